Background: an optimization exercise with open tools, aiming at small area and a short achievable clock period. Do not read the settings as production practice. Function was checked by simulation only, so behaviour that the tests miss may differ from the original. The runs stand in the order in which they began. Some may have run side by side, so a run need not build on the results above it, and the first need not be the original design. Not every run is shown, and edits may drop behaviour that the tests do not exercise. Power figures rest on the tool's default switching activity, not on a simulated workload.

==> design/flow/design.v <==
module AND2X1 (
input i0,
input i1,
output reg out_and);
	always@(*)
		out_and = i0 & i1;
endmodule
module ADDER_4 (
input [7:0] DATA_ADDER,
output reg [7:0] out_adder);
always@(*)
	out_adder = DATA_ADDER + 8'h4;  
endmodule
module ADDER_8 (
input [7:0] DATA_ADDER0,
input [7:0] DATA_ADDER1,
output reg [7:0] out_adder);
always@(*)
	out_adder = DATA_ADDER0 + DATA_ADDER1;  
endmodule
module CONTROL_UNIT(
input [6:0] OP,  
input [2:0] Funct3,  
input [6:0] Funct7,  
output reg [2:0] ULAControl, output reg ULASrc, output reg RegWrite,
output reg MemWrite, ResultSrc, Branch, output reg [1:0] ImmSrc);
reg [16:0] register_concatenation;  
	always@(*)begin
		register_concatenation = {OP, Funct3, Funct7};  
		RegWrite = 0;
		ULASrc = 0;
		ULAControl = 3'b000;
		ImmSrc = 2'b00;
		MemWrite = 0;
		ResultSrc = 0;
		Branch = 0;
		casez(register_concatenation)
			17'b01100110000000000	:	begin  
								RegWrite = 1;
								ULASrc = 0;
								ULAControl = 3'b000;
								ImmSrc = 2'b00;
								MemWrite = 0;
								ResultSrc = 0;
								Branch = 0;
							end
			17'b01100110000100000	:	begin  
								RegWrite = 1;
								ULASrc = 0;
								ULAControl = 3'b001;
								ImmSrc = 2'b00;
								MemWrite = 0;
								ResultSrc = 0;
								Branch = 0;
							end
			17'b01100111110000000	:	begin  
								RegWrite = 1;
								ULASrc = 0;
								ULAControl = 3'b010;
								ImmSrc = 2'b00;
								MemWrite = 0;
								ResultSrc = 0;
								Branch = 0;
							end
			17'b01100111100000000	:	begin  
								RegWrite = 1;
								ULASrc = 0;
								ULAControl = 3'b011;
								ImmSrc = 2'b00;
								MemWrite = 0;
								ResultSrc = 0;
								Branch = 0;
							end
			17'b01100111000000000	:	begin  
								RegWrite = 1;
								ULASrc = 0;
								ULAControl = 3'b100;
								ImmSrc = 2'b00;
								MemWrite = 0;
								ResultSrc = 0;
								Branch = 0;
							end
			17'b01100110100000000	:	begin  
								RegWrite = 1;
								ULASrc = 0;
								ULAControl = 3'b101;
								ImmSrc = 2'b00;
								MemWrite = 0;
								ResultSrc = 0;
								Branch = 0;
							end
			17'b0010011000???????	:	begin  
								RegWrite = 1;
								ULASrc = 1;
								ULAControl = 3'b000;
								ImmSrc = 2'b00;
								MemWrite = 0;
								ResultSrc = 0;
								Branch = 0;
							end
			17'b0000011000???????	:	begin  
								RegWrite = 1;
								ULASrc = 1;
								ULAControl = 3'b000;
								ImmSrc = 2'b00;
								MemWrite = 0;
								ResultSrc = 1;
								Branch = 0;
							end
			17'b0100011000???????	:	begin  
								RegWrite = 0;
								ULASrc = 1;
								ULAControl = 3'b000;
								ImmSrc = 2'b01;
								MemWrite = 1;
								ResultSrc = 1'b0;
								Branch = 0;
							end
			17'b1100011000???????	:	begin  
								RegWrite = 0;
								ULASrc = 0;
								ULAControl = 3'b001;
								ImmSrc = 2'b10;
								MemWrite = 0;
								ResultSrc = 1'b0;
								Branch = 1;
							end
			default	: register_concatenation = 17'b00000000000000000; 
		endcase
		end
endmodule
module dma_controler(  
input clock_reg,  
input reset,  
input [7:0] dest_addr,  
input [7:0] data_input,  
output reg [7:0] data);  
always@(posedge clock_reg or negedge reset)begin
	if(!reset) begin
		data <= 0;  
	end
	else if(dest_addr != 8'hFF) begin  
		data <= data_input;  
	end
end
endmodule
module MUX_4X1 #(parameter BITS=12)(
input [BITS-1:0] i0,
input [BITS-1:0] i1,
input [BITS-1:0] i2,
input [1:0] sel,
output reg [7:0] out_mux);
	always@(*)
		casez(sel)
			2'b00	:	begin  
				out_mux = i0;
			end
			2'b01	:	begin  
				out_mux = i1;
			end
			2'b10	:	begin  
				out_mux = i2;
			end
			default : out_mux = 0; 
		endcase
endmodule
module MUX_2X1 #(parameter BITS=8)(
input [BITS-1:0] i0,
input [BITS-1:0] i1,
input sel,
output reg [7:0] out_mux);
	always@(*)
		if(sel == 0)
			out_mux= i0;
		else
			out_mux = i1;
endmodule
module PROGRAM_COUNTER_8(  
input clock_reg,  
input reset,  
input [7:0] PCin,  
output reg [7:0] PC);  
always@(posedge clock_reg or negedge reset)begin
	if(!reset) begin
		PC <= 0;  
	end
	else begin
		PC <= PCin;
	end
end
endmodule
module ULA (
input [7:0] SrcA,  
input [7:0] SrcB,  
input [2:0] ULAControl,  
  output reg [7:0] ULAResult, output reg Zero);
	always@(*)
		begin	
		case(ULAControl)
			3'b000	:	ULAResult = SrcA + SrcB;  
			3'b001	:	ULAResult = SrcA + ~SrcB + 1;  
			3'b010	:	ULAResult = SrcA & SrcB;  
			3'b011	:	ULAResult = SrcA | SrcB;  
				3'b100	:	ULAResult = SrcA ^ SrcB;  
			3'b101	:	begin  
								if(SrcA < SrcB)
									ULAResult = 1;
								else
									ULAResult = 0;
							end
			default	:	ULAResult = 0;
	endcase
    if(ULAResult == 0)
		Zero = 1;
	else
		Zero = 0;
	end
endmodule
module DATA_MEMORY(
input clk,  
input rst,  
input WE,  
input [7:0] WD, 
input [7:0] A, 
input start_DMA,  
input [7:0] WD_DMA, 
input [7:0] A_DMA, 
output [7:0] RD
 );
reg [7:0] register [255:0]; 
integer j; 
assign RD = register[A];  
always@(posedge clk or negedge rst)begin
	if(!rst) begin
		for(j = 0; j < 256; j = j + 1) begin
			register[j] <= 8'b00000000;  
		end
	end		
	else begin
	if(WE == 1)begin
		register[A] <= WD;  
		register[0] <= 0;  
	end
	if(start_DMA == 1)begin  
		register[A_DMA] <= WD_DMA;  
		register[0] <= 0;
	end
	end
end
endmodule
module Parallel_IN (
input [7:0] Address,  
input [7:0] MemData,  
input [7:0] DataIn,  
output reg [7:0] RegData);
always@(*)begin
	if(Address == 8'hFF)begin
		RegData = DataIn;
	end
	else begin
		RegData = MemData;
	end
	end
endmodule
module Parallel_OUT (
input EN, 
input [7:0] Address,  
input [7:0] RegData,  
input clk,
input rst,
output reg [7:0] DataOut);
reg [7:0] register;
always@(posedge clk or negedge rst)begin
	if(!rst) begin
		register <= 8'b00000000;  
		end		
	else if(EN == 1 & Address == 8'hFF)begin
		register <= RegData;  
	end
end
always@(*)
	DataOut = register;  
endmodule
module register_8BITS(
input clock_reg,  
input reset,  
input write_enable,  
input [2:0] write_address,  
input [7:0] write_data,  
input [2:0]register_address1,  
input [2:0]register_address2,
output [7:0] register_data1,register_data2,
output [7:0] x0,x1,x2,x3,x4,x5,x6,x7);
reg [7:0] register [7:0];
always@(posedge clock_reg or negedge reset)begin
	if(!reset) begin
		register[0] <= 0;
		register[1] <= 0;
		register[2] <= 0;
		register[3] <= 0;
		register[4] <= 0;
		register[5] <= 0;
		register[6] <= 0;
		register[7] <= 0;
	end		
	else if(write_enable == 1)begin
		register[write_address] <= write_data;
		register[0] <= 0;  
	end
end
assign x0 = register[0];
assign x1 = register[1];
assign x2 = register[2];
assign x3 = register[3];
assign x4 = register[4];
assign x5 = register[5];
assign x6 = register[6];
assign x7 = register[7];
assign register_data1 = register[register_address1];
assign register_data2 = register[register_address2];
endmodule
`default_nettype none
module lasd_riscv8 (
    input  wire        clk,
    input  wire        rst_n,       
    input  wire [31:0] instr,       
    input  wire [7:0]  sw_in,       
    input  wire [7:0]  dma_addr,    
    output wire [7:0]  pc,          
    output wire [7:0]  io_out,      
    output wire [55:0] xregs        
);
wire w_ULASrc;
wire [2:0] w_ULAControl;
wire [7:0] w_rd1SrcA;
wire [7:0] w_rd2;
wire [7:0] w_SrcB;
wire [7:0] w_ULAResult;
wire w_Zero;
wire [7:0] w_PC;
wire [7:0] w_PCp4;
wire w_RegWrite;
wire [31:0] w_Inst;
wire [1:0] w_ImmSrc;
wire w_MemWrite;
wire w_ResultSrc;
wire [7:0] w_Wd3;
wire [7:0] w_Imm;
wire [7:0] w_RData;
wire w_PCSrc;
wire w_Branch;
wire [7:0] w_ImmPC;
wire [7:0] w_PCn;
wire [7:0] w_DataOut;
wire [7:0] w_DataIn;
wire [7:0] w_RegData;
wire [7:0] w_A_DMA;
wire [7:0] w_WD_DMA;
wire [7:0] w_dest_addr;
wire [7:0] w_x0, w_x1, w_x2, w_x3, w_x4, w_x5, w_x6, w_x7;
assign w_Inst = instr;
assign w_DataIn = sw_in;
assign w_dest_addr = dma_addr;
assign pc = w_PC;
assign io_out = w_DataOut;
assign xregs = {w_x7, w_x6, w_x5, w_x4, w_x3, w_x2, w_x1};
register_8BITS myReg(
.clock_reg(clk),
.reset(rst_n),
.write_enable(w_RegWrite),
.write_address(w_Inst[9:7]),
.write_data(w_Wd3),
.register_address1(w_Inst[17:15]),
.register_address2(w_Inst[22:20]),
.register_data1(w_rd1SrcA),
.register_data2(w_rd2),
.x0(w_x0), .x1(w_x1), .x2(w_x2), .x3(w_x3),
.x4(w_x4), .x5(w_x5), .x6(w_x6), .x7(w_x7)
);
MUX_2X1 MuxULASrc(
.i0(w_rd2),
.i1(w_Imm),
.sel(w_ULASrc),
.out_mux(w_SrcB)
);
MUX_4X1 #(8) MuxImmSrc(
.i0(w_Inst[27:20]),
.i1({w_Inst[27:25], w_Inst[11:7]}),
.i2({w_Inst[27:25], w_Inst[11:8], 1'b0}),
.sel(w_ImmSrc),
.out_mux(w_Imm)
);
MUX_2X1 MuxResSrc(
.i0(w_ULAResult),
.i1(w_RegData),
.sel(w_ResultSrc),
.out_mux(w_Wd3)
);
MUX_2X1 MuxPCSrc(
.i0(w_PCp4),
.i1(w_ImmPC),
.sel(w_PCSrc),
.out_mux(w_PCn)
);
ULA myULA(
.SrcA(w_rd1SrcA),
.SrcB(w_SrcB),
.ULAControl(w_ULAControl),
.Zero(w_Zero),
.ULAResult(w_ULAResult)
);
CONTROL_UNIT my_unit_control(
.OP(w_Inst[6:0]),
.Funct3(w_Inst[14:12]),
.Funct7(w_Inst[31:25]),
.ULAControl(w_ULAControl),
.ULASrc(w_ULASrc),
.RegWrite(w_RegWrite),
.ImmSrc(w_ImmSrc),
.MemWrite(w_MemWrite),
.ResultSrc(w_ResultSrc),
.Branch(w_Branch)
);
ADDER_4 my_adder(
.DATA_ADDER(w_PC),
.out_adder(w_PCp4)
);
ADDER_8 myadder8(
.DATA_ADDER0(w_Imm),
.DATA_ADDER1(w_PC),
.out_adder(w_ImmPC)
);
PROGRAM_COUNTER_8 my_program_counter(
.clock_reg(clk),
.reset(rst_n),
.PCin(w_PCn),
.PC(w_PC)
);
DATA_MEMORY my_data_memory(
.clk(clk),
.rst(rst_n),
.WE(w_MemWrite),
.WD(w_rd2),
.A(w_ULAResult),
.start_DMA(1'b1),
.WD_DMA(w_WD_DMA),
.A_DMA(w_A_DMA),
.RD(w_RData)
);
AND2X1 myAND(
.i0(w_Branch),
.i1(w_Zero),
.out_and(w_PCSrc)
);
Parallel_OUT my_parall_out(
.EN(w_MemWrite),
.Address(w_ULAResult),
.RegData(w_rd2),
.clk(clk),
.rst(rst_n),
.DataOut(w_DataOut)
);
Parallel_IN my_parall_in(
.Address(w_ULAResult),
.MemData(w_RData),
.DataIn(w_DataIn),
.RegData(w_RegData)
);
dma_controler my_dma_controler(
.clock_reg(clk),
.reset(rst_n),
.dest_addr(w_A_DMA),
.data_input(w_DataIn),
.data(w_WD_DMA)
);
ADDER_4 dma_adder(
.DATA_ADDER(w_dest_addr),
.out_adder(w_A_DMA)
);
endmodule
`default_nettype wire
==> design/flow/run.sh <==
#!/bin/bash
# synth_recipe.tcl (not shown) runs the flow's synth.tcl, then flattens the netlist and writes it again
# the make line also repeats each setting of config.mk as NAME=value (left out here)
make -C /OpenROAD-flow-scripts/flow DESIGN_CONFIG=/design/flow/config.mk WORK_HOME=/design/flow/orfs CLKGATE_MAP_FILE= SYNTH_SCRIPT=/design/flow/synth_recipe.tcl finish
==> design/flow/config.mk <==
export PLATFORM = sky130hd
export DESIGN_NAME = lasd_riscv8
export DESIGN_NICKNAME = lasd_riscv8
export VERILOG_FILES = /design/flow/design.v
export SDC_FILE = /design/flow/constraint.sdc
export NUM_CORES = 4
export LEC_CHECK = 0
export CAP_MARGIN = 40
export CORE_MARGIN = 2
export CORE_UTILIZATION = 25
export PLACE_DENSITY = 0.36
export SLEW_MARGIN = 40
==> design/flow/constraint.sdc <==
create_clock -name core_clock -period 16.0 [get_ports {clk}]
set_input_delay 3.2000 -clock core_clock [delete_from_list [all_inputs] [get_ports {clk}]]
set_output_delay 3.2000 -clock core_clock [all_outputs]
set_load 0.01 [all_outputs]
==> results of run 1 <==
area by class of cell:
type / count / area share
Sequential cell: 2112 / 0.378
Timing Repair Buffer: 951 / 0.0653
Antenna cell: 224 / 0.00401
Clock inverter: 61 / 0.00509
Inverter: 39 / 0.00105
Clock buffer: 455 / 0.0609
Tap cell: 6149 / 0.0550
Multi-Input combinational cell: 11700 / 0.430
through the flow:
step	cell area (sq um)	setup slack, ns	hold WS [ns]	instances	util
CTS	139000	4.52	0.479	21400	0.301
global placement	127000	2.99	0.463	20800	0.276
detailed placement	129000	3.50	0.467	20900	0.281
global route	139000	4.45	0.503	21500	0.303
finish	140000	4.17	0.472	21700	0.304
floorplan	116000	6.62	0.508	15200	-
registers in the layout (all words and copies together) (netlist names):
register	cells
my_parall_out.register	8
my_dma_controler.data	8
myReg.register	56
my_program_counter.PC	8
my_data_memory.register	2032
cell families (layout without fill, tap and decap cells):
| logic type | Yosys count | after routing |
|---|---|---|
| and+or+nand+nor | 6091 | 6091 |
| muxes | 122 | 122 |
| DFF | 2112 | 2112 |
| xor gates and xnor gates | 21 | 21 |
| other | 0 | 224 |
| AOI/OAI and AO/OA | 5398 | 5398 |
| adders and majority gates | 36 | 36 |
| buffers and inverters | 1427 | 1506 |
synth_stat cells, types with 23 or more instances:
| master | instances |
|---|---|
| inv_1 | 39 |
| nor2b_1 | 23 |
| and3_1 | 67 |
| a2111oi_0 | 25 |
| a22oi_1 | 293 |
| a22o_1 | 114 |
| nor4_1 | 86 |
| or4_1 | 24 |
| o21ai_1 | 54 |
| nand2_1 | 2694 |
| nor3_1 | 114 |
| a32oi_1 | 149 |
| mux2_2 | 35 |
| o21ai_0 | 2144 |
| a31oi_1 | 53 |
| nand4_1 | 160 |
| ha_1 | 32 |
| and4_1 | 30 |
| a21oi_1 | 2183 |
| a211oi_1 | 25 |
| buf_1 | 336 |
| nor2_1 | 2477 |
| mux2i_1 | 78 |
| o22ai_1 | 57 |
| a32o_1 | 42 |
| a221oi_1 | 33 |
| nand3_1 | 345 |
| buf_2 | 130 |
| dfrtp_1 | 2112 |
| clkbuf_1 | 914 |
placed cells by master, fill, tap and decap left out, drive strengths merged, types with 33 or more instances in the layout:
master / n
nand2: 2695
nor2: 2477
o21ai: 2202
a21oi: 2185
dfrtp: 2112
buf: 831
clkbuf: 459
nand3: 348
a22oi: 293
diode: 224
nand4: 161
a32oi: 149
clkdlybuf4s50: 116
nor3: 115
a22o: 114
nor4: 97
mux2i: 78
and3: 67
o22ai: 57
a31oi: 53
inv: 51
a32o: 42
clkinv: 42
mux2: 36
a221oi: 33
worst reg2reg max path, stage by stage, from the launching register on:
cell,delay (ns)
dfrtp_1,0.46
mux4_2,0.53
o21ai_4,0.37
mux2_2,0.26
inv_1,0.06
ha_1,0.21
fa_1,0.47
o21bai_1,0.20
nand3b_1,0.18
a211o_1,0.33
nand4_1,0.20
and2_4,0.44
buf_4,0.56
nor4_4,0.13
buf_12,0.27
buf_4,0.46
a22oi_1,0.73
o22ai_1,0.43
a221oi_1,0.63
nand4_1,0.19
or4_1,0.84
nor4_4,0.37
buf_4,0.31
o21ai_1,0.15
per-layer routing:
| metal | GRT usage | up-vias | part of all wire |
|---|---|---|---|
| met5 | 0.000102 | - | 0.00037 |
| met4 | 0.431 | 48 | 0.10 |
| met3 | 0.212 | 3137 | 0.13 |
| met2 | 0.639 | 11900 | 0.39 |
| met1 | 0.582 | 68200 | 0.38 |
| li1 | - | 53000 | - |
worst paths after layout:
path                                                   end  slack, ns  cells after the start
max                                   myReg.register[1][0]       4.17                     27
max reg2reg                           myReg.register[6][3]       7.09                     23
min in group asynchronous  my_data_memory.register[103][2]       2.08                      1
min reg2reg                       my_program_counter.PC[7]       0.47                      1
min                               my_program_counter.PC[7]       0.47                      1
max in group asynchronous  my_data_memory.register[233][0]      11.21                      5
report_power, final:
part           internal [mW]  total [mW]  switching, mW
registers               5.79        6.54          0.745
logic                  0.427        1.86           1.44
clock network           3.74        6.77           3.03
total                   9.96        15.2           5.21
==> out/metrics.csv, run 1 <==
stage,metric,value,unit
synthesis,"EDFF count, synth",0,
cts,Post-CTS Hold Buffers,0,
run,Max-Cap Viols,0,
worst_setup_path,CP peak stage delay,0.83,ns
global_routing,total global routing overflow,0,
cts,CTS root buffer,clkbuf_16,
synthesis,asr flop ratio synth,1.00,
outcome,status,finished clean,
synthesis,"flops & latches, synth",2112,
routing,Post-Route WL,1170000,um
worst_setup_path,arrival time at the worst endpoint,12.74,ns
synthesis,ranking of synthesized cells by area,"dfrtp_1 (46%), a21oi_1 (9.4%), o21ai_0 (9.3%)",
worst_setup_path,worst path required time,16.90,ns
synthesis,"area leader, netlist",dfrtp_1,
die,FP Rows,249,
power,Leak,53.2,nW
cells_and_area,Reg area,0.0529,sq mm
place,# port buffers,119,
synthesis,adder-cell share of the synthesized area,0.00407,
die,Starting Density,0.251,
sta,unrepaired setup endpoints after global routing,false,
global_routing,initial antenna violation count,248,
sta,Final Hold Fails,0,
worst_setup_path,worst-path maximum fanout,22,
routing,DRT antenna net count,0,
synthesis,xor and xnor area share after synthesis,0.00159,
cts,CTS tree,built,
worst_setup_path,critical path class,in2reg,
routing,drt pass-1 iters,7,
cts,post-CTS sizing,0,
place,GP Congestion,1.12,
synthesis,largest family of logic cells by synthesized area,compound AO/OA/AOI/OAI gates,
cts,CTS Sinks,2112,
die,Die X-Extent,684,um
sta,actual slew at the worst max-slew pin,1.14,ns
synthesis,Synth Area per Inst,7.60,sq um
worst_setup_path,crit path capture type,register,
cts,CTS buffer count,291,
worst_hold_path,Hold Crit Start,my_program_counter.PC[7],
place,DP HPWL,856000,um
cells_and_area,layout cells sized above 1,0.122,
synthesis,multiplexer share of the synthesized area,0.0118,
synthesis,"Cell Area, Synth",0.116,sq mm
sta,Slew HR,0.234,
synthesis,Syn. warnings,15,
synthesis,Synth Area in Compound Gates,0.262,
die,Die Y,684,um
cts,Clock Tree Buf Depth,4,
die,DIE AREA,0.468,sq mm
synthesis,Mapped Cells,15200,
sta,final slew viol count,0,
worst_setup_path,CP Launch Point,instr[20],
synthesis,register area share after synthesis,0.457,
worst_setup_path,RR Startpoint,myReg.register[6][0],
cts,Skew-Pair Late Insertion Delay,1.10,ns
cts,# Post-CTS Setup Buffers,0,
worst_hold_path,type of the tightest min-delay check,reg2reg,
die,Top Ports,122,
synthesis,share of the synthesized area in the top cell type,0.457,
global_routing,largest net degree at the start of global routing,128,
synthesis,Post-Synth Simple-Gate Area,0.215,
power,power density over the cells,108,mW/mm^2
worst_setup_path,Worst path most repeated cell,buf_4,
cts,CTS clock-pin slew for the worst setup and hold paths,0.06,ns
routing,Residual DRC,0,
sta,fmax,84.5,MHz
sta,Tcrit/Tclk final,0.740,
routing,drt wl/cell,53.8,um
global_routing,Tot GR Track Use,0.482,
sta,final setup fails,0,
cells_and_area,area grow syn2layout,21.0,%
worst_setup_path,Startpoint Class,primary input,
sta,post-layout min period,11.83,ns
sta,total negative setup slack,0,ns
cells_and_area,footprint of the multi-input gates,0.0602,sq mm
routing,DR vias,136000,
routing,Iter 0 DRT Violations,24700,
sta,Worst Skew,0.0705,ns
synthesis,Synth Flop Type,dfrtp_1,
worst_setup_path,CP max stage cell,a311oi_1,
synthesis,synth unique cells,97,
routing,Vias/cell,6.30,
worst_setup_path,Crit path buffers/inverters,8,
worst_setup_path,Crit path max-delay family,buffers and inverters,
global_routing,first-pass GRT wire length,1440000,um
power,total power,15.2,mW
cells_and_area,Nets,15100,
cts,H-tree Lvls,5,
die,Core Region,0.460,sq mm
cells_and_area,fill cell count,49000,
global_routing,vias in the first global route,115000,
power,Max rail drop VDD,0.0852,mV
==> run 2, diff against run 1 <==
==> design/flow/design.v (replaced) <==
`default_nettype none
module lasd_riscv8 (
    input  wire        clk,
    input  wire        rst_n,       
    input  wire [31:0] instr,       
    input  wire [7:0]  sw_in,       
    input  wire [7:0]  dma_addr,    
    output wire [7:0]  pc,          
    output wire [7:0]  io_out,      
    output wire [55:0] xregs        
);
reg [7:0] pc_r;
reg [7:0] io_r;
reg [7:0] dmad;
reg [7:0] x1, x2, x3, x4, x5, x6, x7;
assign pc = pc_r;
assign io_out = io_r;
assign xregs = {x7, x6, x5, x4, x3, x2, x1};
wire [6:0] op = instr[6:0];
wire [2:0] f3 = instr[14:12];
wire [6:0] f7 = instr[31:25];
wire [2:0] rd = instr[9:7];
wire [2:0] ra = instr[17:15];
wire [2:0] rb = instr[22:20];
wire f3z = (f3 == 3'b000);
wire is_r   = (op == 7'b0110011);
wire is_add = is_r & f3z & (f7 == 7'b0000000);
wire is_sub = is_r & f3z & (f7 == 7'b0100000);
wire is_and = is_r & (f3 == 3'b111) & (f7 == 7'b0000000);
wire is_or  = is_r & (f3 == 3'b110) & (f7 == 7'b0000000);
wire is_xor = is_r & (f3 == 3'b100) & (f7 == 7'b0000000);
wire is_slt = is_r & (f3 == 3'b010) & (f7 == 7'b0000000);
wire is_addi = (op == 7'b0010011) & f3z;
wire is_lb   = (op == 7'b0000011) & f3z;
wire is_sb   = (op == 7'b0100011) & f3z;
wire is_beq  = (op == 7'b1100011) & f3z;
wire reg_we = is_add | is_sub | is_and | is_or | is_xor | is_slt | is_addi | is_lb;
wire [7:0] imm_i = instr[27:20];
wire [7:0] imm_s = {instr[27:25], instr[11:7]};
wire [7:0] imm_b = {instr[27:25], instr[11:8], 1'b0};
function [7:0] rsel;
    input [2:0] n;
    input [7:0] r1, r2, r3, r4, r5, r6, r7;
    case (n)
        3'd1: rsel = r1;
        3'd2: rsel = r2;
        3'd3: rsel = r3;
        3'd4: rsel = r4;
        3'd5: rsel = r5;
        3'd6: rsel = r6;
        3'd7: rsel = r7;
        default: rsel = 8'h00;
    endcase
endfunction
wire [7:0] rs1 = rsel(ra, x1, x2, x3, x4, x5, x6, x7);
wire [7:0] rs2 = rsel(rb, x1, x2, x3, x4, x5, x6, x7);
wire [7:0] alu_b = is_addi ? imm_i : rs2;
wire [7:0] sum   = rs1 + alu_b;
wire [7:0] diff  = rs1 - rs2;
wire       ltu   = (rs1 < rs2);
wire [7:0] alu =
      ({8{is_add | is_addi}} & sum)
    | ({8{is_sub}} & diff)
    | ({8{is_and}} & (rs1 & rs2))
    | ({8{is_or}}  & (rs1 | rs2))
    | ({8{is_xor}} & (rs1 ^ rs2))
    | {7'b0, is_slt & ltu};
wire [7:0] ma = rs1;
wire [7:0] mb = instr[5] ? imm_s : imm_i;
wire [7:0] mp = ma ^ mb;
wire [7:0] mg = ma & mb;
wire [7:0] mt = ma | mb;
wire [255:0] line;
genvar k;
generate
    for (k = 0; k < 256; k = k + 1) begin : dec
        wire [7:0] kk = k;
        wire [7:0] cin = {(kk[6:0] & mg[6:0]) | (~kk[6:0] & mt[6:0]), 1'b0};
        assign line[k] = ((mp ^ kk) == cin);
    end
endgenerate
wire [255:0] dsel;        
wire [7:0]   mem [0:255];
assign mem[0] = 8'h00;
assign mem[255] = sw_in;    
generate
    for (k = 1; k < 255; k = k + 1) begin : m
        reg [7:0] b;
        wire [7:0] ka = k - 4;
        wire dma_hit = (dma_addr == ka);
        wire st_hit = is_sb & line[k];
        always @(posedge clk or negedge rst_n) begin
            if (!rst_n)
                b <= 8'h00;
            else if (dma_hit)
                b <= dmad;
            else if (st_hit)
                b <= rs2;
        end
        assign mem[k] = b;
    end
endgenerate
reg [7:0] ld;
integer j;
always @(*) begin
    ld = 8'h00;
    for (j = 1; j < 256; j = j + 1)
        ld = ld | ({8{line[j]}} & mem[j]);
end
wire [7:0] wd = is_lb ? ld : alu;
wire beq_taken = is_beq & (rs1 == rs2);
wire [7:0] pc_next = beq_taken ? (pc_r + imm_b) : (pc_r + 8'd4);
wire io_we = is_sb & line[255];
wire dma_keep = (dma_addr == 8'hFB);
always @(posedge clk or negedge rst_n) begin
    if (!rst_n) begin
        pc_r <= 8'h00;
        io_r <= 8'h00;
        dmad <= 8'h00;
        x1 <= 8'h00; x2 <= 8'h00; x3 <= 8'h00; x4 <= 8'h00;
        x5 <= 8'h00; x6 <= 8'h00; x7 <= 8'h00;
    end else begin
        pc_r <= pc_next;
        if (io_we) io_r <= rs2;
        if (!dma_keep) dmad <= sw_in;
        if (reg_we) begin
            case (rd)
                3'd1: x1 <= wd;
                3'd2: x2 <= wd;
                3'd3: x3 <= wd;
                3'd4: x4 <= wd;
                3'd5: x5 <= wd;
                3'd6: x6 <= wd;
                3'd7: x7 <= wd;
                default: ;
            endcase
        end
    end
end
endmodule
`default_nettype wire
==> run 2 against run 1 <==
Against the previous run: first-iteration DRC count decreased by 12%; global-route usage decreased by 6.9 points; via count decreased by 4.3%.
==> out/metrics.csv, run 2 <==
stage,metric,value,unit,change
die,Starting Density,0.251,,about the same
sta,actual slew at the worst max-slew pin,1.10,ns,-0.0441 ns
global_routing,vias in the first global route,114000,,-0.73%
cts,H-tree Lvls,5,,unchanged
die,DIE AREA,0.472,sq mm,+0.83%
worst_setup_path,crit path capture type,register,,
outcome,status,finished clean,,
cells_and_area,max reg flops,2032,,unchanged
worst_setup_path,worst-path maximum fanout,25,,+14%
cts,CTS Sinks,2111,,-0.047%
cells_and_area,layout cells sized above 1,0.119,,-0.00230
sta,post-layout min period,11.39,ns,-0.442 ns
die,Die Y,687,um,+0.41%
synthesis,synth unique cells,92,,-5.2%
worst_setup_path,critical path class,in2reg,,
routing,Top Layer Used,met5,,
place,GP Congestion,1.10,,-1.4%
routing,DR vias,130000,,-4.3%
cells_and_area,post-route cell area,0.140,sq mm,-0.22%
power,clock power share,0.450,,+0.004
synthesis,asr flop ratio synth,1.00,,unchanged
global_routing,Tot GR Track Use,0.413,,-0.0689
routing,met2 WL,389000,um,-14%
synthesis,Synth Flop Type,dfrtp_1,,
routing,Residual DRC,0,,unchanged
global_routing,largest net degree at the start of global routing,138,,+7.8%
die,Die X-Extent,687,um,+0.41%
synthesis,"area leader, netlist",dfrtp_1,,
routing,Iter 0 DRT Violations,21800,,-12%
worst_setup_path,Startpoint Class,primary input,,
routing,met1 WL,401000,um,-9.5%
cells_and_area,"commonest non-fill, non-tap cells in the layout","nand2_1 (2588), nor2_1 (2216), o21ai_0 (2157)",,
power,Leak,50.5,nW,-5.1%
routing,Vias/cell,6.05,,-3.9%
global_routing,initial antenna violation count,188,,-24%
sta,total negative setup slack,0,ns,unchanged
sta,fmax,87.8,MHz,+3.9%
routing,drt wl/cell,46.6,um,-13%
die,Core Region,0.464,sq mm,+0.81%
synthesis,register area share after synthesis,0.453,,-0.00401
routing,DRT antenna net count,0,,unchanged
power,Switching Fraction,0.334,,-0.00903
sta,unrepaired setup endpoints after global routing,false,,
cts,CTS tree,built,,
global_routing,first-pass GRT wire length,1280000,um,-11%
cts,post-CTS sizing,0,,unchanged
power,Gate power share,0.134,,+0.011
cells_and_area,Nets,15100,,-0.066%
cts,Skew-Pair Late Insertion Delay,1.03,ns,-0.07 ns
cells_and_area,fill cell count,49200,,+0.38%
routing,routed wl met3,125000,um,-15%
cts,CTS root buffer,clkbuf_16,,
synthesis,"EDFF count, synth",0,,unchanged
cells_and_area,area grow syn2layout,19.7,%,
cts,Post-CTS Hold Buffers,0,,unchanged
routing,Post-Route WL,1010000,um,-14%
power,total power,15.0,mW,-0.84%
routing,drt pass-1 iters,6,,-1
global_routing,total global routing overflow,0,,unchanged
cells_and_area,"most common cell after layout, fill and taps aside",nand2_1,,
cells_and_area,Largest Register,m.b,,
sta,Tcrit/Tclk final,0.712,,-0.0276
synthesis,"Cell Area, Synth",0.117,sq mm,+0.84%
power,internal power,10.0,mW,+0.52%
synthesis,commonest cells in the netlist,"nand2_1 (2622), nor2_1 (2472), o21ai_0 (2178)",,
worst_hold_path,type of the tightest min-delay check,reg2reg,,
run,Max-Cap Viols,0,,unchanged
sta,final setup fails,0,,unchanged
synthesis,share of the synthesized area in the top cell type,0.453,,-0.00401
sta,Final Hold Fails,0,,unchanged
cts,# Post-CTS Setup Buffers,0,,unchanged
cts,CTS buffer count,295,,+1.4%
place,# port buffers,118,,-0.84%
cts,Clock Tree Buf Depth,4,,unchanged
synthesis,Syn. warnings,1,,-14
die,Top Ports,122,,unchanged
power,power share of the sequential group,0.415,,-0.016
sta,Worst Skew,0.0598,ns,-0.0108 ns
die,FP Rows,250,,+0.40%
cts,CTS clock-pin slew for the worst setup and hold paths,0.05,ns,about the same
synthesis,Mapped Cells,15200,,+0.13%
power,power density over the cells,108,mW/mm^2,-0.62%
worst_setup_path,worst path required time,16.83,ns,-0.07 ns
sta,final slew viol count,0,,unchanged
place,DP HPWL,721000,um,-16%
power,Psw,5.03,mW,-3.4%
sta,Slew HR,0.265,,+0.0306
synthesis,"flops & latches, synth",2111,,-0.047%
synthesis,"count leader, synth",nand2_1,,
worst_setup_path,arrival time at the worst endpoint,12.23,ns,-0.51 ns
place,Placed Instance Area,0.129,sq mm,-0.16%
synthesis,ranking of synthesized cells by area,"dfrtp_1 (45%), o21ai_0 (9.4%), a21oi_1 (9.1%)",,
power,Max rail drop VDD,0.0684,mV,-20%
synthesis,Synth Area per Inst,7.66,sq um,+0.70%
==> run 2: metrics by stage <==
step / util / hold slack, ns / worst slack [ns] / std cells
floorplan: - / 0.508 / 8.09 / 15200
global placement: 0.274 / 0.461 / 3.88 / 20800
detailed placement: 0.278 / 0.469 / 4.09 / 20900
CTS: 0.298 / 0.482 / 5.12 / 21400
global route: 0.300 / 0.493 / 4.97 / 21500
finish: 0.301 / 0.474 / 4.61 / 21600
==> run 2: routing by layer <==
| metal | global-route usage | vias to the layer above |
|---|---|---|
| met5 | 0.00582 | - |
| met4 | 0.299 | 62 |
| met3 | 0.170 | 2430 |
| met2 | 0.553 | 9589 |
| met1 | 0.527 | 65100 |
| li1 | - | 53300 |
==> run 2: worst max-delay path, cell delays in order <==
cell and delay, ns:
clkdlybuf4s50_1 0.86, mux4_2 0.58, mux2i_1 0.59, inv_1 0.42
ha_4 0.74, buf_4 0.58, xnor2_2 0.18, buf_4 0.39
nor4_2 0.10, buf_4 0.28, buf_4 0.33, a22oi_1 0.37
nor4_4 0.16, a2111oi_1 0.82, o2111ai_1 0.72, a2111oi_0 0.57
nand4_1 0.34, nor4_4 0.35, buf_4 0.36, o31ai_1 0.12
==> run 2: power groups by stage <==
| stage | Combinational (mW) | Clock [mW] | Sequential, mW |
|---|---|---|---|
| floorplan | 0.753 | 0 | 6.02 |
| global placement | 1.86 | 0 | 6.30 |
| detailed placement | 1.90 | 0 | 6.30 |
| CTS | 1.90 | 6.81 | 6.20 |
| global route | 2.02 | 7.01 | 6.25 |
| finish | 2.02 | 6.77 | 6.24 |
==> run 2: cells by family (layout without fill, tap and decap cells) <==
group / after synthesis / count (layout) / share of synthesized area
mux: 85 / 85 / 0.00864
xor+xnor: 44 / 44 / 0.00350
buf+inv: 1436 / 1454 / 0.0474
flops: 2111 / 2111 / 0.453
simple gates: 5841 / 5841 / 0.202
fa+ha+maj: 55 / 55 / 0.00610
compound gates: 5654 / 5654 / 0.279
other cells: 1 / 141 / 0.0000322
==> run 2: path summary, 6_finish.rpt <==
path / start / end / slack [ns] / depth (start not counted)
hold reg to reg: io_r[4] / io_r[4] / 0.47 / 2
setup reg to reg: x6[1] / x1[0] / 7.35 / 19
hold / removal: io_r[4] / io_r[4] / 0.47 / 2
max in group asynchronous: rst_n / m[170].b[7] / 10.87 / 6
setup / recovery: instr[15] / x1[0] / 4.61 / 20
min in group asynchronous: rst_n / m[252].b[5] / 2.08 / 1
==> run 2: cell type report <==
class                           count  area (sq um)  area share
Timing Repair Buffer              899          8080      0.0579
Sequential cell                  2111         52900       0.379
Inverter                           46           173     0.00124
Clock inverter                     74           865     0.00620
Multi-Input combinational cell  11700         61100       0.438
Tap cell                         6174          7720      0.0554
Clock buffer                      435          8430      0.0604
Antenna cell                      140           350     0.00251
==> run 3, diff against run 2 <==
--- a/design/flow/design.v
+++ b/design/flow/design.v
@@ -39,20 +39,18 @@
 wire [7:0] imm_s = {instr[27:25], instr[11:7]};
 wire [7:0] imm_b = {instr[27:25], instr[11:8], 1'b0};
-function [7:0] rsel;
-    input [2:0] n;
-    input [7:0] r1, r2, r3, r4, r5, r6, r7;
-    case (n)
-        3'd1: rsel = r1;
-        3'd2: rsel = r2;
-        3'd3: rsel = r3;
-        3'd4: rsel = r4;
-        3'd5: rsel = r5;
-        3'd6: rsel = r6;
-        3'd7: rsel = r7;
-        default: rsel = 8'h00;
-    endcase
-endfunction
-wire [7:0] rs1 = rsel(ra, x1, x2, x3, x4, x5, x6, x7);
-wire [7:0] rs2 = rsel(rb, x1, x2, x3, x4, x5, x6, x7);
+genvar k;
+wire [7:1] ra_oh, rb_oh;
+generate
+    for (k = 1; k < 8; k = k + 1) begin : rdec
+        assign ra_oh[k] = (ra == k);
+        assign rb_oh[k] = (rb == k);
+    end
+endgenerate
+wire [7:0] rs1 = ({8{ra_oh[1]}} & x1) | ({8{ra_oh[2]}} & x2) | ({8{ra_oh[3]}} & x3)
+               | ({8{ra_oh[4]}} & x4) | ({8{ra_oh[5]}} & x5) | ({8{ra_oh[6]}} & x6)
+               | ({8{ra_oh[7]}} & x7);
+wire [7:0] rs2 = ({8{rb_oh[1]}} & x1) | ({8{rb_oh[2]}} & x2) | ({8{rb_oh[3]}} & x3)
+               | ({8{rb_oh[4]}} & x4) | ({8{rb_oh[5]}} & x5) | ({8{rb_oh[6]}} & x6)
+               | ({8{rb_oh[7]}} & x7);
 wire [7:0] alu_b = is_addi ? imm_i : rs2;
 wire [7:0] sum   = rs1 + alu_b;
@@ -72,5 +70,4 @@
 wire [7:0] mt = ma | mb;
 wire [255:0] line;
-genvar k;
 generate
     for (k = 0; k < 256; k = k + 1) begin : dec
@@ -101,11 +98,24 @@
     end
 endgenerate
-reg [7:0] ld;
-integer j;
-always @(*) begin
-    ld = 8'h00;
-    for (j = 1; j < 256; j = j + 1)
-        ld = ld | ({8{line[j]}} & mem[j]);
-end
+wire [7:0] row [0:15];
+generate
+    for (k = 0; k < 16; k = k + 1) begin : rd_row
+        wire [7:0] t [0:15];
+        genvar c;
+        for (c = 0; c < 16; c = c + 1) begin : col
+            assign t[c] = {8{line[16*k+c]}} & mem[16*k+c];
+        end
+        wire [7:0] q0 = t[0] | t[1] | t[2] | t[3];
+        wire [7:0] q1 = t[4] | t[5] | t[6] | t[7];
+        wire [7:0] q2 = t[8] | t[9] | t[10] | t[11];
+        wire [7:0] q3 = t[12] | t[13] | t[14] | t[15];
+        assign row[k] = (q0 | q1) | (q2 | q3);
+    end
+endgenerate
+wire [7:0] r0 = row[0] | row[1] | row[2] | row[3];
+wire [7:0] r1 = row[4] | row[5] | row[6] | row[7];
+wire [7:0] r2 = row[8] | row[9] | row[10] | row[11];
+wire [7:0] r3 = row[12] | row[13] | row[14] | row[15];
+wire [7:0] ld = (r0 | r1) | (r2 | r3);
 wire [7:0] wd = is_lb ? ld : alu;
 wire beq_taken = is_beq & (rs1 == rs2);
==> design/flow/flow/run.sh (new file) <==
#!/bin/bash
# Own layout flow: the standard ORFS flow (standard.sh, with the standard
# synthesis unchanged), with these changes to how the layout is optimised:
#  - timing repair (CTS and global-route stages) aims for 10 ns of setup slack
#    instead of 0, so it keeps shortening the critical paths although the
#    16 ns clock is met; only the worst 5% of endpoints are repaired;
#  - the floorplan-stage repair is replaced by plain removal of synthesis
#    buffers (REMOVE_ABC_BUFFERS);
set -euo pipefail
export REMOVE_ABC_BUFFERS=1
export SETUP_SLACK_MARGIN=10
export TNS_END_PERCENT=5
export BUFFER_PORTS_ARGS="-buffer_cell sky130_fd_sc_hd__buf_4"
bash standard.sh synth > make_synth.log 2>&1
bash standard.sh > make_finish.log 2>&1
==> design/flow/standard.sh (new file) <==
#!/bin/bash
# synth_recipe.tcl (not shown) runs the flow's synth.tcl, then flattens the netlist and writes it again
# the make line also repeats each setting of config.mk as NAME=value (left out here)
make -C /OpenROAD-flow-scripts/flow DESIGN_CONFIG=/design/flow/config.mk WORK_HOME=/design/flow/orfs CLKGATE_MAP_FILE= SYNTH_SCRIPT=/design/flow/synth_recipe.tcl "${@:-finish}"
--- a/design/flow/config.mk
+++ b/design/flow/config.mk
@@ -8,5 +8,5 @@
 export CAP_MARGIN = 40
 export CORE_MARGIN = 2
-export CORE_UTILIZATION = 25
-export PLACE_DENSITY = 0.36
+export CORE_UTILIZATION = 55
+export PLACE_DENSITY = 0.65
 export SLEW_MARGIN = 40
removed: design/flow/run.sh
==> run 3 against run 2 <==
Against the previous run: the flow now stops in global routing (5_1_grt); synthesized area decreased by 1.7%; synthesized cell count decreased by 2.1%.
==> out/metrics.csv, run 3 <==
stage,metric,value,unit,change
outcome,status,did not finish,,
outcome,Halt Stage,global routing (5_1_grt),,
outcome,Run Error,[ERROR GRT-0116] Global routing finished with congestion. Check the congestion regions in the DRC Viewer.,,
die,Starting Density,0.553,,+0.302
cts,CTS buffer count,228,,-23%
synthesis,"flops & latches, synth",2111,,unchanged
synthesis,Mapped Cells,14900,,-2.1%
synthesis,Synth Area in Compound Gates,0.270,,-0.00896
synthesis,register area share after synthesis,0.461,,+0.00792
die,Top Ports,122,,unchanged
synthesis,ranking of synthesized cells by area,"dfrtp_1 (46%), o21ai_0 (9.3%), a21oi_1 (9.2%)",,
synthesis,"Cell Area, Synth",0.115,sq mm,-1.7%
global_routing,Tot GR Track Use,0.869,,
die,Die X-Extent,460,um,-33%
synthesis,Post-Synth Simple-Gate Area,0.206,,+0.00380
global_routing,largest net degree at the start of global routing,162,,
cts,H-tree Lvls,4,,-1
die,FP Rows,167,,-33%
synthesis,multiplexer share of the synthesized area,0.00641,,-0.00223
synthesis,Synth Area per Inst,7.69,sq um,+0.40%
place,# port buffers,118,,unchanged
cts,CTS Sinks,2111,,unchanged
synthesis,"EDFF count, synth",0,,unchanged
place,GP Congestion,1.37,,+25%
synthesis,"count leader, synth",nand2_1,,
synthesis,synth unique cells,87,,-5.4%
cts,CTS root buffer,clkbuf_16,,
synthesis,"area leader, netlist",dfrtp_1,,
cts,Post-CTS Hold Buffers,0,,unchanged
place,DP HPWL,552000,um,-23%
synthesis,asr flop ratio synth,1.00,,unchanged
synthesis,share of the synthesized area in the top cell type,0.461,,+0.00792
global_routing,total global routing overflow,1322,,
synthesis,commonest cells in the netlist,"nand2_1 (2515), nor2_1 (2434), o21ai_0 (2129)",,
global_routing,first-pass GRT wire length,1290000,um,
global_routing,vias in the first global route,143000,,
synthesis,Synth Flop Type,dfrtp_1,,
synthesis,adder-cell share of the synthesized area,0.00598,,-0.000112
die,Die Y,460,um,-33%
synthesis,largest family of logic cells by synthesized area,compound AO/OA/AOI/OAI gates,,
synthesis,Syn. warnings,1,,unchanged
synthesis,xor and xnor area share after synthesis,0.00396,,+0.000465
cts,Clock Tree Buf Depth,3,,-1
-- run 3: per-layer routing --
metal  GRT overflow  track usage
met1            165        0.888
met2            600        0.945
met3            161        0.806
met4            380        0.806
met5             16        0.664
-- run 3: through the flow --
stage	area, sq um	cells	setup slack [ns]	setup TNS (ns)
after detailed placement	120000	17000	5.54	0
after floorplan	109000	13600	-20.93	-7100.82
after global placement	119000	17000	5.39	0
after CTS	135000	17700	8.49	0
-- run 3: logic make-up after synthesis --
group / count (synthesis)
other: 1
AND/OR/NAND/NOR: 5819
AO/OA/AOI/OAI: 5432
adder cells (fa/ha/maj): 53
multiplexers: 62
XOR/XNOR: 48
flip-flops: 2111
buffers and inverters: 1379
-- run 3: timing repair --
item                       4_1_cts
gates cloned                    34
resized for setup              769
setup endpoints to repair     2098
buffers inserted               202
pin swaps                      153
-- run 3: power groups by stage --
stage	clock, mW	combinational [mW]	sequential (mW)
CTS	5.58	1.83	6.19
detailed placement	0	1.56	6.27
global placement	0	1.49	6.26
floorplan	0	0.618	6.07
-- run 3: worst max-delay path by stage --
stage,from,end
after floorplan,instr[20],x7[0]
after global placement,instr[17],x3[5]
after detailed placement,instr[17],x5[4]
after CTS,instr[15],x6[2]
==> run 4, diff against run 3 <==
--- a/design/flow/design.v
+++ b/design/flow/design.v
@@ -47,7 +47,15 @@
     end
 endgenerate
-wire [7:0] rs1 = ({8{ra_oh[1]}} & x1) | ({8{ra_oh[2]}} & x2) | ({8{ra_oh[3]}} & x3)
-               | ({8{ra_oh[4]}} & x4) | ({8{ra_oh[5]}} & x5) | ({8{ra_oh[6]}} & x6)
-               | ({8{ra_oh[7]}} & x7);
+wire [7:0] rs1;
+generate
+    for (k = 0; k < 8; k = k + 1) begin : r1b
+        wire n12, n34, n56, n7;
+        g_aoi22 u12 (.a1(ra_oh[1]), .a2(x1[k]), .b1(ra_oh[2]), .b2(x2[k]), .y(n12));
+        g_aoi22 u34 (.a1(ra_oh[3]), .a2(x3[k]), .b1(ra_oh[4]), .b2(x4[k]), .y(n34));
+        g_aoi22 u56 (.a1(ra_oh[5]), .a2(x5[k]), .b1(ra_oh[6]), .b2(x6[k]), .y(n56));
+        g_nand2 u7 (.a(ra_oh[7]), .b(x7[k]), .y(n7));
+        g_nand4 uo (.a(n12), .b(n34), .c(n56), .d(n7), .y(rs1[k]));
+    end
+endgenerate
 wire [7:0] rs2 = ({8{rb_oh[1]}} & x1) | ({8{rb_oh[2]}} & x2) | ({8{rb_oh[3]}} & x3)
                | ({8{rb_oh[4]}} & x4) | ({8{rb_oh[5]}} & x5) | ({8{rb_oh[6]}} & x6)
@@ -83,39 +91,59 @@
 generate
     for (k = 1; k < 255; k = k + 1) begin : m
-        reg [7:0] b;
+        reg  [7:0] b;
+        wire [7:0] d;
         wire [7:0] ka = k - 4;
-        wire dma_hit = (dma_addr == ka);
-        wire st_hit = is_sb & line[k];
+        wire sd = (dma_addr == ka);           
+        wire ss = is_sb & line[k] & ~sd;     
+        wire h = ~(sd | ss);                  
+        genvar i;
+        for (i = 0; i < 8; i = i + 1) begin : wb
+            wsel u (.q(b[i]), .h(h), .dm(dmad[i]), .sd(sd), .r(rs2[i]), .ss(ss), .d(d[i]));
+        end
         always @(posedge clk or negedge rst_n) begin
             if (!rst_n)
                 b <= 8'h00;
-            else if (dma_hit)
-                b <= dmad;
-            else if (st_hit)
-                b <= rs2;
+            else
+                b <= d;
         end
         assign mem[k] = b;
     end
 endgenerate
-wire [7:0] row [0:15];
-generate
-    for (k = 0; k < 16; k = k + 1) begin : rd_row
-        wire [7:0] t [0:15];
-        genvar c;
-        for (c = 0; c < 16; c = c + 1) begin : col
-            assign t[c] = {8{line[16*k+c]}} & mem[16*k+c];
-        end
-        wire [7:0] q0 = t[0] | t[1] | t[2] | t[3];
-        wire [7:0] q1 = t[4] | t[5] | t[6] | t[7];
-        wire [7:0] q2 = t[8] | t[9] | t[10] | t[11];
-        wire [7:0] q3 = t[12] | t[13] | t[14] | t[15];
-        assign row[k] = (q0 | q1) | (q2 | q3);
-    end
-endgenerate
-wire [7:0] r0 = row[0] | row[1] | row[2] | row[3];
-wire [7:0] r1 = row[4] | row[5] | row[6] | row[7];
-wire [7:0] r2 = row[8] | row[9] | row[10] | row[11];
-wire [7:0] r3 = row[12] | row[13] | row[14] | row[15];
-wire [7:0] ld = (r0 | r1) | (r2 | r3);
+wire [7:0] ld;
+generate
+    for (k = 0; k < 8; k = k + 1) begin : ldt
+        wire [127:0] l0;    
+        wire [63:0]  l1;    
+        wire [31:0]  l2;    
+        wire [15:0]  l3;    
+        wire [7:0]   l4;    
+        wire [3:0]   l5;    
+        wire [1:0]   l6;    
+        genvar j;
+        g_nand2 p0 (.a(line[1]), .b(mem[1][k]), .y(l0[0]));
+        for (j = 1; j < 128; j = j + 1) begin : p
+            g_aoi22 u (.a1(line[2*j]), .a2(mem[2*j][k]), .b1(line[2*j+1]), .b2(mem[2*j+1][k]), .y(l0[j]));
+        end
+        for (j = 0; j < 64; j = j + 1) begin : t1
+            g_nand2 u (.a(l0[2*j]), .b(l0[2*j+1]), .y(l1[j]));
+        end
+        for (j = 0; j < 32; j = j + 1) begin : t2
+            g_nor2 u (.a(l1[2*j]), .b(l1[2*j+1]), .y(l2[j]));
+        end
+        for (j = 0; j < 16; j = j + 1) begin : t3
+            g_nand2 u (.a(l2[2*j]), .b(l2[2*j+1]), .y(l3[j]));
+        end
+        for (j = 0; j < 8; j = j + 1) begin : t4
+            g_nor2 u (.a(l3[2*j]), .b(l3[2*j+1]), .y(l4[j]));
+        end
+        for (j = 0; j < 4; j = j + 1) begin : t5
+            g_nand2 u (.a(l4[2*j]), .b(l4[2*j+1]), .y(l5[j]));
+        end
+        for (j = 0; j < 2; j = j + 1) begin : t6
+            g_nor2 u (.a(l5[2*j]), .b(l5[2*j+1]), .y(l6[j]));
+        end
+        g_nand2 t7 (.a(l6[0]), .b(l6[1]), .y(ld[k]));
+    end
+endgenerate
 wire [7:0] wd = is_lb ? ld : alu;
 wire beq_taken = is_beq & (rs1 == rs2);
@@ -149,3 +177,26 @@
 end
 endmodule
+module wsel (
+    input  wire q,
+    input  wire h,
+    input  wire dm,
+    input  wire sd,
+    input  wire r,
+    input  wire ss,
+    output wire d
+);
+assign d = (q & h) | (dm & sd) | (r & ss);
+endmodule
+module g_aoi22 (input wire a1, input wire a2, input wire b1, input wire b2, output wire y);
+assign y = ~((a1 & a2) | (b1 & b2));
+endmodule
+module g_nand2 (input wire a, input wire b, output wire y);
+assign y = ~(a & b);
+endmodule
+module g_nand4 (input wire a, input wire b, input wire c, input wire d, output wire y);
+assign y = ~(a & b & c & d);
+endmodule
+module g_nor2 (input wire a, input wire b, output wire y);
+assign y = ~(a | b);
+endmodule
 `default_nettype wire
--- a/design/flow/config.mk
+++ b/design/flow/config.mk
@@ -8,5 +8,6 @@
 export CAP_MARGIN = 40
 export CORE_MARGIN = 2
-export CORE_UTILIZATION = 55
-export PLACE_DENSITY = 0.65
+export CORE_UTILIZATION = 40
+export PLACE_DENSITY = 0.5
 export SLEW_MARGIN = 40
+export SYNTH_HIERARCHICAL = 1
==> run 4 against run 3 <==
Against the previous run: now clean on timing, DRC and antenna; synthesized area down 6.3%; synthesized cell count fell by 32%.
==> out/metrics.csv, run 4 <==
stage,metric,value,unit,change
outcome,status,finished clean,,
cts,CTS clock-pin slew for the worst setup and hold paths,0.06,ns,
worst_hold_path,type of the tightest min-delay check,reg2reg,,
sta,fmax,153,MHz,
die,Die Y,522,um,+13%
power,total power,13.7,mW,
global_routing,vias in the first global route,97800,,
global_routing,total global routing overflow,0,,
power,power share of the sequential group,0.445,,
sta,actual slew at the worst max-slew pin,0.971,ns,
sta,Slew HR,0.353,,
power,Leak,68.1,nW,
worst_setup_path,crit path capture type,register,,
power,power density over the cells,102,mW/mm^2,
synthesis,Synth Area per Inst,10.6,sq um,+37%
synthesis,Syn. warnings,7,,+6
synthesis,synth unique cells,78,,-10%
cts,Clock Tree Buf Depth,4,,+1
synthesis,"Cell Area, Synth",0.107,sq mm,-6.3%
worst_setup_path,worst reg2reg path depth,12,,
synthesis,share of the synthesized area in the top cell type,0.492,,+0.0308
sta,unrepaired setup endpoints after global routing,true,,
sta,final setup fails,0,,
power,Gate power share,0.114,,
worst_setup_path,RR Startpoint,x3[5],,
die,Core Region,0.267,sq mm,
cells_and_area,layout cells sized above 1,0.291,,
routing,Iter 0 DRT Violations,23200,,
routing,Vias/cell,6.98,,
sta,Tcrit/Tclk final,0.407,,
worst_setup_path,Startpoint Class,primary input,,
sta,total negative setup slack,0,ns,
global_routing,first-pass GRT wire length,718000,um,
synthesis,"EDFF count, synth",0,,unchanged
worst_hold_path,hold path depth,1,,
routing,drt wl/cell,35.0,um,
power,Psw,3.71,mW,
global_routing,largest net degree at the start of global routing,155,,
cts,Skew-Pair Late Insertion Delay,0.94,ns,
die,Starting Density,0.402,,-0.152
die,Die X-Extent,522,um,+13%
sta,final slew viol count,0,,
worst_setup_path,reg2reg end,m[6].b[0],,
place,GP Congestion,0.973,,-29%
synthesis,Synth Flop Type,dfrtp_1,,
worst_setup_path,worst-path maximum fanout,8,,
cts,CTS Sinks,2111,,unchanged
sta,Final Hold Fails,0,,
run,Max-Cap Viols,0,,
synthesis,"area leader, netlist",dfrtp_1,,
power,clock power share,0.441,,
cells_and_area,max reg flops,2032,,
worst_hold_path,Worst Hold End,pc_r[7],,
synthesis,Mapped Cells,10200,,-32%
worst_hold_path,Hold Crit Start,pc_r[7],,
cts,CTS tree,built,,
synthesis,"flops & latches, synth",2111,,unchanged
power,Switching Fraction,0.270,,
synthesis,"count leader, synth",dfrtp_1,,
worst_setup_path,arrival time at the worst endpoint,7.29,ns,
cells_and_area,Largest Register,m.b,,
place,Placed Instance Area,0.115,sq mm,-4.8%
die,DIE AREA,0.273,sq mm,
worst_setup_path,critical path class,in2reg,,
place,# port buffers,118,,unchanged
cts,CTS root buffer,clkbuf_16,,
die,FP Rows,190,,+14%
global_routing,Tot GR Track Use,0.360,,
place,DP HPWL,304000,um,-45%
cells_and_area,Nets,11000,,
routing,Post-Route WL,514000,um,
synthesis,ranking of synthesized cells by area,"dfrtp_1 (49%), a222oi_1 (19%), a22oi_2 (12%)",,
routing,drt pass-1 iters,14,,
sta,Worst Skew,0.0675,ns,
power,Max rail drop VDD,0.0925,mV,
synthesis,register area share after synthesis,0.492,,+0.0308
die,Top Ports,122,,unchanged
cells_and_area,"commonest non-fill, non-tap cells in the layout","dfrtp_1 (2103), inv_1 (2061), a222oi_1 (2032)",,
routing,Residual DRC,0,,
synthesis,asr flop ratio synth,1.00,,unchanged
routing,DRT antenna net count,0,,
worst_setup_path,r2r setup slk,11.75,ns,
worst_setup_path,worst path required time,16.77,ns,
cts,H-tree Lvls,4,,unchanged
cells_and_area,"most common cell after layout, fill and taps aside",dfrtp_1,,
synthesis,commonest cells in the netlist,"dfrtp_1 (2111), inv_1 (2069), a222oi_1 (2032)",,
routing,DR vias,103000,,
power,internal power,10.0,mW,
cells_and_area,area grow syn2layout,25.2,%,
global_routing,initial antenna violation count,23,,
cells_and_area,post-route cell area,0.135,sq mm,
sta,post-layout min period,6.52,ns,
cts,CTS buffer count,248,,+8.8%
## run 4: cell count changes after synthesis, moves of 1040 or more
cell	previous run	this run
o21ai_0	2129	54
inv_1	36	2069
a222oi_1	17	2032
a21oi_1	2117	282
nand2_1	2515	861
nor2_1	2434	968
a22oi_2	0	1040
## run 4: power by group through the flow
stage               Sequential, mW  Clock, mW  Combinational [mW]
global placement              6.19          0                1.23
finish                        6.11       6.06                1.57
detailed placement            6.20          0                1.28
floorplan                     6.13          0               0.748
CTS                           6.10       6.12                1.46
global route                  6.15       6.34                1.66
## run 4: cell type report
class,count,area (sq um)
well taps,3552,4440
inverters,2070,7790
repair buffers,661,7550
fillers,23900,133000
diodes,19,47.5
clock buffers,354,7320
clock inverters,95,1280
multi-input cells,5838,53200
flip-flops and latches,2111,52900
## run 4: worst max-delay path by stage
| stage | start | endpoint | depth (start not counted) |
|---|---|---|---|
| after floorplan | instr[21] | x5[7] | 12 |
| after global placement | instr[16] | x2[4] | 22 |
| after detailed placement | instr[16] | x4[2] | 21 |
| after CTS | instr[15] | x7[2] | 22 |
| after global routing | instr[16] | x6[2] | 22 |
| final | instr[17] | m[6].b[0] | 14 |
## run 4: repair_timing
item,in CTS,in global routing
buffers inserted,133,179
setup endpoints to repair,2103,2078
hold buffers,0,0
cloned,13,6
pin swaps,109,245
gates resized for setup,1237,420
## run 4: per-module statistics from Yosys, one instance, submodules excluded
| module | cells inside | cell area [sq um] | times used |
|---|---|---|---|
| g_nor2 | 1 | 3.75 | 336 |
| g_aoi22 | 1 | 12.5 | 1040 |
| g_nand4 | 1 | 6.26 | 8 |
| g_nand2 | 1 | 3.75 | 696 |
| wsel | 2 | 13.8 | 2032 |
| lasd_riscv8 | 4027 | 62500 | 1 |
## run 4: stage by stage
| stage | setup slack, ns | instances | util | hold WS [ns] |
|---|---|---|---|---|
| finish | 9.48 | 14700 | 0.503 | 0.475 |
| global route | 9.45 | 14700 | 0.503 | 0.495 |
| CTS | 9.60 | 14500 | 0.487 | 0.484 |
| detailed placement | 6.30 | 13900 | 0.429 | 0.472 |
| global placement | 6.10 | 13900 | 0.426 | 0.468 |
| floorplan | -3.77 | 10000 | - | 0.490 |
## run 4: worst max-delay path, stage by stage
cell	delay, ns
buf_8	0.11
and3b_2	0.40
a22oi_2	0.12
nand4_1	0.12
buf_6	0.14
inv_4	0.05
ha_4	0.40
xor2_4	0.28
buf_4	0.17
nand2_1	0.47
nor2_1	0.88
a21oi_1	0.42
a222oi_1	0.45
inv_1	0.08
## run 4: per-layer routing
layer | track usage | part of all wire
met5 | 0.00176 | 0.00014
met4 | 0.194 | 0.061
met3 | 0.109 | 0.15
met2 | 0.514 | 0.42
met1 | 0.488 | 0.37
## run 4: cells by family after synthesis
| logic type | count (synthesis) | synth area share |
|---|---|---|
| AO/OA/AOI/OAI | 3494 | 0.333 |
| XOR/XNOR | 38 | 0.00310 |
| adder cells (fa/ha/maj) | 55 | 0.00662 |
| buffers and inverters | 2228 | 0.0784 |
| flip-flops | 2111 | 0.492 |
| multiplexers | 37 | 0.00415 |
| other | 1 | 0.0000349 |
| AND/OR/NAND/NOR | 2207 | 0.0832 |
==> run 5, diff against run 4 <==
--- a/design/flow/design.v
+++ b/design/flow/design.v
@@ -47,5 +47,5 @@
     end
 endgenerate
-wire [7:0] rs1;
+wire [7:0] rs1, rs1m;
 generate
     for (k = 0; k < 8; k = k + 1) begin : r1b
@@ -56,4 +56,12 @@
         g_nand2 u7 (.a(ra_oh[7]), .b(x7[k]), .y(n7));
         g_nand4 uo (.a(n12), .b(n34), .c(n56), .d(n7), .y(rs1[k]));
+    end
+    for (k = 0; k < 8; k = k + 1) begin : r1m
+        wire n12, n34, n56, n7;
+        g_aoi22 u12 (.a1(ra_oh[1]), .a2(x1[k]), .b1(ra_oh[2]), .b2(x2[k]), .y(n12));
+        g_aoi22 u34 (.a1(ra_oh[3]), .a2(x3[k]), .b1(ra_oh[4]), .b2(x4[k]), .y(n34));
+        g_aoi22 u56 (.a1(ra_oh[5]), .a2(x5[k]), .b1(ra_oh[6]), .b2(x6[k]), .y(n56));
+        g_nand2 u7 (.a(ra_oh[7]), .b(x7[k]), .y(n7));
+        g_nand4 uo (.a(n12), .b(n34), .c(n56), .d(n7), .y(rs1m[k]));
     end
 endgenerate
@@ -72,5 +80,5 @@
     | ({8{is_xor}} & (rs1 ^ rs2))
     | {7'b0, is_slt & ltu};
-wire [7:0] ma = rs1;
+wire [7:0] ma = rs1m;
 wire [7:0] mb = instr[5] ? imm_s : imm_i;
 wire [7:0] mp = ma ^ mb;
@@ -146,5 +154,20 @@
     end
 endgenerate
-wire [7:0] wd = is_lb ? ld : alu;
+wire [7:0] xq [1:7];
+wire [7:0] xd [1:7];
+assign xq[1] = x1; assign xq[2] = x2; assign xq[3] = x3; assign xq[4] = x4;
+assign xq[5] = x5; assign xq[6] = x6; assign xq[7] = x7;
+generate
+    for (k = 1; k < 8; k = k + 1) begin : wbk
+        wire we = reg_we & (rd == k);
+        wire sl = we & is_lb;
+        wire sa = we & ~is_lb;
+        wire h = ~we;
+        genvar i;
+        for (i = 0; i < 8; i = i + 1) begin : wb
+            wsel u (.q(xq[k][i]), .h(h), .dm(ld[i]), .sd(sl), .r(alu[i]), .ss(sa), .d(xd[k][i]));
+        end
+    end
+endgenerate
 wire beq_taken = is_beq & (rs1 == rs2);
 wire [7:0] pc_next = beq_taken ? (pc_r + imm_b) : (pc_r + 8'd4);
@@ -162,16 +185,6 @@
         if (io_we) io_r <= rs2;
         if (!dma_keep) dmad <= sw_in;
-        if (reg_we) begin
-            case (rd)
-                3'd1: x1 <= wd;
-                3'd2: x2 <= wd;
-                3'd3: x3 <= wd;
-                3'd4: x4 <= wd;
-                3'd5: x5 <= wd;
-                3'd6: x6 <= wd;
-                3'd7: x7 <= wd;
-                default: ;
-            endcase
-        end
+        x1 <= xd[1]; x2 <= xd[2]; x3 <= xd[3]; x4 <= xd[4];
+        x5 <= xd[5]; x6 <= xd[6]; x7 <= xd[7];
     end
 end
--- a/design/flow/config.mk
+++ b/design/flow/config.mk
@@ -8,6 +8,6 @@
 export CAP_MARGIN = 40
 export CORE_MARGIN = 2
-export CORE_UTILIZATION = 40
-export PLACE_DENSITY = 0.5
+export CORE_UTILIZATION = 30
+export PLACE_DENSITY = 0.42
 export SLEW_MARGIN = 40
 export SYNTH_HIERARCHICAL = 1
==> run 5 against run 4 <==
Against the previous run: critical endpoint is now x4[2]; non-clock buffer count shrank 28; clock power grew 2%; design area grew 0.20%; combinational power is essentially flat; via count shrank 0.51%; register-to-register slack lost 0.23 ns; maximum frequency shrank 1.8%; still clean on timing, DRC and antenna; sequential power is essentially flat; largest power group is now the clock network; first-iteration DRC count shrank 5.4%; synthesized area grew 1.2%; worst setup slack lost 0.12 ns; count of clock-buffer cells in the layout grew 26.
==> out/metrics.csv, run 5 <==
stage,metric,value,unit,change
worst_setup_path,arrival time at the worst endpoint,7.41,ns,+0.12 ns
cts,Clock Tree Buf Depth,4,,unchanged
synthesis,asr flop ratio synth,1.00,,unchanged
synthesis,synth unique cells,69,,-12%
cts,CTS tree,built,,
sta,final setup fails,0,,unchanged
power,power density over the cells,103,mW/mm^2,+0.64%
routing,DR vias,102000,,-0.51%
routing,drt pass-1 iters,15,,+1
sta,Worst Skew,0.0597,ns,-0.00776 ns
worst_setup_path,r2r setup slk,11.52,ns,-0.23 ns
worst_hold_path,hold path depth,1,,unchanged
synthesis,Syn. warnings,7,,unchanged
cts,H-tree Lvls,5,,+1
synthesis,commonest cells in the netlist,"inv_1 (2137), dfrtp_1 (2111), a222oi_1 (2089)",,
sta,actual slew at the worst max-slew pin,1.00,ns,+0.0299 ns
cts,CTS Sinks,2111,,unchanged
routing,Residual DRC,0,,unchanged
global_routing,Tot GR Track Use,0.285,,-0.0755
cts,CTS clock-pin slew for the worst setup and hold paths,0.05,ns,about the same
worst_setup_path,worst-path maximum fanout,8,,unchanged
global_routing,first-pass GRT wire length,759000,um,+5.7%
cells_and_area,Largest Register,m.b,,
cells_and_area,Layout Cells excl Fill,16000,,+8.5%
power,Leak,68.4,nW,+0.44%
synthesis,"area leader, netlist",dfrtp_1,,
run,Max-Cap Viols,0,,unchanged
synthesis,"Cell Area, Synth",0.109,sq mm,+1.2%
sta,fmax,151,MHz,-1.8%
worst_setup_path,crit path capture type,register,,
synthesis,share of the synthesized area in the top cell type,0.486,,-0.00597
worst_hold_path,type of the tightest min-delay check,reg2reg,,
cells_and_area,"most common cell after layout, fill and taps aside",inv_1,,
worst_setup_path,RR Startpoint,x5[1],,
cells_and_area,max reg flops,2032,,unchanged
routing,DRT antenna net count,0,,unchanged
worst_hold_path,Worst Hold End,pc_r[7],,
routing,drt wl/cell,34.2,um,-2.3%
die,Die Y,606,um,+16%
routing,Iter 0 DRT Violations,22000,,-5.4%
global_routing,largest net degree at the start of global routing,155,,unchanged
synthesis,"flops & latches, synth",2111,,unchanged
cells_and_area,layout cells sized above 1,0.286,,-0.00496
routing,Vias/cell,6.40,,-8.3%
sta,Tcrit/Tclk final,0.415,,+0.00732
routing,Post-Route WL,545000,um,+6.0%
sta,post-layout min period,6.64,ns,+0.117 ns
sta,final slew viol count,0,,unchanged
cts,Skew-Pair Late Insertion Delay,0.91,ns,-0.03 ns
die,Die X-Extent,606,um,+16%
synthesis,register area share after synthesis,0.486,,-0.00597
global_routing,vias in the first global route,99500,,+1.7%
synthesis,ranking of synthesized cells by area,"dfrtp_1 (49%), a222oi_1 (19%), a22oi_2 (12%)",,
die,Starting Density,0.301,,-0.101
cts,CTS root buffer,clkbuf_16,,
worst_setup_path,worst path required time,16.77,ns,about the same
cells_and_area,"commonest non-fill, non-tap cells in the layout","inv_1 (2129), dfrtp_1 (2103), a222oi_1 (2089)",,
synthesis,Synth Flop Type,dfrtp_1,,
cells_and_area,Nets,11100,,+0.22%
place,DP HPWL,331000,um,+9.1%
sta,Final Hold Fails,0,,unchanged
global_routing,initial antenna violation count,22,,-4.3%
worst_setup_path,critical path class,in2reg,,
sta,Slew HR,0.333,,-0.0199
cts,CTS buffer count,262,,+5.6%
synthesis,Mapped Cells,10200,,+0.23%
place,placed cell count,15200,,+9.2%
synthesis,"EDFF count, synth",0,,unchanged
cts,Post-CTS Hold Buffers,0,,unchanged
global_routing,total global routing overflow,0,,unchanged
outcome,status,finished clean,,
synthesis,Synth Area per Inst,10.7,sq um,+1.0%
worst_hold_path,Hold Crit Start,pc_r[7],,
place,# port buffers,118,,unchanged
cells_and_area,Final Util,0.373,,-0.130
power,Max rail drop VDD,0.0757,mV,-18%
place,GP Congestion,0.929,,-4.5%
die,Core Region,0.362,sq mm,+35%
cells_and_area,area grow syn2layout,24.0,%,
synthesis,"count leader, synth",inv_1,,
worst_setup_path,Startpoint Class,primary input,,
die,DIE AREA,0.367,sq mm,+35%
die,Top Ports,122,,unchanged
sta,unrepaired setup endpoints after global routing,true,,
worst_setup_path,reg2reg end,x4[2],,
die,FP Rows,221,,+16%
worst_setup_path,worst reg2reg path depth,19,,+7
## run 5: where the power goes
group	internal, mW	leakage, nW	switching (mW)
Sequential	5.76	28.8	0.356
Combinational	0.620	35.4	0.967
Clock	3.61	4.30	2.54
Total	9.99	68.4	3.87
## run 5: timing repair
item / in CTS / in global routing
setup buffers: 199 / 85
pin swaps: 136 / 216
resized for setup: 949 / 246
gates cloned: 14 / 5
endpoints found under the setup margin: 2096 / 2087
## run 5: how the worst max path moves through the flow
stage              start     to  slack, ns  cells past startpoint
3_3_place_gp   instr[16]  x1[2]       5.75                     20
5_1_grt        instr[15]  x3[2]       9.36                     25
4_1_cts        instr[16]  x4[0]       9.58                     24
3_5_place_dp   instr[16]  x3[2]       6.12                     21
2_1_floorplan  instr[22]  x1[6]      -4.76                     13
6_report       instr[15]  x4[2]       9.36                     22
## run 5: final cells by class
class	instances	area, sq um
Tap cell	4794	6000
Inverter	2137	8050
Multi-Input combinational cell	5809	52100
Sequential cell	2111	52900
Clock buffer	380	7800
Clock inverter	77	863
Timing Repair Buffer	633	7090
Fill cell	35500	227000
Antenna cell	12	30.0
## run 5: worst max-delay path, stage by stage
cell and delay, ns:
buf_12 0.11, and3b_4 0.20, buf_12 0.14, a22oi_2 0.15, nand4_1 0.28, inv_2 0.15, ha_4 0.24, xnor2_4 0.26
nand4b_1 0.27, buf_12 0.21, nor2_4 0.09, a22oi_2 0.23, nand2_2 0.12, nor2_4 0.33, nand2_2 0.11, nor2_4 0.11
nand2_4 0.12, nor2_4 0.36, nand2_4 0.18, buf_4 0.18, a222oi_1 0.21, inv_1 0.07
## run 5: modules after synthesis, one instance, submodules excluded
module       times used  flops+latches
lasd_riscv8           1           2111
g_aoi22            1064              0
g_nand2             704              0
wsel               2088              0
g_nor2              336              0
g_nand4              16              0
## run 5: routing by layer
metal  GRT usage  vias to the layer above  share of wire
li1            -                    41900              -
met1       0.382                    52400           0.40
met2       0.436                     6674           0.44
met3      0.0635                     1113           0.11
met4       0.134                        2          0.053
met5           0                        -       0.000018
## run 5: kinds of logic (layout without fill, tap and decap cells)
group,count (synthesis),after routing,synth area share
other cells,1,13,0.0000345
buf+inv,2283,3227,0.0808
xor+xnor,38,38,0.00319
flops,2111,2111,0.486
fa+ha+maj,55,55,0.00654
mux,34,34,0.00360
compound gates,3504,3504,0.333
simple gates,2168,2177,0.0873
## run 5: metrics by stage
step	setup TNS, ns	hold slack [ns]	setup WS, ns	total power, mW	cell area, sq um
finish	0	0.483	9.36	13.9	135000
global route	0	0.491	9.36	14.3	135000
CTS	0	0.483	9.58	13.9	132000
detailed placement	0	0.472	6.12	7.57	118000
global placement	0	0.461	5.75	7.50	117000
floorplan	-1757.33	0.490	-4.76	6.91	108000
==> run 6, diff against run 5 <==
--- a/design/flow/design.v
+++ b/design/flow/design.v
@@ -85,10 +85,35 @@
 wire [7:0] mg = ma & mb;
 wire [7:0] mt = ma | mb;
+wire [1:0] z0;
+wire [3:0] zz [1:7];
+g_inv  z0n (.a(mp[0]), .y(z0[0]));
+assign z0[1] = mp[0];
+generate
+    for (k = 1; k < 8; k = k + 1) begin : zb
+        g_xnor2 u00 (.a(mp[k]), .b(mt[k-1]), .y(zz[k][0]));    
+        g_xnor2 u01 (.a(mp[k]), .b(mg[k-1]), .y(zz[k][1]));    
+        g_xor2  u10 (.a(mp[k]), .b(mt[k-1]), .y(zz[k][2]));    
+        g_xor2  u11 (.a(mp[k]), .b(mg[k-1]), .y(zz[k][3]));    
+    end
+endgenerate
+wire [7:0]  ga_n;    
+wire [15:0] gb_n;    
+wire [7:0]  gc_n;    
+generate
+    for (k = 0; k < 8; k = k + 1) begin : pga
+        g_nand3 u (.a(z0[k & 1]), .b(zz[1][(k >> 0) & 3]), .c(zz[2][(k >> 1) & 3]), .y(ga_n[k]));
+    end
+    for (k = 0; k < 16; k = k + 1) begin : pgb
+        g_nand3 u (.a(zz[3][(k >> 0) & 3]), .b(zz[4][(k >> 1) & 3]), .c(zz[5][(k >> 2) & 3]), .y(gb_n[k]));
+    end
+    for (k = 0; k < 8; k = k + 1) begin : pgc
+        g_nand2 u (.a(zz[6][(k >> 0) & 3]), .b(zz[7][(k >> 1) & 3]), .y(gc_n[k]));
+    end
+endgenerate
 wire [255:0] line;
-generate
-    for (k = 0; k < 256; k = k + 1) begin : dec
-        wire [7:0] kk = k;
-        wire [7:0] cin = {(kk[6:0] & mg[6:0]) | (~kk[6:0] & mt[6:0]), 1'b0};
-        assign line[k] = ((mp ^ kk) == cin);
+assign line[0] = 1'b0;      
+generate
+    for (k = 1; k < 256; k = k + 1) begin : dec
+        g_nor3 u (.a(ga_n[k & 7]), .b(gb_n[(k >> 2) & 15]), .c(gc_n[(k >> 5) & 7]), .y(line[k]));
     end
 endgenerate
@@ -210,4 +235,19 @@
 assign y = ~(a & b & c & d);
 endmodule
+module g_inv (input wire a, output wire y);
+assign y = ~a;
+endmodule
+module g_xor2 (input wire a, input wire b, output wire y);
+assign y = a ^ b;
+endmodule
+module g_xnor2 (input wire a, input wire b, output wire y);
+assign y = ~(a ^ b);
+endmodule
+module g_nand3 (input wire a, input wire b, input wire c, output wire y);
+assign y = ~(a & b & c);
+endmodule
+module g_nor3 (input wire a, input wire b, input wire c, output wire y);
+assign y = ~(a | b | c);
+endmodule
 module g_nor2 (input wire a, input wire b, output wire y);
 assign y = ~(a | b);
--- a/design/flow/config.mk
+++ b/design/flow/config.mk
@@ -8,6 +8,6 @@
 export CAP_MARGIN = 40
 export CORE_MARGIN = 2
-export CORE_UTILIZATION = 30
-export PLACE_DENSITY = 0.42
+export CORE_UTILIZATION = 25
+export PLACE_DENSITY = 0.36
 export SLEW_MARGIN = 40
 export SYNTH_HIERARCHICAL = 1
==> run 6 against run 5 <==
Against the previous run: critical path depth is 3 higher; global-route usage decreased by 5.6 points; maximum frequency up 1.0%; clock skew down 0.026 ns; largest cell class unchanged.
==> out/metrics.csv, run 6 <==
stage,metric,value,unit,change
worst_setup_path,r2r setup slk,11.71,ns,+0.19 ns
cts,CTS tree,built,,
cells_and_area,Layout Cells excl Fill,17200,,+7.6%
synthesis,commonest cells in the netlist,"inv_1 (2137), dfrtp_1 (2111), a222oi_1 (2089)",,
outcome,status,finished clean,,
global_routing,initial antenna violation count,19,,-14%
synthesis,"count leader, synth",inv_1,,
die,Die X-Extent,666,um,+9.8%
cts,CTS root buffer,clkbuf_16,,
sta,actual slew at the worst max-slew pin,0.971,ns,-0.0291 ns
synthesis,"Cell Area, Synth",0.109,sq mm,+0.67%
worst_setup_path,reg2reg end,x6[6],,
routing,Residual DRC,0,,unchanged
die,Starting Density,0.251,,-0.0501
cts,Skew-Pair Late Insertion Delay,0.91,ns,about the same
worst_setup_path,Startpoint Class,primary input,,
power,Max rail drop VDD,0.0802,mV,+6.0%
sta,final slew viol count,0,,unchanged
cells_and_area,Largest Register,m.b,,
run,Max-Cap Viols,0,,unchanged
routing,drt wl/cell,31.3,um,-8.4%
synthesis,Synth Flop Type,dfrtp_1,,
sta,Tcrit/Tclk final,0.410,,-0.00429
synthesis,Mapped Cells,10300,,+0.85%
worst_hold_path,hold path depth,1,,unchanged
routing,Post-Route WL,537000,um,-1.4%
global_routing,largest net degree at the start of global routing,151,,-2.6%
synthesis,"EDFF count, synth",0,,unchanged
cells_and_area,"most common cell after layout, fill and taps aside",inv_1,,
cts,CTS buffer count,269,,+2.7%
routing,Iter 0 DRT Violations,19000,,-14%
power,Leak,72.5,nW,+5.9%
sta,total negative setup slack,0,ns,unchanged
die,FP Rows,243,,+10%
sta,unrepaired setup endpoints after global routing,true,,
worst_setup_path,crit path capture type,register,,
die,Die Y,666,um,+9.8%
worst_setup_path,RR Startpoint,x5[2],,
global_routing,first-pass GRT wire length,747000,um,-1.5%
sta,fmax,152,MHz,+1.0%
worst_setup_path,critical path class,in2reg,,
worst_hold_path,type of the tightest min-delay check,reg2reg,,
cells_and_area,Reg area,0.0529,sq mm,unchanged
sta,Worst Skew,0.0334,ns,-0.0264 ns
worst_setup_path,worst reg2reg path depth,22,,+3
cells_and_area,area grow syn2layout,26.5,%,
synthesis,Syn. warnings,7,,unchanged
sta,Slew HR,0.350,,+0.0170
cells_and_area,Nets,11300,,+2.1%
sta,hold_ws,0.480,ns,-0.00300 ns
sta,Final Hold Fails,0,,unchanged
place,DP HPWL,311000,um,-6.2%
synthesis,"flops & latches, synth",2111,,unchanged
worst_hold_path,Worst Hold End,pc_r[7],,
global_routing,total global routing overflow,0,,unchanged
power,total power,14.2,mW,+2.4%
global_routing,Tot GR Track Use,0.229,,-0.0557
place,Placed Instance Area,0.121,sq mm,+2.4%
die,DIE AREA,0.443,sq mm,+21%
cells_and_area,"commonest non-fill, non-tap cells in the layout","inv_1 (2126), dfrtp_1 (2103), a222oi_1 (2089)",,
worst_setup_path,worst path required time,16.78,ns,about the same
synthesis,asr flop ratio synth,1.00,,unchanged
cts,H-tree Lvls,5,,unchanged
synthesis,register area share after synthesis,0.483,,-0.00325
place,placed cell count,16300,,+7.1%
place,GP Congestion,0.824,,-11%
synthesis,ranking of synthesized cells by area,"dfrtp_1 (48%), a222oi_1 (19%), a22oi_2 (12%)",,
cells_and_area,max reg flops,2032,,unchanged
routing,DR vias,102000,,-0.53%
sta,final setup fails,0,,unchanged
routing,Vias/cell,5.92,,-7.5%
cells_and_area,Final Util,0.317,,-0.0556
synthesis,Synth Area per Inst,10.6,sq um,-0.18%
die,Top Ports,122,,unchanged
power,power density over the cells,102,mW/mm^2,-0.36%
place,# port buffers,118,,unchanged
global_routing,vias in the first global route,99300,,-0.18%
cells_and_area,post-route cell area,0.139,sq mm,+2.8%
worst_setup_path,worst-path maximum fanout,9,,+1
worst_setup_path,arrival time at the worst endpoint,7.35,ns,-0.06 ns
cells_and_area,layout cells sized above 1,0.258,,-0.0275
routing,drt pass-1 iters,17,,+2
synthesis,synth unique cells,57,,-17%
cts,CTS clock-pin slew for the worst setup and hold paths,0.06,ns,about the same
die,Core Region,0.437,sq mm,+21%
place,Placement Setup Slack,6.16,ns,+0.0387 ns
cells_and_area,footprint of the multi-input gates,0.0526,sq mm,+0.95%
worst_hold_path,Hold Crit Start,pc_r[7],,
synthesis,share of the synthesized area in the top cell type,0.483,,-0.00325
routing,DRT antenna net count,0,,unchanged
cts,Clock Tree Buf Depth,4,,unchanged
cts,CTS Sinks,2111,,unchanged
cells_and_area,fill cell count,44300,,+25%
sta,worst setup margin,9.43,ns,+0.0686 ns
sta,post-layout min period,6.57,ns,-0.0686 ns
synthesis,"area leader, netlist",dfrtp_1,,
==> run 6: power by group <==
part	internal, mW	switching, mW	total (mW)
Clock	3.70	2.55	6.25
Sequential	5.76	0.360	6.12
Combinational	0.707	1.12	1.82
==> run 6: logic make-up (layout without fill, tap and decap cells) <==
kind of cell             after synthesis  in the layout  share of synthesized area
AO/OA/AOI/OAI                       3506           3506                      0.330
XOR/XNOR                              44             44                    0.00352
adder cells (fa/ha/maj)               55             55                    0.00649
buffers and inverters               2244           3295                     0.0777
flip-flops                          2111           2111                      0.483
multiplexers                          32             32                    0.00369
other                                  1             22                  0.0000343
AND/OR/NAND/NOR                     2288           2337                     0.0959
==> run 6: per-module statistics from Yosys, one instance, submodules excluded, excerpt <==
module   flops+latches  cells inside  area, sq um
g_aoi22              0             1         12.5
wsel                 0             2         13.8
g_nor3               0             1         10.0
g_nand3              0             1         5.00
g_nand2              0             1         3.75
g_nand4              0             1         6.26
g_inv                0             1         3.75
g_xnor2              0             1         8.76
==> run 6: critical path, cell delays in order <==
cell      delay [ns]
buf_8           0.11
and3b_2         0.22
buf_12          0.15
a22oi_2         0.17
nand4_1         0.29
inv_2           0.16
ha_4            0.25
xor2_2          0.20
nand3_4         0.16
buf_12          0.18
buf_8           0.15
buf_12          0.14
buf_12          0.11
nor3_4          0.04
buf_12          0.15
a22oi_2         0.16
nand2_1         0.07
nor2_1          0.14
nand2_2         0.12
nor2_4          0.25
nand2_4         0.12
nor2_4          0.22
nand2_4         0.17
a222oi_1        0.30
inv_1           0.07
==> run 6: routing by layer <==
metal,wire length [um],global-route usage,vias to the layer above,part of all wire
met5,41,0,-,0.000076
met4,19900,0.0870,6,0.037
met3,52200,0.0430,841,0.097
met2,241000,0.355,5717,0.45
met1,224000,0.316,52400,0.42
li1,-,-,42600,-
==> run 6: layout make-up <==
cell class,count,area share
sequential,2111,0.382
multi-input combinational,5975,0.380
timing repair buffer,695,0.0647
inverter,2137,0.0585
clock buffer,399,0.0573
tap,5757,0.0520
clock inverter,63,0.00587
antenna,21,0.000379
timing repair inverter,1,0.0000813
==> run 6: worst max path at each step <==
stage               from  depth (start not counted)      end  slack, ns
2_1_floorplan   instr[3]                          5  io_r[0]      -2.56
3_3_place_gp   instr[16]                         22    x7[2]       6.15
3_5_place_dp   instr[17]                         23    x2[2]       6.16
4_1_cts        instr[17]                         24    x4[2]       9.57
5_1_grt        instr[17]                         24    x1[6]       9.37
6_report       instr[17]                         25    x6[6]       9.43
==> run 6: repair_timing <==
item | CTS | global route
pin swaps | 164 | 93
hold buffers | 0 | 0
gates resized for setup | 719 | 192
gates cloned | 35 | 38
setup endpoints to repair | 2096 | 2076
setup buffers | 211 | 125
==> run 7, diff against run 6 <==
--- a/design/flow/config.mk
+++ b/design/flow/config.mk
@@ -8,6 +8,7 @@
 export CAP_MARGIN = 40
 export CORE_MARGIN = 2
-export CORE_UTILIZATION = 25
-export PLACE_DENSITY = 0.36
+export CORE_UTILIZATION = 30
+export CTS_BUF_LIST = sky130_fd_sc_hd__clkbuf_8
+export PLACE_DENSITY = 0.42
 export SLEW_MARGIN = 40
 export SYNTH_HIERARCHICAL = 1
==> run 7 against run 6 <==
Against the previous run: highest routed layer unchanged; utilization grew 6.2 points; count of clock-buffer cells in the layout increased by 99; sequential power about the same; flip-flop and latch count is the same; critical endpoint is now x7[3]; register-to-register slack got worse by 0.17 ns; clock power down 15%; worst setup slack improved by 0.17 ns; total power fell by 6.2%; first-iteration DRC count grew 7.5%; still clean; synthesized area unchanged; global-route usage up 3.7 points; design area fell by 0.63%.
==> out/metrics.csv, run 7 <==
stage,metric,value,unit,change
sta,post-layout min period,6.40,ns,-0.166 ns
synthesis,register area share after synthesis,0.483,,unchanged
cts,Post-CTS Hold Buffers,0,,unchanged
cells_and_area,"commonest non-fill, non-tap cells in the layout","inv_1 (2285), dfrtp_1 (2103), a222oi_1 (2089)",,
synthesis,"area leader, netlist",dfrtp_1,,
global_routing,total global routing overflow,0,,unchanged
worst_setup_path,crit path to,x7[3],,
worst_setup_path,CP peak stage delay,0.30,ns,about the same
synthesis,asr flop ratio synth,1.00,,unchanged
cts,CTS tree,built,,
synthesis,ranking of synthesized cells by area,"dfrtp_1 (48%), a222oi_1 (19%), a22oi_2 (12%)",,
global_routing,Tot GR Track Use,0.266,,+0.0371
sta,fmax,156,MHz,+2.6%
worst_setup_path,RR Startpoint,dmad[0],,
worst_setup_path,CP Launch Point,instr[15],,
sta,Slew HR,0.354,,+0.00417
synthesis,Synth Flop Type,dfrtp_1,,
run,Max-Cap Viols,0,,unchanged
sta,Tcrit/Tclk final,0.400,,-0.0104
synthesis,Synth Area per Inst,10.6,sq um,unchanged
cells_and_area,max reg flops,2032,,unchanged
synthesis,Mapped Cells,10300,,unchanged
global_routing,largest net degree at the start of global routing,150,,-0.66%
sta,actual slew at the worst max-slew pin,0.969,ns,-0.00267 ns
routing,Post-Route WL,515000,um,-4.2%
sta,final setup fails,0,,unchanged
place,GP Congestion,0.862,,+4.7%
worst_setup_path,r2r setup slk,11.54,ns,-0.17 ns
global_routing,vias in the first global route,100000,,+1.0%
cells_and_area,Largest Register,m.b,,
worst_setup_path,worst-path maximum fanout,7,,-2
synthesis,synth unique cells,57,,unchanged
routing,Residual DRC,0,,unchanged
power,Leak,73.4,nW,+1.2%
sta,unrepaired setup endpoints after global routing,true,,
place,DP HPWL,295000,um,-5.3%
outcome,status,finished clean,,
sta,hold_ws,0.480,ns,-0.000308 ns
place,# port buffers,118,,unchanged
die,Core Region,0.363,sq mm,-17%
cts,CTS root buffer,clkbuf_8,,
worst_setup_path,Crit path max-delay family,simple AND/OR/NAND/NOR gates,,
worst_setup_path,crit path capture type,register,,
place,Placement Setup Slack,6.39,ns,+0.230 ns
power,Max rail drop VDD,0.0681,mV,-15%
cells_and_area,"most common cell after layout, fill and taps aside",inv_1,,
die,FP Rows,221,,-9.1%
worst_setup_path,arrival time at the worst endpoint,7.37,ns,+0.02 ns
cells_and_area,Final Util,0.379,,+0.0624
cts,H-tree Lvls,5,,unchanged
worst_setup_path,worst reg2reg path depth,6,,-73%
sta,final slew viol count,0,,unchanged
routing,DR vias,103000,,+1.3%
cts,CTS Sinks,2111,,unchanged
routing,Vias/cell,6.24,,+5.3%
power,total power,13.3,mW,-6.2%
synthesis,"EDFF count, synth",0,,unchanged
die,Die X-Extent,608,um,-8.7%
die,DIE AREA,0.370,sq mm,-17%
worst_hold_path,type of the tightest min-delay check,reg2reg,,
cts,CTS buffer count,395,,+47%
cells_and_area,Nets,11500,,+1.7%
die,Top Ports,122,,unchanged
synthesis,share of the synthesized area in the top cell type,0.483,,unchanged
synthesis,"count leader, synth",inv_1,,
sta,Worst Skew,0.0650,ns,+0.0316 ns
sta,worst setup margin,9.60,ns,+0.166 ns
cells_and_area,area grow syn2layout,25.8,%,
routing,Iter 0 DRT Violations,20400,,+7.5%
power,power density over the cells,96.7,mW/mm^2,-5.7%
worst_setup_path,critical path class,in2reg,,
cells_and_area,layout cells sized above 1,0.268,,+0.00931
synthesis,commonest cells in the netlist,"inv_1 (2137), dfrtp_1 (2111), a222oi_1 (2089)",,
die,Die Y,608,um,-8.7%
die,Starting Density,0.302,,+0.0512
global_routing,initial antenna violation count,20,,+1
cts,CTS clock-pin slew for the worst setup and hold paths,0.06,ns,about the same
sta,Final Hold Fails,0,,unchanged
synthesis,"flops & latches, synth",2111,,unchanged
worst_setup_path,worst path required time,16.97,ns,+0.19 ns
worst_setup_path,Crit path buffers/inverters,9,,unchanged
routing,drt wl/cell,31.2,um,-0.35%
synthesis,Syn. warnings,7,,unchanged
worst_setup_path,CP max stage cell,nand4_1,,
worst_setup_path,reg2reg end,m[67].b[0],,
cts,Skew-Pair Late Insertion Delay,1.13,ns,+0.22 ns
worst_setup_path,Startpoint Class,primary input,,
routing,drt pass-1 iters,17,,unchanged
cts,Clock Tree Buf Depth,4,,unchanged
worst_setup_path,WP depth,25,,unchanged
global_routing,first-pass GRT wire length,731000,um,-2.1%
routing,DRT antenna net count,0,,unchanged
synthesis,"Cell Area, Synth",0.109,sq mm,unchanged
-- run 7: cell types whose count changed in the layout (fill, tap and decap cells not counted), moves of 13 or more --
| cell | previous run | this run |
|---|---|---|
| a21oi_1 | 259 | 272 |
| buf_12 | 154 | 192 |
| buf_6 | 64 | 87 |
| bufinv_16 | 17 | 1 |
| clkbuf_1 | 70 | 0 |
| clkbuf_16 | 289 | 0 |
| clkbuf_8 | 50 | 498 |
| diode_2 | 21 | 8 |
| inv_1 | 2126 | 2285 |
| nor2_1 | 681 | 718 |
| nor2_2 | 120 | 85 |
| nor3_2 | 35 | 48 |
-- run 7: worst min path at each step --
stage | from | end | slack [ns] | depth (start not counted)
floorplan | m[1].b[0] | m[1].b[0] | 0.49 | 2
global placement | pc_r[7] | pc_r[7] | 0.47 | 1
detailed placement | io_r[0] | io_r[0] | 0.47 | 2
CTS | pc_r[7] | pc_r[7] | 0.49 | 1
global route | pc_r[7] | pc_r[7] | 0.51 | 1
finish | io_r[1] | io_r[1] | 0.48 | 2
-- run 7: cells by family (layout without fill, tap and decap cells) --
logic type	count (synthesis)	in the layout	share of synthesized area
fa+ha+maj	55	55	0.00649
flops	2111	2111	0.483
compound gates	3506	3506	0.330
mux	32	32	0.00369
buf+inv	2244	3606	0.0777
xor+xnor	44	44	0.00352
simple gates	2288	2340	0.0959
other cells	1	9	0.0000343
-- run 7: worst register-to-register path: cells and delay by family, from the launching register on --
kind	cells	cell delay, ns
AOI/OAI and AO/OA	1	0.19
DFF	1	0.87
buffers and inverters	5	3.30
-- run 7: per-layer routing --
layer | global-route usage | vias to the layer above | part of all wire | wire, um
li1 | - | 43000 | - | -
met1 | 0.367 | 52500 | 0.41 | 209000
met2 | 0.400 | 6439 | 0.44 | 225000
met3 | 0.0618 | 884 | 0.12 | 60100
met4 | 0.108 | 10 | 0.040 | 20400
met5 | 0 | - | 0.00013 | 68
-- run 7: timing repair --
action | CTS | global route
resized for setup | 830 | 102
buffers inserted | 343 | 45
gates cloned | 84 | 14
endpoints found under the setup margin | 2096 | 1242
pin swaps | 284 | 136
-- run 7: per-module statistics from Yosys, one instance, submodules excluded --
module / copies in the design / cells
g_nand2: 712 / 1
g_nand4: 16 / 1
g_nor3: 255 / 1
g_nor2: 336 / 1
g_xor2: 14 / 1
lasd_riscv8: 1 / 3669
g_nand3: 24 / 1
g_inv: 1 / 1
g_aoi22: 1064 / 1
wsel: 2088 / 2
g_xnor2: 14 / 1
-- run 7: final cells by class --
type                    instances  area [sq um]
repair buffers                754         10200
inverters                    2137          8100
fillers                     35700        225000
multi-input cells            5978         52600
clock inverters               216           980
flip-flops and latches       2111         52900
diodes                          8          20.0
well taps                    4794          6000
clock buffers                 498          6850
repair inverters                1          8.76
-- run 7: stage by stage --
| step | setup TNS [ns] | area [sq um] | std cells |
|---|---|---|---|
| final | 0 | 138000 | 16500 |
| after floorplan | -4274.31 | 109000 | 10200 |
| after detailed placement | 0 | 119000 | 15300 |
| after global routing | 0 | 138000 | 16500 |
| after global placement | 0 | 118000 | 15300 |
| after CTS | 0 | 136000 | 16400 |
-- run 7: where the power goes --
part / leakage, nW / internal [mW] / switching [mW]
Clock: 4.63 / 2.80 / 2.51
Combinational: 40.0 / 0.753 / 1.13
Sequential: 28.8 / 5.76 / 0.354

==> re-timing with driven ports <==
In the flow no input, the clock included, has a driving cell. The finished layouts below were timed again as built, in two steps. Step 1: set_driving_cell puts a clkbuf_16 on clk and a buf_2 on each other input, an assumption about the parent block. Step 2 moves the port delays by t, midway between the first and last clock arrival at a register: inputs arrive t later, outputs are due t later. That takes back most of the time a late clock gives input paths. Three values: ideal, step 1, step 2; two values: the first two.
run	t, ns	setup slack, ns	worst register clock-pin slew, ns
run 1	1.185	4.166 / 4.263 / 3.077	0.08 / 0.08
run 2	1.122	4.607 / 4.705 / 3.583	0.07 / 0.07
run 4	1.022	9.481 / 9.552 / 8.530	0.07 / 0.07
run 5	1.000	9.364 / 9.378 / 8.377	0.07 / 0.07
run 6	1.023	9.432 / 9.496 / 8.473	0.07 / 0.07
run 7	1.222	9.599 / 9.671 / 8.449	0.07 / 0.07
After both steps setup and hold are still met in every run listed. The setup slack of run 7, which loses most, moves by +0.072 ns with the drivers and by -1.150 ns with both steps.
